This is an optimization exercise on Yosys and OpenROAD, whose aim is small area, not a production implementation.
In this exercise RTL edits were held to simulation tests only and were not proved equivalent to the original.
Order is by start time. A run may have started before the one above it ended, and the first run may already hold edits.
Some runs may be left out. An edit can pass the tests and still lose a function that they never use.
The clock cells of runs 4 to 6 come from the design's own scripts or RTL, not from TritonCTS.
No driver is modelled on the clock port, so clock power and skew are understated where the tree is cut down; a real chip needs a root buffer or a tree.
Power is estimated from default activity; no workload was simulated.

--- flow/run.sh ---
#!/bin/bash
# synth_recipe.tcl (not shown) runs the flow's synth.tcl, then flattens the netlist and writes it again
# the make line also repeats each setting of config.mk as NAME=value (left out here)
make -C /OpenROAD-flow-scripts/flow DESIGN_CONFIG=/design/flow/config.mk WORK_HOME=/design/flow/orfs CLKGATE_MAP_FILE= SYNTH_SCRIPT=/design/flow/synth_recipe.tcl finish
--- flow/config.mk ---
export PLATFORM = sky130hd
export DESIGN_NAME = dma_if
export DESIGN_NICKNAME = dma_if
export VERILOG_FILES = /design/flow/design.v
export SDC_FILE = /design/flow/constraint.sdc
export NUM_CORES = 4
export LEC_CHECK = 0
export CAP_MARGIN = 20
export CORE_MARGIN = 2
export CORE_UTILIZATION = 40
export SLEW_MARGIN = 20
--- flow/constraint.sdc ---
create_clock -name core_clock -period 5.0 [get_ports {clk}]
set_input_delay 1.0000 -clock core_clock [delete_from_list [all_inputs] [get_ports {clk}]]
set_output_delay 1.0000 -clock core_clock [all_outputs]
set_load 0.01 [all_outputs]
--- flow/design.v ---
module dma_if (
  input      [1:0]    peri_sel,
  output reg          dma_req,
  input               dma_gnt,
  output reg [31:0]   dma_addr,
  output reg          dma_we,
  output reg [31:0]   dma_wdata,
  input      [31:0]   dma_rdata,
  input               dma_rvalid,
  input               peri0_req,
  output reg          peri0_gnt,
  input      [31:0]   peri0_addr,
  input               peri0_we,
  input      [31:0]   peri0_wdata,
  output reg [31:0]   peri0_rdata,
  output reg          peri0_rvalid,
  input               peri1_req,
  output reg          peri1_gnt,
  input      [31:0]   peri1_addr,
  input               peri1_we,
  input      [31:0]   peri1_wdata,
  output reg [31:0]   peri1_rdata,
  output reg          peri1_rvalid,
  input               peri2_req,
  output reg          peri2_gnt,
  input      [31:0]   peri2_addr,
  input               peri2_we,
  input      [31:0]   peri2_wdata,
  output reg [31:0]   peri2_rdata,
  output reg          peri2_rvalid,
  input               peri3_req,
  output reg          peri3_gnt,
  input      [31:0]   peri3_addr,
  input               peri3_we,
  input      [31:0]   peri3_wdata,
  output reg [31:0]   peri3_rdata,
  output reg          peri3_rvalid,
  input               clk,
  input               reset 
);
  reg                 peri0_req_regNext;
  reg                 peri0_we_regNext;
  reg        [31:0]   peri0_addr_regNext;
  reg        [31:0]   peri0_wdata_regNext;
  reg                 dma_gnt_regNext;
  reg        [31:0]   dma_rdata_regNextWhen;
  reg                 dma_rvalid_regNext;
  reg                 peri1_req_regNext;
  reg                 peri1_we_regNext;
  reg        [31:0]   peri1_addr_regNext;
  reg        [31:0]   peri1_wdata_regNext;
  reg                 dma_gnt_regNext_1_;
  reg        [31:0]   dma_rdata_regNextWhen_1_;
  reg                 dma_rvalid_regNext_1_;
  reg                 peri2_req_regNext;
  reg                 peri2_we_regNext;
  reg        [31:0]   peri2_addr_regNext;
  reg        [31:0]   peri2_wdata_regNext;
  reg                 dma_gnt_regNext_2_;
  reg        [31:0]   dma_rdata_regNextWhen_2_;
  reg                 dma_rvalid_regNext_2_;
  reg                 peri3_req_regNext;
  reg                 peri3_we_regNext;
  reg        [31:0]   peri3_addr_regNext;
  reg        [31:0]   peri3_wdata_regNext;
  reg                 dma_gnt_regNext_3_;
  reg        [31:0]   dma_rdata_regNextWhen_3_;
  reg                 dma_rvalid_regNext_3_;
  always @ (*) begin
    peri0_gnt = 1'b0;
    case(peri_sel)
      2'b00 : begin
        peri0_gnt = dma_gnt_regNext;
      end
      2'b01 : begin
      end
      2'b10 : begin
      end
      default : begin
      end
    endcase
  end
  always @ (*) begin
    peri0_rdata = 32'h0;
    case(peri_sel)
      2'b00 : begin
        peri0_rdata = dma_rdata_regNextWhen;
      end
      2'b01 : begin
      end
      2'b10 : begin
      end
      default : begin
      end
    endcase
  end
  always @ (*) begin
    peri0_rvalid = 1'b0;
    case(peri_sel)
      2'b00 : begin
        peri0_rvalid = dma_rvalid_regNext;
      end
      2'b01 : begin
      end
      2'b10 : begin
      end
      default : begin
      end
    endcase
  end
  always @ (*) begin
    peri1_gnt = 1'b0;
    case(peri_sel)
      2'b00 : begin
      end
      2'b01 : begin
        peri1_gnt = dma_gnt_regNext_1_;
      end
      2'b10 : begin
      end
      default : begin
      end
    endcase
  end
  always @ (*) begin
    peri1_rdata = 32'h0;
    case(peri_sel)
      2'b00 : begin
      end
      2'b01 : begin
        peri1_rdata = dma_rdata_regNextWhen_1_;
      end
      2'b10 : begin
      end
      default : begin
      end
    endcase
  end
  always @ (*) begin
    peri1_rvalid = 1'b0;
    case(peri_sel)
      2'b00 : begin
      end
      2'b01 : begin
        peri1_rvalid = dma_rvalid_regNext_1_;
      end
      2'b10 : begin
      end
      default : begin
      end
    endcase
  end
  always @ (*) begin
    peri2_gnt = 1'b0;
    case(peri_sel)
      2'b00 : begin
      end
      2'b01 : begin
      end
      2'b10 : begin
        peri2_gnt = dma_gnt_regNext_2_;
      end
      default : begin
      end
    endcase
  end
  always @ (*) begin
    peri2_rdata = 32'h0;
    case(peri_sel)
      2'b00 : begin
      end
      2'b01 : begin
      end
      2'b10 : begin
        peri2_rdata = dma_rdata_regNextWhen_2_;
      end
      default : begin
      end
    endcase
  end
  always @ (*) begin
    peri2_rvalid = 1'b0;
    case(peri_sel)
      2'b00 : begin
      end
      2'b01 : begin
      end
      2'b10 : begin
        peri2_rvalid = dma_rvalid_regNext_2_;
      end
      default : begin
      end
    endcase
  end
  always @ (*) begin
    peri3_gnt = 1'b0;
    case(peri_sel)
      2'b00 : begin
      end
      2'b01 : begin
      end
      2'b10 : begin
      end
      default : begin
        peri3_gnt = dma_gnt_regNext_3_;
      end
    endcase
  end
  always @ (*) begin
    peri3_rdata = 32'h0;
    case(peri_sel)
      2'b00 : begin
      end
      2'b01 : begin
      end
      2'b10 : begin
      end
      default : begin
        peri3_rdata = dma_rdata_regNextWhen_3_;
      end
    endcase
  end
  always @ (*) begin
    peri3_rvalid = 1'b0;
    case(peri_sel)
      2'b00 : begin
      end
      2'b01 : begin
      end
      2'b10 : begin
      end
      default : begin
        peri3_rvalid = dma_rvalid_regNext_3_;
      end
    endcase
  end
  always @ (*) begin
    case(peri_sel)
      2'b00 : begin
        dma_req = peri0_req_regNext;
      end
      2'b01 : begin
        dma_req = peri1_req_regNext;
      end
      2'b10 : begin
        dma_req = peri2_req_regNext;
      end
      default : begin
        dma_req = peri3_req_regNext;
      end
    endcase
  end
  always @ (*) begin
    case(peri_sel)
      2'b00 : begin
        dma_we = peri0_we_regNext;
      end
      2'b01 : begin
        dma_we = peri1_we_regNext;
      end
      2'b10 : begin
        dma_we = peri2_we_regNext;
      end
      default : begin
        dma_we = peri3_we_regNext;
      end
    endcase
  end
  always @ (*) begin
    case(peri_sel)
      2'b00 : begin
        dma_addr = peri0_addr_regNext;
      end
      2'b01 : begin
        dma_addr = peri1_addr_regNext;
      end
      2'b10 : begin
        dma_addr = peri2_addr_regNext;
      end
      default : begin
        dma_addr = peri3_addr_regNext;
      end
    endcase
  end
  always @ (*) begin
    case(peri_sel)
      2'b00 : begin
        dma_wdata = peri0_wdata_regNext;
      end
      2'b01 : begin
        dma_wdata = peri1_wdata_regNext;
      end
      2'b10 : begin
        dma_wdata = peri2_wdata_regNext;
      end
      default : begin
        dma_wdata = peri3_wdata_regNext;
      end
    endcase
  end
  always @ (posedge clk or posedge reset) begin
    if (reset) begin
      peri0_req_regNext <= 1'b0;
      peri0_we_regNext <= 1'b0;
      peri0_addr_regNext <= 32'h0;
      peri0_wdata_regNext <= 32'h0;
      dma_gnt_regNext <= 1'b0;
      dma_rdata_regNextWhen <= 32'h0;
      dma_rvalid_regNext <= 1'b0;
    end else begin
      peri0_req_regNext <= peri0_req;
      if(dma_gnt)begin
        peri0_req_regNext <= 1'b0;
      end
      peri0_we_regNext <= peri0_we;
      peri0_addr_regNext <= peri0_addr;
      peri0_wdata_regNext <= peri0_wdata;
      dma_gnt_regNext <= dma_gnt;
      if((dma_rvalid == 1'b1))begin
        dma_rdata_regNextWhen <= dma_rdata;
      end
      dma_rvalid_regNext <= dma_rvalid;
    end
  end
  always @ (posedge clk or posedge reset) begin
    if (reset) begin
      peri1_req_regNext <= 1'b0;
      peri1_we_regNext <= 1'b0;
      peri1_addr_regNext <= 32'h0;
      peri1_wdata_regNext <= 32'h0;
      dma_gnt_regNext_1_ <= 1'b0;
      dma_rdata_regNextWhen_1_ <= 32'h0;
      dma_rvalid_regNext_1_ <= 1'b0;
    end else begin
      peri1_req_regNext <= peri1_req;
      if(dma_gnt)begin
        peri1_req_regNext <= 1'b0;
      end
      peri1_we_regNext <= peri1_we;
      peri1_addr_regNext <= peri1_addr;
      peri1_wdata_regNext <= peri1_wdata;
      dma_gnt_regNext_1_ <= dma_gnt;
      if((dma_rvalid == 1'b1))begin
        dma_rdata_regNextWhen_1_ <= dma_rdata;
      end
      dma_rvalid_regNext_1_ <= dma_rvalid;
    end
  end
  always @ (posedge clk or posedge reset) begin
    if (reset) begin
      peri2_req_regNext <= 1'b0;
      peri2_we_regNext <= 1'b0;
      peri2_addr_regNext <= 32'h0;
      peri2_wdata_regNext <= 32'h0;
      dma_gnt_regNext_2_ <= 1'b0;
      dma_rdata_regNextWhen_2_ <= 32'h0;
      dma_rvalid_regNext_2_ <= 1'b0;
    end else begin
      peri2_req_regNext <= peri2_req;
      if(dma_gnt)begin
        peri2_req_regNext <= 1'b0;
      end
      peri2_we_regNext <= peri2_we;
      peri2_addr_regNext <= peri2_addr;
      peri2_wdata_regNext <= peri2_wdata;
      dma_gnt_regNext_2_ <= dma_gnt;
      if((dma_rvalid == 1'b1))begin
        dma_rdata_regNextWhen_2_ <= dma_rdata;
      end
      dma_rvalid_regNext_2_ <= dma_rvalid;
    end
  end
  always @ (posedge clk or posedge reset) begin
    if (reset) begin
      peri3_req_regNext <= 1'b0;
      peri3_we_regNext <= 1'b0;
      peri3_addr_regNext <= 32'h0;
      peri3_wdata_regNext <= 32'h0;
      dma_gnt_regNext_3_ <= 1'b0;
      dma_rdata_regNextWhen_3_ <= 32'h0;
      dma_rvalid_regNext_3_ <= 1'b0;
    end else begin
      peri3_req_regNext <= peri3_req;
      if(dma_gnt)begin
        peri3_req_regNext <= 1'b0;
      end
      peri3_we_regNext <= peri3_we;
      peri3_addr_regNext <= peri3_addr;
      peri3_wdata_regNext <= peri3_wdata;
      dma_gnt_regNext_3_ <= dma_gnt;
      if((dma_rvalid == 1'b1))begin
        dma_rdata_regNextWhen_3_ <= dma_rdata;
      end
      dma_rvalid_regNext_3_ <= dma_rvalid;
    end
  end
endmodule
==> run_results.csv, run 1 <==
group,metric,value,unit
outcome,status,"timing/DRC/antenna clean",
routing,first_pass_iters,4,
critical_path,reg2reg_setup_slack,4.11,ns
logic_synthesis,netlist_area,10600,µm²
die,die_area,27900,µm²
logic_synthesis,synth_area_leader_cell,"dfrtp_1",
routing,final_antenna_net_count,0,
min_path,hold_start,"dma_rdata_regNextWhen_1_[9]",
sta,fmax,0.251,GHz
grt,grt_pass1_vias,7671,
critical_path,critPathBufInv,3,
grt,top_usage_layer,"met2",
run,maxCapViolations,0,
logic_synthesis,synth_fp_nets,887,
logic_synthesis,synthTopCellsByArea,"dfrtp_1 70%, mux4_2 14%, and3b_1 5.6%",
sta,finalSetupViolCount,0,
logic_synthesis,ys_top_cells_by_count,"298 x dfrtp_1, 68 x and3b_1, 66 x mux4_2, 34 x and3_1, 34 x nor3b_1",
critical_path,rr_endpoint,"dma_rdata_regNextWhen_1_[27]",
die,start_util,0.408,
grt,grt_usage,0.243,
critical_path,path_cells,"buf_6, buf_4, and3_1, clkdlybuf4s50_1",
power,cellPowerDensity,335,nW/µm²
logic_synthesis,synth_warnings,1,
cts,htreeDepth,1,
grt,antenna_found_initial,16,
min_path,hp-class,"reg -> reg",
placed_design,place_area,16000,µm²
cts,cts_tree,"done",
die,core_area,26100,µm²
cts,post_cts_buffers,0,
sta,worstMarginPinSlew,0.941,ns
cts,cts_hold_buf,0,
cts,clock_latency,0.54,ns
logic_synthesis,synth_area_per_cell,18.2,µm²
sta,final_max_slew_viol_count,0,
grt,grtUsageMet3,0.0893,
critical_path,r2r-start,"dma_rdata_regNextWhen_1_[27]",
logic_synthesis,synth_seq_area_share,0.701,
sta,slew_headroom,0.373,
sta,fin_skew,0,ns
critical_path,slowest_delay,0.62,ns
placed_design,dpl.hpwl,25700,µm
die,die_width,167,µm
critical_path,cp_max_fo,124,
critical_path,cp_top_family,"buffers and inverters",
cts,cts_num_sinks,298,
sta,post-route-period-util,0.795,
placed_design,place_ws,1.03,ns
die,ios,504,
die,die_h,167,µm
critical_path,path_class,"in -> out",
critical_path,critical_path.slowest_cell,"buf_6",
placed_design,io_buffers,503,
power,power,5.71,mW
die,rows,59,
logic_synthesis,synth.distinct_cells,14,
sta,rsz0062_at_grt,"false",
critical_path,critPathLaunchType,"input port",
logic_synthesis,synth_top_area_share,0.701,
min_path,hold_depth,1,
min_path,worstHoldEndpoint,"dma_rdata_regNextWhen_1_[9]",
power,p_leak,7.24,nW
cts,clk_path_buf_depth,3,
sta,hold_violations,0,
sta,fin_ws,1.02,ns
placed_design,dp.cells,1386,
critical_path,endpoint_kind,"primary output",
grt,grt_use_met2,0.437,
routing,drt-total-wl,33800,µm
sta,tns,0,ns
sta,fin_crit,3.98,ns
routing,wl_per_cell,23.3,µm
layout,utilization,0.654,
critical_path,crit_arrival,2.98,ns
logic_synthesis,synthCells,585,
cts,clk_pin_slew,0.06,ns
layout,area_growth,60.1,%
routing,drt-initial-drc-count,329,
grt,grt_start_max_net_pins,160,
grt,grt_overflow,0,
layout,fin_cells,1449,
routing,num_vias,7068,
critical_path,required,4.00,ns
routing,drc_errors,0,
power,ir_worst_vdd,349,µV
routing,routed_via_density,4.88,
cts,numCtsBuffers,31,
grt,grt_pass1_wl,49800,µm
layout,fillers,1928,
logic_synthesis,ys_ff_latch,298,
logic_synthesis,yosysMostFrequentCell,"dfrtp_1",
cts,ctsResizeCount,0,
sta,hold_slack,0.582,ns
critical_path,reg2reg_depth,1,
layout,nets,1386,
grt,use_met1,0.262,
logic_synthesis,synth_flop_cell,"dfrtp_1",
cts,cts_root_buffer,"clkbuf_16",
logic_synthesis,synth_edf_count,0,
logic_synthesis,async_flop_share,1.00,
layout,design_area,17000,µm²
placed_design,place.gp.congestion,0.824,
layout,drive_gt1_frac,0.141,
cell type report:
class	count	area (µm²)	area share
Inverter	1	7.51	0.000440
Clock inverter	4	73.8	0.00433
Multi-Input combinational cell	238	2940	0.172
Antenna cell	11	27.5	0.00162
Sequential cell	298	7460	0.438
Clock buffer	48	940	0.0551
Tap cell	335	419	0.0246
Timing Repair Buffer	514	5180	0.304
registers in the layout, summed over array words and instances, names as in the netlist, 32 cells and up:
register	flops
peri2_addr_regNext	32
peri0_addr_regNext	32
peri1_wdata_regNext	32
peri3_wdata_regNext	32
peri2_wdata_regNext	32
peri3_addr_regNext	32
peri1_addr_regNext	32
peri0_wdata_regNext	32
dma_rdata_regNextWhen_1_	32
worst max-delay path by stage:
stage | from | endpoint | slack (ns) | depth (start not counted)
after floorplan | reset | dma_gnt_regNext_2_ | 0.04 | 1
after global placement | peri_sel[0] | dma_addr[1] | 1.03 | 4
after detailed placement | peri_sel[1] | peri3_rdata[21] | 1.03 | 4
after CTS | peri_sel[1] | peri3_rdata[21] | 1.03 | 4
after global routing | peri_sel[1] | peri3_rdata[26] | 0.89 | 4
final | peri_sel[1] | peri3_rdata[21] | 1.02 | 4
cells by family (layout without fill, tap and decap cells):
| kind of cell | Yosys count | after routing | synth area share |
|---|---|---|---|
| flip-flops | 298 | 298 | 0.701 |
| AND/OR/NAND/NOR | 140 | 140 | 0.102 |
| multiplexers | 98 | 98 | 0.174 |
| buffers and inverters | 49 | 567 | 0.0235 |
| other | 0 | 11 | 0 |
layout by cell type, fill, tap and decap left out, drive strengths merged:
cell type and n:
dfrtp 298, clkinvlp 1, diode 11, nor3b 34, inv 1, clkbuf 48
mux2 32, clkdlybuf4s50 501, buf 13, bufinv 2, and3b 68, mux4 66
clkinv 1, and3 34, nor2b 4
where the power goes:
part / switching, mW / internal [mW]
Clock: 0.882 / 1.38
Combinational: 0.297 / 0.536
Sequential: 0.0701 / 2.55
per-layer routing:
| metal | up-vias | routed length [µm] |
|---|---|---|
| li1 | 3129 | - |
| met1 | 3534 | 11200 |
| met2 | 341 | 18300 |
| met3 | 58 | 3340 |
| met4 | 6 | 940 |
| met5 | - | 41 |
==> run 2: changes to the inputs <==
==> flow/design.v (replaced) <==
module dma_if (
  input      [1:0]    peri_sel,
  output              dma_req,
  input               dma_gnt,
  output     [31:0]   dma_addr,
  output              dma_we,
  output     [31:0]   dma_wdata,
  input      [31:0]   dma_rdata,
  input               dma_rvalid,
  input               peri0_req,
  output              peri0_gnt,
  input      [31:0]   peri0_addr,
  input               peri0_we,
  input      [31:0]   peri0_wdata,
  output     [31:0]   peri0_rdata,
  output              peri0_rvalid,
  input               peri1_req,
  output              peri1_gnt,
  input      [31:0]   peri1_addr,
  input               peri1_we,
  input      [31:0]   peri1_wdata,
  output     [31:0]   peri1_rdata,
  output              peri1_rvalid,
  input               peri2_req,
  output              peri2_gnt,
  input      [31:0]   peri2_addr,
  input               peri2_we,
  input      [31:0]   peri2_wdata,
  output     [31:0]   peri2_rdata,
  output              peri2_rvalid,
  input               peri3_req,
  output              peri3_gnt,
  input      [31:0]   peri3_addr,
  input               peri3_we,
  input      [31:0]   peri3_wdata,
  output     [31:0]   peri3_rdata,
  output              peri3_rvalid,
  input               clk,
  input               reset
);
  reg                 live;
  reg                 rd_ok;
  reg        [65:0]   bus0, bus1, bus2, bus3;
  reg                 gnt_q;
  reg                 rvalid_q;
  reg        [31:0]   rdata_n;                  
  always @ (posedge clk or posedge reset) begin
    if (reset) begin
      live  <= 1'b0;
      rd_ok <= 1'b0;
    end else begin
      live  <= 1'b1;
      if (dma_rvalid) rd_ok <= 1'b1;
    end
  end
  always @ (posedge clk) begin
    bus0 <= {peri0_req, peri0_we, peri0_addr, peri0_wdata};
    bus1 <= {peri1_req, peri1_we, peri1_addr, peri1_wdata};
    bus2 <= {peri2_req, peri2_we, peri2_addr, peri2_wdata};
    bus3 <= {peri3_req, peri3_we, peri3_addr, peri3_wdata};
    gnt_q <= dma_gnt;
    rvalid_q <= dma_rvalid;
    if (dma_rvalid) rdata_n <= ~dma_rdata;
  end
  wire s0 = live & (peri_sel == 2'd0);
  wire s1 = live & (peri_sel == 2'd1);
  wire s2 = live & (peri_sel == 2'd2);
  wire s3 = live & (peri_sel == 2'd3);
  wire r0 = rd_ok & (peri_sel == 2'd0);
  wire r1 = rd_ok & (peri_sel == 2'd1);
  wire r2 = rd_ok & (peri_sel == 2'd2);
  wire r3 = rd_ok & (peri_sel == 2'd3);
  wire [65:0] bus;
  genvar i;
  generate
    for (i = 0; i < 65; i = i + 1) begin : g_mux
      wire n012, n3;
      dma_if_aoi222 u_aoi (.a0(s0), .b0(bus0[i]), .a1(s1), .b1(bus1[i]),
                           .a2(s2), .b2(bus2[i]), .y(n012));
      dma_if_nand2 u_n3 (.a(s3), .b(bus3[i]), .y(n3));
      dma_if_nand2 u_or (.a(n012), .b(n3), .y(bus[i]));
    end
  endgenerate
  wire req_n012, req_n3;
  dma_if_aoi222 u_req_aoi (.a0(s0), .b0(bus0[65]), .a1(s1), .b1(bus1[65]),
                           .a2(s2), .b2(bus2[65]), .y(req_n012));
  dma_if_nand2 u_req_n3 (.a(s3), .b(bus3[65]), .y(req_n3));
  dma_if_aoi21 u_req_or (.a1(req_n012), .a2(req_n3), .b(gnt_q), .y(bus[65]));
  assign {dma_req, dma_we, dma_addr, dma_wdata} = bus;
  dma_if_and2 u_gnt0 (.a(s0), .b(gnt_q), .y(peri0_gnt));
  dma_if_and2 u_gnt1 (.a(s1), .b(gnt_q), .y(peri1_gnt));
  dma_if_and2 u_gnt2 (.a(s2), .b(gnt_q), .y(peri2_gnt));
  dma_if_and2 u_gnt3 (.a(s3), .b(gnt_q), .y(peri3_gnt));
  dma_if_and2 u_rvalid0 (.a(s0), .b(rvalid_q), .y(peri0_rvalid));
  dma_if_and2 u_rvalid1 (.a(s1), .b(rvalid_q), .y(peri1_rvalid));
  dma_if_and2 u_rvalid2 (.a(s2), .b(rvalid_q), .y(peri2_rvalid));
  dma_if_and2 u_rvalid3 (.a(s3), .b(rvalid_q), .y(peri3_rvalid));
  wire rn0 = ~r0, rn1 = ~r1, rn2 = ~r2, rn3 = ~r3;
  generate
    for (i = 0; i < 32; i = i + 1) begin : g_rd
      dma_if_nor2 u_r0 (.a(rn0), .b(rdata_n[i]), .y(peri0_rdata[i]));
      dma_if_nor2 u_r1 (.a(rn1), .b(rdata_n[i]), .y(peri1_rdata[i]));
      dma_if_nor2 u_r2 (.a(rn2), .b(rdata_n[i]), .y(peri2_rdata[i]));
      dma_if_nor2 u_r3 (.a(rn3), .b(rdata_n[i]), .y(peri3_rdata[i]));
    end
  endgenerate
endmodule
module dma_if_aoi222 (
  input  a0, b0, a1, b1, a2, b2,
  output y
);
  assign y = ~((a0 & b0) | (a1 & b1) | (a2 & b2));
endmodule
module dma_if_nand2 (
  input  a, b,
  output y
);
  assign y = ~(a & b);
endmodule
module dma_if_nor2 (
  input  a, b,
  output y
);
  assign y = ~(a | b);
endmodule
module dma_if_aoi21 (
  input  a1, a2, b,
  output y
);
  assign y = ~((a1 & a2) | b);
endmodule
module dma_if_and2 (
  input  a, b,
  output y
);
  assign y = a & b;
endmodule
==> flow/flow/run.sh (new file) <==
#!/bin/bash
# Standard layout, with two changes: the port buffers are the smallest
# buffer (buf_1) and the clock tree uses small buffers without dummy loads.
set -euo pipefail
export BUFFER_PORTS_ARGS="-buffer_cell sky130_fd_sc_hd__buf_1"
export CTS_ARGS="-sink_clustering_enable -repair_clock_nets -dont_use_dummy_load -buf_list {sky130_fd_sc_hd__clkbuf_8} -sink_clustering_size 20 -sink_clustering_max_diameter 60"
bash standard.sh > standard.log 2>&1
==> flow/standard.sh (new file) <==
#!/bin/bash
# synth_recipe.tcl (not shown) runs the flow's synth.tcl, then flattens the netlist and writes it again
# the make line also repeats each setting of config.mk as NAME=value (left out here)
make -C /OpenROAD-flow-scripts/flow DESIGN_CONFIG=/design/flow/config.mk WORK_HOME=/design/flow/orfs CLKGATE_MAP_FILE= SYNTH_SCRIPT=/design/flow/synth_recipe.tcl "${@:-finish}"
--- a/flow/config.mk
+++ b/flow/config.mk
@@ -10,2 +10,4 @@
 export CORE_UTILIZATION = 40
 export SLEW_MARGIN = 20
+export SYNTH_HIERARCHICAL = 1
+export SYNTH_MINIMUM_KEEP_SIZE = 0
removed: flow/run.sh
==> run_results.csv, run 2 <==
group,metric,value,unit
outcome,status,"timing/DRC/antenna clean",
routing,drt-total-wl,26700,µm
power,cellPowerDensity,369,nW/µm²
layout,design_area,10800,µm²
run,maxCapViolations,0,
layout,utilization,0.536,
cts,cts_num_sinks,300,
sta,rsz0062_at_grt,"false",
grt,grt_pass1_vias,6824,
critical_path,critPathLaunchType,"input port",
layout,fin_cells,1487,
routing,drc_errors,0,
sta,fin_skew,0,ns
layout,nets,1511,
sta,fmax,0.258,GHz
layout,drive_gt1_frac,0.0290,
die,die_h,147,µm
critical_path,crit_arrival,2.87,ns
die,die_area,21700,µm²
die,die_width,147,µm
grt,grt_start_max_net_pins,69,
logic_synthesis,synth_warnings,7,
min_path,hp-class,"in -> async",
grt,grt_usage,0.231,
layout,final_cell_mix,"502 x buf_1, 266 x dfxtp_1, 131 x nand2_1, 128 x nor2_1, 66 x a222oi_1",
sta,slew_headroom,0.459,
cts,clk_pin_slew,0.07,ns
logic_synthesis,synth.distinct_cells,17,
cts,ctsResizeCount,0,
critical_path,slowest_delay,0.76,ns
grt,antenna_found_initial,8,
routing,num_vias,7005,
die,rows,52,
critical_path,required,4.00,ns
cts,htreeDepth,1,
die,start_util,0.407,
cts,numCtsBuffers,19,
logic_synthesis,yosysMostFrequentCell,"dfxtp_1",
critical_path,reg2reg_setup_slack,4.17,ns
logic_synthesis,ys_ff_latch,300,
sta,fin_ws,1.13,ns
placed_design,io_buffers,503,
critical_path,path_cells,"buf_1, and3b_2, buf_4, a222oi_1, a21oi_2, buf_1",
logic_synthesis,synth_area_leader_cell,"dfxtp_1",
logic_synthesis,synth_edf_count,32,
cts,cts_hold_buf,0,
cts,cts_tree,"done",
logic_synthesis,synthCells,677,
routing,wl_per_cell,17.9,µm
grt,grt_overflow,0,
routing,final_antenna_net_count,0,
critical_path,endpoint_kind,"primary output",
sta,hold_slack,0.307,ns
placed_design,place_ws,1.15,ns
layout,area_growth,31.9,%
sta,fin_crit,3.87,ns
placed_design,dpl.hpwl,20400,µm
logic_synthesis,synth_seq_area_share,0.770,
grt,grt_pass1_wl,38000,µm
placed_design,dp.cells,1458,
routing,first_pass_iters,7,
die,core_area,20200,µm²
routing,routed_via_density,4.71,
sta,tns,0,ns
logic_synthesis,synth_area_per_cell,12.1,µm²
cts,post_cts_buffers,0,
sta,finalSetupViolCount,0,
logic_synthesis,synthTopCellsByArea,"dfxtp_1 65%, edfxtp_1 12%, a222oi_1 8.0%",
power,ir_worst_vdd,307,µV
die,ios,504,
sta,hold_violations,0,
layout,fillers,1911,
logic_synthesis,synth_fp_nets,979,
logic_synthesis,synth_flop_cell,"dfxtp_1",
cts,clock_latency,0.50,ns
sta,worstMarginPinSlew,0.811,ns
logic_synthesis,synth_top_area_share,0.647,
routing,drt-initial-drc-count,501,
logic_synthesis,netlist_area,8230,µm²
placed_design,place.gp.congestion,0.883,
placed_design,place_area,10600,µm²
logic_synthesis,async_flop_share,0.00667,
critical_path,critical_path.slowest_cell,"and3b_2",
power,p_leak,4.42,nW
critical_path,path_class,"in -> out",
layout,final_common_cell,"buf_1",
logic_synthesis,ys_top_cells_by_count,"266 x dfxtp_1, 131 x nand2_1, 128 x nor2_1, 66 x a222oi_1, 33 x inv_1",
critical_path,crit_top_cell,"buf_1",
cts,clk_path_buf_depth,3,
cts,cts_root_buffer,"clkbuf_8",
power,power,4.00,mW
critical_path,cp_max_fo,32,
sta,post-route-period-util,0.775,
sta,final_max_slew_viol_count,0,
## run 2: path summary, 6_finish.rpt
path,endpoint,startpoint,cells after the start
worst max-delay path,dma_req,peri_sel[0],6
worst min-delay path,rd_ok,reset,2
worst max register to register,rd_ok,rd_ok,1
worst min register to register,rd_ok,rd_ok,1
max in group asynchronous,live,reset,2
min in group core_clock,bus0[36],peri0_addr[4],1
## run 2: worst max-delay path, delay by kind of cell
kind            cells  cell delay (ns)
buf+inv             3             0.80
compound gates      2             0.30
simple gates        1             0.76
## run 2: modules after synthesis (local to each module, per instance)
module         flip-flops and latches  cells
dma_if_nor2                         0      1
dma_if_aoi222                       0      1
dma_if_nand2                        0      1
dma_if_and2                         0      1
dma_if                            300    343
dma_if_aoi21                        0      1
## run 2: where the power goes
| part | switching, mW | internal, mW |
|---|---|---|
| clock network | 0.672 | 0.345 |
| logic | 0.214 | 0.145 |
| registers | 0.0567 | 2.57 |
| total | 0.943 | 3.06 |
## run 2: layer usage
layer,track usage,routed length [µm],share of wire
met1,0.225,8800,0.33
met2,0.428,14100,0.53
met3,0.102,2900,0.11
met4,0.0899,908,0.034
met5,0,0,0
## run 2: cells by family (layout without fill, tap and decap cells)
group | after synthesis | in the layout | synth area share
compound gates | 67 | 67 | 0.0814
buf+inv | 33 | 563 | 0.0151
flops | 300 | 300 | 0.770
other cells | 1 | 11 | 0.000456
simple gates | 276 | 276 | 0.133
## run 2: cell type report
cell class / instances / area (µm²) / share of cell area
multi-input cells: 344 / 1780 / 0.164
diodes: 10 / 25.0 / 0.00231
well taps: 270 / 338 / 0.0311
inverters: 33 / 124 / 0.0114
flip-flops and latches: 300 / 6340 / 0.584
repair buffers: 511 / 1990 / 0.183
clock buffers: 19 / 262 / 0.0241
==> run 3: changes to the inputs <==
--- a/flow/design.v
+++ b/flow/design.v
@@ -63,27 +63,42 @@
     if (dma_rvalid) rdata_n <= ~dma_rdata;
   end
-  wire s0 = live & (peri_sel == 2'd0);
-  wire s1 = live & (peri_sel == 2'd1);
-  wire s2 = live & (peri_sel == 2'd2);
-  wire s3 = live & (peri_sel == 2'd3);
-  wire r0 = rd_ok & (peri_sel == 2'd0);
-  wire r1 = rd_ok & (peri_sel == 2'd1);
-  wire r2 = rd_ok & (peri_sel == 2'd2);
-  wire r3 = rd_ok & (peri_sel == 2'd3);
+  localparam NS = 4;    
+  localparam NR = 2;    
+  wire [NS-1:0] s0v, s1v, s2v, s3v;
+  wire [NR-1:0] rn0v, rn1v, rn2v, rn3v;
+  wire sel0 = peri_sel[0], sel1 = peri_sel[1];
+  wire sel0_n, sel1_n;
+  dma_if_inv u_sel0_n (.a(sel0), .y(sel0_n));
+  dma_if_inv u_sel1_n (.a(sel1), .y(sel1_n));
+  genvar i;
+  generate
+    for (i = 0; i < NS; i = i + 1) begin : g_sdec
+      dma_if_and3 u_d0 (.a(live), .b(sel1_n), .c(sel0_n), .y(s0v[i]));
+      dma_if_and3 u_d1 (.a(live), .b(sel1_n), .c(sel0),   .y(s1v[i]));
+      dma_if_and3 u_d2 (.a(live), .b(sel1),   .c(sel0_n), .y(s2v[i]));
+      dma_if_and3 u_d3 (.a(live), .b(sel1),   .c(sel0),   .y(s3v[i]));
+    end
+    for (i = 0; i < NR; i = i + 1) begin : g_rdec
+      dma_if_nand3 u_d0 (.a(rd_ok), .b(sel1_n), .c(sel0_n), .y(rn0v[i]));
+      dma_if_nand3 u_d1 (.a(rd_ok), .b(sel1_n), .c(sel0),   .y(rn1v[i]));
+      dma_if_nand3 u_d2 (.a(rd_ok), .b(sel1),   .c(sel0_n), .y(rn2v[i]));
+      dma_if_nand3 u_d3 (.a(rd_ok), .b(sel1),   .c(sel0),   .y(rn3v[i]));
+    end
+  endgenerate
+  wire s0 = s0v[0], s1 = s1v[0], s2 = s2v[0], s3 = s3v[0];
   wire [65:0] bus;
-  genvar i;
   generate
     for (i = 0; i < 65; i = i + 1) begin : g_mux
       wire n012, n3;
-      dma_if_aoi222 u_aoi (.a0(s0), .b0(bus0[i]), .a1(s1), .b1(bus1[i]),
-                           .a2(s2), .b2(bus2[i]), .y(n012));
-      dma_if_nand2 u_n3 (.a(s3), .b(bus3[i]), .y(n3));
+      dma_if_aoi222 u_aoi (.a0(s0v[i*NS/66]), .b0(bus0[i]), .a1(s1v[i*NS/66]), .b1(bus1[i]),
+                           .a2(s2v[i*NS/66]), .b2(bus2[i]), .y(n012));
+      dma_if_nand2 u_n3 (.a(s3v[i*NS/66]), .b(bus3[i]), .y(n3));
       dma_if_nand2 u_or (.a(n012), .b(n3), .y(bus[i]));
     end
   endgenerate
   wire req_n012, req_n3;
-  dma_if_aoi222 u_req_aoi (.a0(s0), .b0(bus0[65]), .a1(s1), .b1(bus1[65]),
-                           .a2(s2), .b2(bus2[65]), .y(req_n012));
-  dma_if_nand2 u_req_n3 (.a(s3), .b(bus3[65]), .y(req_n3));
+  dma_if_aoi222 u_req_aoi (.a0(s0v[NS-1]), .b0(bus0[65]), .a1(s1v[NS-1]), .b1(bus1[65]),
+                           .a2(s2v[NS-1]), .b2(bus2[65]), .y(req_n012));
+  dma_if_nand2 u_req_n3 (.a(s3v[NS-1]), .b(bus3[65]), .y(req_n3));
   dma_if_aoi21 u_req_or (.a1(req_n012), .a2(req_n3), .b(gnt_q), .y(bus[65]));
   assign {dma_req, dma_we, dma_addr, dma_wdata} = bus;
@@ -96,11 +111,10 @@
   dma_if_and2 u_rvalid2 (.a(s2), .b(rvalid_q), .y(peri2_rvalid));
   dma_if_and2 u_rvalid3 (.a(s3), .b(rvalid_q), .y(peri3_rvalid));
-  wire rn0 = ~r0, rn1 = ~r1, rn2 = ~r2, rn3 = ~r3;
   generate
     for (i = 0; i < 32; i = i + 1) begin : g_rd
-      dma_if_nor2 u_r0 (.a(rn0), .b(rdata_n[i]), .y(peri0_rdata[i]));
-      dma_if_nor2 u_r1 (.a(rn1), .b(rdata_n[i]), .y(peri1_rdata[i]));
-      dma_if_nor2 u_r2 (.a(rn2), .b(rdata_n[i]), .y(peri2_rdata[i]));
-      dma_if_nor2 u_r3 (.a(rn3), .b(rdata_n[i]), .y(peri3_rdata[i]));
+      dma_if_nor2 u_r0 (.a(rn0v[i*NR/32]), .b(rdata_n[i]), .y(peri0_rdata[i]));
+      dma_if_nor2 u_r1 (.a(rn1v[i*NR/32]), .b(rdata_n[i]), .y(peri1_rdata[i]));
+      dma_if_nor2 u_r2 (.a(rn2v[i*NR/32]), .b(rdata_n[i]), .y(peri2_rdata[i]));
+      dma_if_nor2 u_r3 (.a(rn3v[i*NR/32]), .b(rdata_n[i]), .y(peri3_rdata[i]));
     end
   endgenerate
@@ -136,2 +150,20 @@
   assign y = a & b;
 endmodule
+module dma_if_inv (
+  input  a,
+  output y
+);
+  assign y = ~a;
+endmodule
+module dma_if_and3 (
+  input  a, b, c,
+  output y
+);
+  assign y = a & b & c;
+endmodule
+module dma_if_nand3 (
+  input  a, b, c,
+  output y
+);
+  assign y = ~(a & b & c);
+endmodule
==> run_results.csv, run 3 <==
group,metric,value,unit
outcome,status,"timing/DRC/antenna clean",
critical_path,required,4.00,ns
routing,drc_errors,0,
power,ir_worst_vdd,262,µV
logic_synthesis,synth_area_per_cell,12.0,µm²
critical_path,path_class,"in -> out",
placed_design,dp.cells,1468,
layout,utilization,0.532,
power,p_sw_frac,0.239,
sta,finalSetupViolCount,0,
logic_synthesis,netlist_area,8310,µm²
routing,first_pass_iters,5,
sta,fin_crit,3.88,ns
sta,worstMarginPinSlew,0.893,ns
power,power,4.02,mW
grt,grt_start_max_net_pins,35,
routing,drt-total-wl,27800,µm
cts,cts_root_buffer,"clkbuf_8",
sta,tns,0,ns
logic_synthesis,synth_flop_cell,"dfxtp_1",
sta,post-route-period-util,0.776,
cts,ctsResizeCount,0,
placed_design,io_buffers,503,
routing,routed_via_density,4.74,
grt,use_met1,0.283,
sta,slew_headroom,0.405,
layout,area_growth,30.1,%
routing,wl_per_cell,18.7,µm
die,rows,52,
cts,htreeDepth,1,
sta,final_max_slew_viol_count,0,
cts,cts_tree,"done",
grt,grtUsageMet3,0.0804,
die,start_util,0.409,
logic_synthesis,yosysMostFrequentCell,"dfxtp_1",
routing,num_vias,7071,
layout,nets,1521,
sta,fin_ws,1.12,ns
critical_path,endpoint_kind,"primary output",
grt,antenna_found_initial,5,
logic_synthesis,synthCells,695,
routing,final_antenna_net_count,0,
power,cellPowerDensity,372,nW/µm²
cts,post_cts_buffers,0,
power,p_comb_frac,0.090,
grt,top_usage_layer,"met2",
logic_synthesis,synth_area_leader_cell,"dfxtp_1",
run,maxCapViolations,0,
grt,grt_overflow,0,
power,intPower,3.06,mW
grt,grt_pass1_wl,38900,µm
cts,clk_path_buf_depth,3,
die,die_h,148,µm
sta,fmax,0.258,GHz
cts,clock_latency,0.53,ns
logic_synthesis,synth.distinct_cells,13,
cts,cts_num_sinks,300,
power,p_clk_frac,0.256,
logic_synthesis,synth_seq_area_share,0.763,
logic_synthesis,ys_top_cells_by_count,"266 x dfxtp_1, 131 x nand2_1, 128 x nor2_1, 66 x a222oi_1, 35 x inv_1",
sta,rsz0062_at_grt,"false",
critical_path,critPathLaunchType,"input port",
sta,fin_skew,0,ns
placed_design,place_ws,1.09,ns
critical_path,reg2reg_depth,1,
logic_synthesis,synth_edf_count,32,
logic_synthesis,synth_warnings,7,
critical_path,crit_arrival,2.88,ns
layout,final_cell_mix,"502 x buf_1, 266 x dfxtp_1, 131 x nand2_1, 128 x nor2_1, 66 x a222oi_1",
die,die_width,148,µm
logic_synthesis,synth_fp_nets,997,
logic_synthesis,async_flop_share,0.00667,
power,power_switching,0.961,mW
die,die_area,21900,µm²
critical_path,rr_endpoint,"rd_ok",
cts,cts_hold_buf,0,
cts,numCtsBuffers,19,
critical_path,r2r-start,"rd_ok",
critical_path,reg2reg_setup_slack,4.15,ns
critical_path,cp_max_fo,19,
placed_design,dpl.hpwl,21600,µm
grt,grt_use_met2,0.399,
placed_design,place.gp.congestion,0.834,
layout,fin_cells,1491,
min_path,hp-class,"in -> async",
die,ios,504,
layout,final_common_cell,"buf_1",
die,core_area,20300,µm²
logic_synthesis,ys_ff_latch,300,
power,p_leak,4.45,nW
power,p_seq_frac,0.655,
grt,grt_pass1_vias,6507,
routing,drt-initial-drc-count,431,
sta,hold_violations,0,
logic_synthesis,synth_top_area_share,0.641,
grt,grt_usage,0.235,
layout,drive_gt1_frac,0.0173,
logic_synthesis,synthTopCellsByArea,"dfxtp_1 64%, edfxtp_1 12%, a222oi_1 8.0%",
cts,clk_pin_slew,0.12,ns
run 3: cell types whose count changed after synthesis, sizes merged:
cell and change:
and3 +15, nand3 +7, and3b -2, inv +2
nand3b -2, nor3b -1, or3b -1
run 3: layout make-up:
type | count | area [µm²]
repair buffers | 503 | 1890
well taps | 270 | 338
multi-input cells | 360 | 1840
diodes | 4 | 10.0
inverters | 35 | 131
clock buffers | 19 | 262
fillers | 1939 | 9490
flip-flops and latches | 300 | 6340
run 3: through the flow:
step	cell area, µm²	hold WS [ns]
after floorplan	8310	0.581
after global placement	10500	0.629
after detailed placement	10500	0.641
after CTS	10800	0.236
after global routing	10800	0.242
final	10800	0.266
run 3: power by group through the flow:
stage	clock [mW]	sequential [mW]	combinational, mW
after floorplan	0	2.66	0.165
after global placement	0	2.68	0.359
after detailed placement	0	2.68	0.362
after CTS	1.05	2.63	0.364
after global routing	1.15	2.64	0.400
final	1.03	2.63	0.361
run 3: critical path, stage by stage:
cell and delay, ns:
buf_1 0.33, inv_1 0.26, and3_1 0.53, a222oi_1 0.50
nand2_1 0.09, buf_1 0.15
run 3: worst max path at each step:
stage | startpoint | endpoint | slack, ns
finish | peri_sel[0] | dma_wdata[8] | 1.12
global route | peri_sel[0] | dma_addr[27] | 0.95
CTS | peri_sel[0] | dma_addr[27] | 1.09
detailed placement | peri_sel[0] | dma_addr[27] | 1.09
global placement | peri_sel[0] | dma_addr[27] | 1.19
floorplan | peri_sel[0] | dma_req | 2.04
run 3: kinds of logic (layout without fill, tap and decap cells):
group | Yosys count | in the layout | share of synthesized area
and+or+nand+nor | 292 | 292 | 0.141
buffers and inverters | 35 | 557 | 0.0158
DFF | 300 | 300 | 0.763
AOI/OAI and AO/OA | 67 | 67 | 0.0806
other | 1 | 5 | 0.000451
run 3: modules after synthesis (local to each module, per instance):
module	copies in the design	flops+latches
dma_if_aoi21	1	0
dma_if	1	300
dma_if_and3	16	0
dma_if_aoi222	66	0
dma_if_and2	8	0
dma_if_nor2	128	0
dma_if_inv	2	0
dma_if_nand2	131	0
dma_if_nand3	8	0
run 3: routing by layer:
layer	vias to the layer above	wire (µm)
li1	3421	-
met1	3269	10500
met2	341	13700
met3	38	2860
met4	2	765
met5	-	13
==> run 4: changes to the inputs <==
==> flow/flow/run.sh (replaced) <==
#!/bin/bash
# Standard layout with two changes: the port buffers are the smallest buffer
# (buf_1), and the clock tree is built by flow/my_cts.tcl (a small inverter
# tree over balanced k-means groups of flip-flops) in place of ORFS's CTS.
set -euo pipefail
work=$(pwd)
export BUFFER_PORTS_ARGS="-buffer_cell sky130_fd_sc_hd__buf_1"
bash standard.sh place > standard_place.log 2>&1
RESULTS_DIR=$work/orfs/results/$FLOW_PLATFORM/dma_if/base \
PLATFORM_DIR=$FLOW_HOME/platforms/$FLOW_PLATFORM \
LIB_FILES=$FLOW_HOME/platforms/$FLOW_PLATFORM/lib/sky130_fd_sc_hd__tt_025C_1v80.lib \
CTS_LEVELS="sky130_fd_sc_hd__inv_8 16 sky130_fd_sc_hd__clkbuf_8 2 sky130_fd_sc_hd__inv_8 1" \
  openroad -no_init -exit $work/flow/my_cts.tcl > my_cts.log 2>&1
bash standard.sh finish > standard_finish.log 2>&1
==> flow/flow/my_cts.tcl (new file) <==
# A small clock tree in place of ORFS's CTS step. The flip-flops are split
# into groups of nearby flip-flops (k-means, with balanced group sizes); each
# group is driven by one leaf cell at its centre. The leaf cells are grouped
# the same way under mid-level cells, and one root cell, fed by the clock
# port, drives the mid-level cells. CTS_LEVELS lists, from the leaves up,
# "cell count" pairs; the last level has count 1 (the root). The number of
# inverting levels must be even, so every flip-flop sees the clock's polarity.
# Reads 3_place.odb/.sdc, writes 4_1_cts.odb and 4_cts.sdc.
set res $::env(RESULTS_DIR)
set plat $::env(PLATFORM_DIR)
foreach lib $::env(LIB_FILES) { read_liberty $lib }
read_db $res/3_place.odb
read_sdc $res/3_place.sdc
source $plat/setRC.tcl

set db [ord::get_db]
set block [ord::get_db_block]
set clk_port [$block findBTerm clk]
set clknet [$clk_port getNet]

# balanced k-means: items are {payload x y}; returns a list of groups, each
# {cx cy {payloads}}
proc cluster {items ngroups} {
  set n [llength $items]
  if {$ngroups >= $n} { set ngroups $n }
  set sorted [lsort -real -index 1 $items]
  set cx {}; set cy {}
  for {set k 0} {$k < $ngroups} {incr k} {
    set s [lindex $sorted [expr {int(($k + 0.5) * $n / $ngroups)}]]
    lappend cx [lindex $s 1]; lappend cy [lindex $s 2]
  }
  # plain k-means first
  for {set iter 0} {$iter < 100} {incr iter} {
    set sx [lrepeat $ngroups 0.0]; set sy [lrepeat $ngroups 0.0]; set sc [lrepeat $ngroups 0]
    foreach s $items {
      set x [lindex $s 1]; set y [lindex $s 2]
      set best 0; set bd 1e30
      for {set k 0} {$k < $ngroups} {incr k} {
        set d [expr {abs($x - [lindex $cx $k]) + abs($y - [lindex $cy $k])}]
        if {$d < $bd} { set bd $d; set best $k }
      }
      lset sx $best [expr {[lindex $sx $best] + $x}]
      lset sy $best [expr {[lindex $sy $best] + $y}]
      lset sc $best [expr {[lindex $sc $best] + 1}]
    }
    set moved 0
    for {set k 0} {$k < $ngroups} {incr k} {
      set c [lindex $sc $k]
      if {$c == 0} continue
      set nx [expr {[lindex $sx $k] / $c}]; set ny [expr {[lindex $sy $k] / $c}]
      if {abs($nx - [lindex $cx $k]) > 1 || abs($ny - [lindex $cy $k]) > 1} { set moved 1 }
      lset cx $k $nx; lset cy $k $ny
    }
    if {!$moved} break
  }
  # then balance: at most cap items per group
  set cap [expr {int(ceil(double($n) / $ngroups))}]
  for {set round 0} {$round < 10} {incr round} {
    set pairs {}
    set i 0
    foreach s $items {
      set x [lindex $s 1]; set y [lindex $s 2]
      for {set k 0} {$k < $ngroups} {incr k} {
        lappend pairs [list [expr {abs($x - [lindex $cx $k]) + abs($y - [lindex $cy $k])}] $i $k]
      }
      incr i
    }
    set assign [lrepeat $n -1]
    set sc [lrepeat $ngroups 0]
    foreach p [lsort -real -index 0 $pairs] {
      lassign $p d i k
      if {[lindex $assign $i] >= 0 || [lindex $sc $k] >= $cap} continue
      lset assign $i $k
      lset sc $k [expr {[lindex $sc $k] + 1}]
    }
    set sx [lrepeat $ngroups 0.0]; set sy [lrepeat $ngroups 0.0]
    set i 0
    foreach s $items {
      set k [lindex $assign $i]
      lset sx $k [expr {[lindex $sx $k] + [lindex $s 1]}]
      lset sy $k [expr {[lindex $sy $k] + [lindex $s 2]}]
      incr i
    }
    for {set k 0} {$k < $ngroups} {incr k} {
      set c [lindex $sc $k]
      if {$c == 0} continue
      lset cx $k [expr {[lindex $sx $k] / $c}]; lset cy $k [expr {[lindex $sy $k] / $c}]
    }
  }
  set groups {}
  for {set k 0} {$k < $ngroups} {incr k} {
    set members {}
    set i 0
    foreach s $items {
      if {[lindex $assign $i] == $k} { lappend members [lindex $s 0] }
      incr i
    }
    if {[llength $members]} { lappend groups [list [lindex $cx $k] [lindex $cy $k] $members] }
  }
  return $groups
}

# the sinks: every pin on the clock port's net
set items {}
foreach it [$clknet getITerms] {
  set bb [[$it getInst] getBBox]
  lappend items [list $it [expr {([$bb xMin] + [$bb xMax]) / 2.0}] [expr {([$bb yMin] + [$bb yMax]) / 2.0}]]
}
puts "my_cts: [llength $items] sinks"

set level 0
foreach {cell count} $::env(CTS_LEVELS) {
  set master [$db findMaster $cell]
  set groups [cluster $items $count]
  set next {}
  set g 0
  foreach grp $groups {
    lassign $grp gx gy members
    set name "clk_l${level}_$g"
    set inst [odb::dbInst_create $block $master $name]
    set x [expr {int($gx - [$master getWidth] / 2)}]
    set y [expr {int($gy - [$master getHeight] / 2)}]
    $inst setLocation $x $y
    $inst setPlacementStatus PLACED
    set net [odb::dbNet_create $block "clknet_l${level}_$g"]
    $net setSigType CLOCK
    foreach mt [$master getMTerms] {
      if {[$mt getSigType] ne "SIGNAL"} continue
      if {[$mt getIoType] eq "OUTPUT"} { [$inst findITerm [$mt getName]] connect $net }
    }
    foreach it $members { $it disconnect; $it connect $net }
    set in_it ""
    foreach mt [$master getMTerms] {
      if {[$mt getSigType] eq "SIGNAL" && [$mt getIoType] eq "INPUT"} { set in_it [$inst findITerm [$mt getName]] }
    }
    $in_it connect $clknet
    lappend next [list $in_it [expr {$x + [$master getWidth] / 2.0}] [expr {$y + [$master getHeight] / 2.0}]]
    incr g
  }
  puts "my_cts: level $level: [llength $groups] x $cell, group sizes [lmap grp $groups {llength [lindex $grp 2]}]"
  set items $next
  incr level
}
global_connect

set_propagated_clock [all_clocks]
detailed_placement
check_placement -verbose
estimate_parasitics -placement
report_worst_slack -max
report_worst_slack -min
set m 0
foreach p [get_pins -hierarchical */CLK] {
  foreach e {rise fall} { set s [get_property $p slew_max_$e]; if {$s > $m} { set m $s } }
}
puts "my_cts: largest clock-pin slew (placement estimate) $m"
write_db $res/4_1_cts.odb
write_sdc $res/4_cts.sdc
==> run_results.csv, run 4 <==
group,metric,value,unit
sta,worstMarginPinSlew,0.881,ns
logic_synthesis,netlist_area,8310,µm²
routing,num_vias,6997,
routing,drc_errors,0,
power,intPower,2.87,mW
sta,rsz0062_at_grt,"false",
grt,grt_pass1_wl,39100,µm
routing,routed_via_density,4.70,
grt,antenna_found_initial,4,
grt,top_usage_layer,"met2",
layout,fin_cells,1490,
layout,area_growth,29.5,%
routing,first_pass_iters,6,
power,power_switching,1.11,mW
logic_synthesis,async_flop_share,0.00667,
sta,fmax,0.256,GHz
die,core_area,20300,µm²
placed_design,place_ws,1.09,ns
power,ir_worst_vdd,214,µV
die,die_width,148,µm
sta,fin_ws,1.10,ns
logic_synthesis,synth_seq_area_share,0.763,
power,p_seq_frac,0.662,
logic_synthesis,synthTopCellsByArea,"dfxtp_1 64%, edfxtp_1 12%, a222oi_1 8.0%",
placed_design,io_buffers,503,
sta,tns,0,ns
min_path,hp-class,"in -> async",
grt,grt_usage,0.233,
critical_path,crit_arrival,2.90,ns
die,die_area,21900,µm²
power,p_comb_frac,0.091,
sta,finalSetupViolCount,0,
die,die_h,148,µm
placed_design,dpl.hpwl,21600,µm
critical_path,path_class,"in -> out",
power,cellPowerDensity,369,nW/µm²
critical_path,required,4.00,ns
routing,final_antenna_net_count,0,
critical_path,endpoint_kind,"primary output",
outcome,status,"timing/DRC/antenna clean",
grt,grt_use_met2,0.402,
logic_synthesis,synth_flop_cell,"dfxtp_1",
grt,grt_start_max_net_pins,35,
grt,grtUsageMet3,0.0656,
layout,drive_gt1_frac,0.0173,
placed_design,dp.cells,1468,
logic_synthesis,yosysMostFrequentCell,"dfxtp_1",
sta,slew_headroom,0.413,
logic_synthesis,synth_top_area_share,0.641,
layout,final_cell_mix,"502 x buf_1, 266 x dfxtp_1, 131 x nand2_1, 128 x nor2_1, 66 x a222oi_1",
logic_synthesis,synth.distinct_cells,13,
logic_synthesis,synth_area_per_cell,12.0,µm²
sta,fin_crit,3.90,ns
power,power,3.97,mW
logic_synthesis,synth_warnings,7,
power,p_leak,4.43,nW
logic_synthesis,synth_fp_nets,997,
layout,utilization,0.530,
grt,use_met1,0.289,
routing,drt-initial-drc-count,507,
placed_design,place.gp.congestion,0.834,
sta,fin_skew,0,ns
grt,grt_overflow,0,
power,p_sw_frac,0.279,
die,rows,52,
run,maxCapViolations,0,
routing,drt-total-wl,27900,µm
layout,nets,1521,
cts,clock_latency,0.42,ns
logic_synthesis,ys_ff_latch,300,
logic_synthesis,synthCells,695,
sta,post-route-period-util,0.780,
die,start_util,0.409,
sta,hold_slack,0.369,ns
routing,wl_per_cell,18.7,µm
power,p_clk_frac,0.248,
layout,design_area,10800,µm²
logic_synthesis,synth_area_leader_cell,"dfxtp_1",
placed_design,place_area,10500,µm²
critical_path,cp_max_fo,16,
logic_synthesis,ys_top_cells_by_count,"266 x dfxtp_1, 131 x nand2_1, 128 x nor2_1, 66 x a222oi_1, 35 x inv_1",
layout,final_common_cell,"buf_1",
critical_path,critPathLaunchType,"input port",
sta,final_max_slew_viol_count,0,
logic_synthesis,synth_edf_count,32,
grt,grt_pass1_vias,6511,
die,ios,504,
cts,clk_pin_slew,0.11,ns
sta,hold_violations,0,
## run 4: power by group through the flow
stage | Combinational, mW | Sequential, mW | Clock, mW
5_1_grt | 0.400 | 2.64 | 1.12
3_5_place_dp | 0.362 | 2.68 | 0
2_1_floorplan | 0.165 | 2.66 | 0
6_report | 0.361 | 2.63 | 0.984
3_3_place_gp | 0.359 | 2.68 | 0
## run 4: final timing paths
check / to / slack (ns) / start / depth (start not counted)
max: dma_addr[27] / 1.10 / peri_sel[0] / 6
min: live / 0.37 / reset / 2
max reg2reg: rd_ok / 4.15 / rd_ok / 1
min reg2reg: rd_ok / 0.68 / rd_ok / 1
max in group asynchronous: rd_ok / 4.53 / reset / 2
min in group core_clock: bus0[56] / 0.64 / peri0_addr[24] / 1
## run 4: critical path, stage by stage
cell and delay (ns):
buf_1 0.34, inv_1 0.27, and3_1 0.47, a222oi_1 0.55, nand2_1 0.12, buf_1 0.14
## run 4: layout make-up
type	instances	area, µm²
Antenna cell	3	7.51
Inverter	52	323
Timing Repair Buffer	503	1890
Multi-Input combinational cell	360	1840
Tap cell	270	338
Sequential cell	300	6340
Buffer	2	27.5
Fill cell	1943	9540
## run 4: logic make-up (layout without fill, tap and decap cells)
family / count (synthesis) / count (layout) / share of synthesized area
buffers and inverters: 35 / 557 / 0.0158
other: 1 / 4 / 0.000451
DFF: 300 / 300 / 0.763
and+or+nand+nor: 292 / 292 / 0.141
AOI/OAI and AO/OA: 67 / 67 / 0.0806
## run 4: modules after synthesis (local to each module, per instance)
module	cell area (µm²)	times used	flops+latches
dma_if_nand2	3.75	131	0
dma_if_and3	6.26	16	0
dma_if_aoi222	10.0	66	0
dma_if_aoi21	8.76	1	0
dma_if_inv	3.75	2	0
dma_if_nor2	3.75	128	0
dma_if_nand3	5.00	8	0
dma_if	6470	1	300
dma_if_and2	6.26	8	0
## run 4: layer usage
layer	part of all wire	routed length, µm
met5	0.00047	13
met3	0.11	2980
met2	0.49	13700
met1	0.38	10500
met4	0.023	634
==> run 5: changes to the inputs <==
--- a/flow/flow/run.sh
+++ b/flow/flow/run.sh
@@ -10,5 +10,5 @@
 PLATFORM_DIR=$FLOW_HOME/platforms/$FLOW_PLATFORM \
 LIB_FILES=$FLOW_HOME/platforms/$FLOW_PLATFORM/lib/sky130_fd_sc_hd__tt_025C_1v80.lib \
-CTS_LEVELS="sky130_fd_sc_hd__inv_8 16 sky130_fd_sc_hd__clkbuf_8 2 sky130_fd_sc_hd__inv_8 1" \
+CTS_LEVELS="sky130_fd_sc_hd__inv_8 18 sky130_fd_sc_hd__clkbuf_8 2 sky130_fd_sc_hd__inv_8 1" \
   openroad -no_init -exit $work/flow/my_cts.tcl > my_cts.log 2>&1
 bash standard.sh finish > standard_finish.log 2>&1
==> run_results.csv, run 5 <==
group,metric,value,unit
routing,drc_errors,0,
sta,fin_crit,3.87,ns
power,p_leak,4.45,nW
logic_synthesis,muxShareOfSynthArea,0,
grt,grt_overflow,0,
layout,fillers,1933,
logic_synthesis,async_flop_share,0.00667,
critical_path,rr_endpoint,"rd_ok",
routing,final_antenna_net_count,0,
sta,slew_headroom,0.412,
routing,drt-initial-drc-count,491,
layout,final_cell_mix,"502 x buf_1, 266 x dfxtp_1, 131 x nand2_1, 128 x nor2_1, 66 x a222oi_1",
layout,multiInputGateArea,1840,µm²
die,core_area,20300,µm²
routing,routed_via_density,4.78,
critical_path,crit_arrival,2.87,ns
critical_path,critical_path.slowest_cell,"a222oi_1",
critical_path,slowest_delay,0.54,ns
grt,grtUsageMet3,0.0669,
grt,top_usage_layer,"met2",
critical_path,required,4.00,ns
critical_path,reg2reg_depth,1,
sta,hold_violations,0,
logic_synthesis,synth_top_family_by_area,"simple AND/OR/NAND/NOR gates",
critical_path,critPathLaunchType,"input port",
critical_path,critPathBufInv,3,
layout,area_growth,29.8,%
logic_synthesis,synth_warnings,7,
critical_path,path_class,"in -> out",
critical_path,endpoint_kind,"primary output",
logic_synthesis,synth_area_leader_cell,"dfxtp_1",
die,die_area,21900,µm²
sta,tns,0,ns
critical_path,path_cells,"buf_1, inv_1, and3_1, a222oi_1, nand2_1, buf_1",
layout,drive_gt1_frac,0.0189,
logic_synthesis,synth_xor_area_frac,0,
routing,num_vias,7138,
logic_synthesis,synthTopCellsByArea,"dfxtp_1 64%, edfxtp_1 12%, a222oi_1 8.0%",
critical_path,cp_top_family,"buffers and inverters",
cts,clk_pin_slew,0.10,ns
die,start_util,0.409,
grt,grt_use_met2,0.400,
grt,grt_pass1_wl,39100,µm
logic_synthesis,synth.distinct_cells,13,
sta,final_max_slew_viol_count,0,
sta,fin_skew,0,ns
logic_synthesis,synth_fp_nets,997,
logic_synthesis,ys_top_cells_by_count,"266 x dfxtp_1, 131 x nand2_1, 128 x nor2_1, 66 x a222oi_1, 35 x inv_1",
min_path,hp-class,"in -> async",
placed_design,dp.cells,1468,
logic_synthesis,synthCells,695,
critical_path,crit_start,"peri_sel[0]",
logic_synthesis,synth_area_per_cell,12.0,µm²
placed_design,io_buffers,503,
sta,worstMarginPinSlew,0.882,ns
sta,post-route-period-util,0.774,
sta,finalSetupViolCount,0,
logic_synthesis,synth_flop_cell,"dfxtp_1",
routing,drt-total-wl,28000,µm
logic_synthesis,synth_top_area_share,0.641,
grt,antenna_found_initial,5,
die,die_width,148,µm
routing,wl_per_cell,18.7,µm
logic_synthesis,yosysMostFrequentCell,"dfxtp_1",
sta,rsz0062_at_grt,"false",
placed_design,dpl.hpwl,21600,µm
grt,grt_pass1_vias,6552,
layout,nets,1523,
routing,first_pass_iters,7,
layout,regArea,6340,µm²
run,maxCapViolations,0,
critical_path,crit_top_cell,"buf_1",
grt,grt_start_max_net_pins,35,
placed_design,place.gp.congestion,0.834,
grt,use_met1,0.288,
critical_path,cp_max_fo,16,
logic_synthesis,ys_ff_latch,300,
layout,final_common_cell,"buf_1",
logic_synthesis,yosys.area_share.adder,0,
logic_synthesis,synth_seq_area_share,0.763,
die,ios,504,
die,die_h,148,µm
grt,grt_usage,0.232,
sta,fmax,0.258,GHz
logic_synthesis,synth_compound_area_frac,0.0806,
layout,fin_cells,1493,
critical_path,reg2reg_setup_slack,4.16,ns
die,rows,52,
outcome,status,"timing/DRC/antenna clean",
critical_path,r2r-start,"rd_ok",
power,cellPowerDensity,372,nW/µm²
logic_synthesis,yosys.area_share.simple,0.141,
logic_synthesis,synth_edf_count,32,
logic_synthesis,netlist_area,8310,µm²
cts,clock_latency,0.44,ns
power,ir_worst_vdd,262,µV
run 5: logic make-up (layout without fill, tap and decap cells):
| group | after synthesis | after routing |
|---|---|---|
| compound gates | 67 | 67 |
| buf+inv | 35 | 559 |
| flops | 300 | 300 |
| other cells | 1 | 5 |
| simple gates | 292 | 292 |
run 5: per-stage QoR:
step / utilization / setup WS [ns] / cell area, µm² / total power, mW / hold WS (ns)
6_report: 0.531 / 1.13 / 10800 / 4.02 / 0.360
5_1_grt: 0.531 / 0.948 / 10800 / 4.20 / 0.347
3_3_place_gp: 0.519 / 1.19 / 10500 / 3.04 / 0.629
3_5_place_dp: 0.519 / 1.09 / 10500 / 3.05 / 0.641
2_1_floorplan: - / 2.04 / 8310 / 2.83 / 0.581
run 5: report_power, final:
group | switching, mW | leakage [nW] | internal [mW]
clock | 0.856 | 0.129 | 0.169
sequential | 0.0603 | 2.58 | 2.57
combinational | 0.220 | 1.74 | 0.141
run 5: worst max path at each step:
stage,end,slack [ns],cells past startpoint
5_1_grt,dma_addr[27],0.95,6
6_report,dma_addr[27],1.13,6
2_1_floorplan,dma_req,2.04,4
3_3_place_gp,dma_addr[27],1.19,6
3_5_place_dp,dma_addr[27],1.09,6
run 5: layout make-up:
type / instances / share of cell area
well taps: 270 / 0.0313
repair buffers: 503 / 0.175
multi-input cells: 360 / 0.171
plain buffers: 2 / 0.00255
diodes: 4 / 0.000928
inverters: 54 / 0.0320
flip-flops and latches: 300 / 0.587
run 5: per-layer routing:
layer,wire length (µm),up-vias
met4,643,2
met2,13800,354
li1,-,3441
met3,2840,34
met5,13,-
met1,10600,3307
run 5: Yosys stat by module (local to each module, per instance), a selection:
module,flip-flops and latches,cells
dma_if,300,335
dma_if_nor2,0,1
dma_if_inv,0,1
dma_if_and2,0,1
dma_if_and3,0,1
dma_if_nand3,0,1
dma_if_aoi21,0,1
==> run 6: changes to the inputs <==
--- a/flow/flow/run.sh
+++ b/flow/flow/run.sh
@@ -10,5 +10,5 @@
 PLATFORM_DIR=$FLOW_HOME/platforms/$FLOW_PLATFORM \
 LIB_FILES=$FLOW_HOME/platforms/$FLOW_PLATFORM/lib/sky130_fd_sc_hd__tt_025C_1v80.lib \
-CTS_LEVELS="sky130_fd_sc_hd__inv_8 18 sky130_fd_sc_hd__clkbuf_8 2 sky130_fd_sc_hd__inv_8 1" \
+CTS_LEVELS="sky130_fd_sc_hd__inv_8 16 sky130_fd_sc_hd__inv_12 1" \
   openroad -no_init -exit $work/flow/my_cts.tcl > my_cts.log 2>&1
 bash standard.sh finish > standard_finish.log 2>&1
==> run_results.csv, run 6 <==
group,metric,value,unit
sta,tns,0,ns
logic_synthesis,yosys.area_share.adder,0,
logic_synthesis,ys_ff_latch,300,
critical_path,cp.depth,6,
logic_synthesis,synth.distinct_cells,13,
routing,num_vias,7005,
placed_design,dpl.hpwl,21600,µm
grt,grt_start_max_net_pins,35,
power,p_clk_frac,0.239,
logic_synthesis,synthTopCellsByArea,"dfxtp_1 64%, edfxtp_1 12%, a222oi_1 8.0%",
sta,final_max_slew_viol_count,0,
logic_synthesis,synthCells,695,
grt,grt_overflow,0,
routing,routed_via_density,4.71,
sta,fin_skew,0,ns
critical_path,cp_max_fo,16,
power,p_leak,4.42,nW
layout,fillers,1946,
routing,drt-initial-drc-count,496,
die,start_util,0.409,
logic_synthesis,synth_flop_cell,"dfxtp_1",
sta,fmax,0.257,GHz
placed_design,place_ws,1.09,ns
sta,finalSetupViolCount,0,
run,maxCapViolations,0,
logic_synthesis,yosysMostFrequentCell,"dfxtp_1",
sta,post-route-period-util,0.777,
logic_synthesis,synth_area_leader_cell,"dfxtp_1",
placed_design,place.gp.congestion,0.834,
sta,rsz0062_at_grt,"false",
die,die_area,21900,µm²
outcome,status,"timing/DRC/antenna clean",
power,p_comb_frac,0.092,
critical_path,reg2reg_depth,1,
logic_synthesis,synth_compound_area_frac,0.0806,
grt,grt_pass1_vias,6465,
cts,clock_latency,0.27,ns
layout,final_common_cell,"buf_1",
die,core_area,20300,µm²
grt,grt_usage,0.232,
critical_path,path_class,"in -> out",
cts,clk_pin_slew,0.10,ns
placed_design,io_buffers,503,
critical_path,endpoint_kind,"primary output",
logic_synthesis,muxShareOfSynthArea,0,
power,intPower,2.83,mW
power,cellPowerDensity,366,nW/µm²
die,rows,52,
sta,worstMarginPinSlew,0.877,ns
grt,grt_pass1_wl,39000,µm
sta,hold_violations,0,
critical_path,critPathLaunchType,"input port",
die,ios,504,
logic_synthesis,synth_top_area_share,0.641,
logic_synthesis,synth_top_family_by_area,"simple AND/OR/NAND/NOR gates",
routing,drc_errors,0,
logic_synthesis,synth_edf_count,32,
logic_synthesis,synth_area_per_cell,12.0,µm²
logic_synthesis,netlist_area,8310,µm²
logic_synthesis,ys_top_cells_by_count,"266 x dfxtp_1, 131 x nand2_1, 128 x nor2_1, 66 x a222oi_1, 35 x inv_1",
sta,fin_ws,1.12,ns
layout,final_cell_mix,"502 x buf_1, 266 x dfxtp_1, 131 x nand2_1, 128 x nor2_1, 66 x a222oi_1",
power,ir_worst_vdd,368,µV
layout,drive_gt1_frac,0.0156,
sta,hold_slack,0.525,ns
die,die_h,148,µm
layout,area_growth,29.3,%
routing,first_pass_iters,7,
layout,design_area,10700,µm²
min_path,hp-class,"in -> async",
logic_synthesis,yosys.area_share.simple,0.141,
layout,nets,1519,
logic_synthesis,synth_xor_area_frac,0,
critical_path,crit_top_cell,"buf_1",
sta,slew_headroom,0.415,
logic_synthesis,synth_seq_area_share,0.763,
critical_path,required,4.00,ns
power,power_switching,1.10,mW
critical_path,cp_top_family,"buffers and inverters",
die,die_width,148,µm
sta,fin_crit,3.88,ns
routing,wl_per_cell,18.7,µm
grt,antenna_found_initial,4,
power,p_sw_frac,0.279,
logic_synthesis,synth_fp_nets,997,
placed_design,place_area,10500,µm²
critical_path,critPathBufInv,3,
routing,final_antenna_net_count,0,
critical_path,slowest_delay,0.54,ns
critical_path,crit_arrival,2.88,ns
critical_path,critical_path.slowest_cell,"a222oi_1",
logic_synthesis,synth_warnings,7,
critical_path,path_cells,"buf_1, inv_1, and3_1, a222oi_1, nand2_1, buf_1",
routing,drt-total-wl,27900,µm
logic_synthesis,async_flop_share,0.00667,
power,p_seq_frac,0.669,
## run 6: cell counts after synthesis
Identical to the previous run, type by type.
## run 6: modules after synthesis (local to each module, per instance)
module | cell area [µm²] | copies in the design | cells inside
dma_if_aoi21 | 8.76 | 1 | 1
dma_if | 6470 | 1 | 335
dma_if_nor2 | 3.75 | 128 | 1
dma_if_and2 | 6.26 | 8 | 1
dma_if_aoi222 | 10.0 | 66 | 1
dma_if_and3 | 6.26 | 16 | 1
dma_if_nand3 | 5.00 | 8 | 1
dma_if_inv | 3.75 | 2 | 1
dma_if_nand2 | 3.75 | 131 | 1
## run 6: stage by stage
step                instances  power, mW  utilization
global placement         1468       3.04        0.519
finish                   1488       3.93        0.529
floorplan                 695       2.83            -
global route             1488       4.13        0.529
detailed placement       1468       3.05        0.519
## run 6: layer usage
metal / GRT usage / share of wire / vias up
li1: - / - / 3424
met1: 0.289 / 0.38 / 3195
met3: 0.0687 / 0.11 / 28
met4: 0.0500 / 0.021 / 2
met2: 0.402 / 0.50 / 356
met5: 0 / 0.00047 / -
## run 6: power groups by stage
stage / combinational (mW) / sequential, mW / clock (mW)
2_1_floorplan: 0.165 / 2.66 / 0
3_3_place_gp: 0.359 / 2.68 / 0
3_5_place_dp: 0.362 / 2.68 / 0
5_1_grt: 0.400 / 2.65 / 1.08
6_report: 0.360 / 2.63 / 0.942
## run 6: cell families (layout without fill, tap and decap cells)
family	after synthesis	after routing
flops	300	300
simple gates	292	292
compound gates	67	67
buf+inv	35	555
other cells	1	4
## run 6: area by class of cell
type                            count  area [µm²]  area share
Sequential cell                   300        6340       0.590
Timing Repair Buffer              503        1890       0.176
Multi-Input combinational cell    360        1840       0.171
Tap cell                          270         338      0.0315
Inverter                           52         328      0.0305
Antenna cell                        3        7.51    0.000699
## run 6: path summary, 6_finish.rpt
check,endpoint,from,slack (ns)
min in group core_clock,rd_ok,rd_ok,0.68
worst max-delay path,dma_addr[27],peri_sel[0],1.12
worst max register to register,rd_ok,rd_ok,4.15
max in group asynchronous,rd_ok,reset,4.37
worst min register to register,rd_ok,rd_ok,0.68
worst min-delay path,live,reset,0.53

-- separate check: timing with driven ports --
Ports are ideal in the flow. The routed layouts listed here were re-timed in OpenROAD.
Step 1: set_driving_cell puts a clkbuf_16 on clk and a buf_2 on each other input, an assumption about the parent block.
Step 2 moves the port delays by t, midway between the first and last clock arrival at a register: inputs arrive t later, outputs are due t later. That takes back most of the time a late clock gives input paths.
a / b / c = no drivers / after step 1 / after step 2; a / b = the first two.
run | t (ns) | setup slack, ns | hold slack, ns | clock arrival spread, ns
run 1 | 0.587 | 1.023 / 0.983 / 0.983 | 0.582 / 0.582 / 0.582 | 0.010 / 0.010
run 2 | 0.555 | 1.127 / 1.075 / 1.075 | 0.307 / 0.310 / 0.552 | 0.042 / 0.042
run 3 | 0.554 | 1.121 / 1.066 / 1.066 | 0.266 / 0.275 / 0.681 | 0.038 / 0.037
run 4 | 0.482 | 1.098 / 1.043 / 1.043 | 0.369 / 0.365 / 0.681 | 0.024 / 0.024
run 5 | 0.496 | 1.128 / 1.071 / 1.071 | 0.360 / 0.353 / 0.668 | 0.020 / 0.020
run 6 | 0.339 | 1.116 / 1.061 / 1.061 | 0.525 / 0.506 / 0.681 | 0.019 / 0.020
After both steps setup and hold are still met in every run listed. The setup slack of run 5, which loses most, moves by -0.057 ns with the drivers and by -0.057 ns with both steps.
